Source: an optimization exercise on an open RTL-to-GDS flow (aim: small area, a short achievable clock period and few clock cycles). Production flows keep margins and buffers that such runs may drop.
The RTL was checked by simulation tests, not by an equivalence proof against the original design.
The runs stand in the order in which they began. Some may have run side by side, so a run need not build on the results above it, and the first need not be the original design.
The series may have gaps, and a smaller design here may also do less where the tests do not look.

**design/flow/design.v**
```verilog
module Floating_Point_Adder(Sum, InA, InB);
	input [31:0] InA, InB;
	output [31:0] Sum;
	reg [7:0] Exponent, Exponent_A, Exponent_B, Exponent_A_Out, Exponent_B_Out;
	reg  Sign_A, Sign_B, Sign, S, Temp;
	reg [23:0] Fraction_A,  Fraction_B, Fraction, Fraction_A_Out, Fraction_B_Out;
	reg [24:0] Result_Fraction, Fraction_Temp;
	reg [7:0] Ex_Difference;
	always @ (InA or InB)
	begin
		Ex_Difference = 8'd0;
		Sign_A = InA[31];
		Sign_B = InB[31];
		Exponent_A = InA[30:23];
		Exponent_B = InB[30:23];
		Fraction_A = {1'b1,	InA[22:0]};
		Fraction_B = {1'b1, InB[22:0]};
		if (Exponent_A == Exponent_B)
		begin
			Exponent_A_Out = Exponent_A + 8'd1;
			Exponent_B_Out = Exponent_B + 8'd1;
			Fraction_A_Out = Fraction_A;
			Fraction_B_Out = Fraction_B;
			S = 1'b1;
		end
		else if (Exponent_A > Exponent_B)
		begin
			Ex_Difference = Exponent_A - Exponent_B; 
			Exponent_A_Out = Exponent_A + 8'd1;
			Exponent_B_Out = Exponent_A + 8'd1;
			Fraction_A_Out = Fraction_A;
			Fraction_B_Out = Fraction_B >> Ex_Difference;
			S = 1'b1;
		end
		else
		begin
			Ex_Difference = Exponent_B - Exponent_A;
			Exponent_A_Out = Exponent_B + 8'd1;
			Exponent_B_Out = Exponent_B + 8'd1;
			Fraction_A_Out = Fraction_B;
			Fraction_B_Out = Fraction_A >> Ex_Difference;
			S = 1'b0;
		end
		if (Sign_A ^ Sign_B)
			Result_Fraction = Fraction_A_Out - Fraction_B_Out;
		else
			Result_Fraction = Fraction_A_Out + Fraction_B_Out;
		Temp = Sign_A ^ Sign_B;
		Sign = S ? (Sign_A ^ (Result_Fraction[24] & Temp)) : (Sign_B ^ (Result_Fraction[24] & Temp));
		Fraction_Temp = (Result_Fraction[24] & Temp) ? (~Result_Fraction + 25'd1) : Result_Fraction;
		Fraction = Fraction_Temp[24:1];
		Exponent = Exponent_A_Out;
		repeat(24)
		begin
			if (Fraction[23] == 1'b0)
			begin
				Fraction = Fraction << 1'b1;
				Exponent = Exponent - 8'd1;
			end
		end
	end
	assign Sum = {Sign, Exponent, Fraction[22:0]};
endmodule
module Floating_Point_Sub(Sum, InA, InB);
	input [31:0] InA, InB;
	output [31:0] Sum;
	reg [7:0] Exponent, Exponent_A, Exponent_B, Exponent_A_Out, Exponent_B_Out;
	reg  Sign_A, Sign_B, Sign, S, Temp;
	reg [23:0] Fraction_A,  Fraction_B, Fraction, Fraction_A_Out, Fraction_B_Out;
	reg [24:0] Result_Fraction, Fraction_Temp;
	reg [7:0] Ex_Difference;
	always @ (InA or InB)
	begin
		Ex_Difference = 8'd0;
		Sign_A = InA[31];
		Sign_B = ~InB[31];
		Exponent_A = InA[30:23];
		Exponent_B = InB[30:23];
		Fraction_A = {1'b1,	InA[22:0]};
		Fraction_B = {1'b1, InB[22:0]};
		if (Exponent_A == Exponent_B)
		begin
			Exponent_A_Out = Exponent_A + 8'd1;
			Exponent_B_Out = Exponent_B + 8'd1;
			Fraction_A_Out = Fraction_A;
			Fraction_B_Out = Fraction_B;
			S = 1'b1;
		end
		else if (Exponent_A > Exponent_B)
		begin
			Ex_Difference = Exponent_A - Exponent_B; 
			Exponent_A_Out = Exponent_A + 8'd1;
			Exponent_B_Out = Exponent_A + 8'd1;
			Fraction_A_Out = Fraction_A;
			Fraction_B_Out = Fraction_B >> Ex_Difference;
			S = 1'b1;
		end
		else
		begin
			Ex_Difference = Exponent_B - Exponent_A;
			Exponent_A_Out = Exponent_B + 8'd1;
			Exponent_B_Out = Exponent_B + 8'd1;
			Fraction_A_Out = Fraction_B;
			Fraction_B_Out = Fraction_A >> Ex_Difference;
			S = 1'b0;
		end
		if (Sign_A ^ Sign_B)
			Result_Fraction = Fraction_A_Out - Fraction_B_Out;
		else
			Result_Fraction = Fraction_A_Out + Fraction_B_Out;
		Temp = Sign_A ^ Sign_B;
		Sign = S ? (Sign_A ^ (Result_Fraction[24] & Temp)) : (Sign_B ^ (Result_Fraction[24] & Temp));
		Fraction_Temp = (Result_Fraction[24] & Temp) ? (~Result_Fraction + 25'd1) : Result_Fraction;
		Fraction = Fraction_Temp[24:1];
		Exponent = Exponent_A_Out;
		repeat(24)
		begin
			if (Fraction[23] == 1'b0)
			begin
				Fraction = Fraction << 1'b1;
				Exponent = Exponent - 8'd1;
			end
		end
	end
	assign Sum = {Sign, Exponent, Fraction[22:0]};
endmodule
module compare_floating_point(out, InA, InB);
	input [31:0] InA, InB;
	output reg out;
	wire Sign_A, Sign_B;
	wire [7:0] Exponent_A, Exponent_B;
	wire [22:0] Fraction_A, Fraction_B;
	assign Sign_A = InA[31];
	assign Sign_B = InB[31];
	assign Exponent_A = InA[30:23];
	assign Exponent_B = InB[30:23];
	assign Fraction_A = InA[22:0];
	assign Fraction_B = InB[22:0];
	always @ (*)
	begin
		if(Sign_A > Sign_B )
			out <= 1'b0;
		else if(Sign_A < Sign_B)
			out <= 1'b1;
		else
		begin
			if (Exponent_A > Exponent_B)
				out <= 1'b1;
			else if (Exponent_A < Exponent_B)
				out <= 1'b0;
			else
			begin
				if(Fraction_A > Fraction_B)
					out <= 1'b1;
				else
					out <= 1'b0;
			end
		end
	end
endmodule
module ShiftRight(Out, In, i);
	input [4:0] i;
	input [31:0] In;
	output [31:0] Out;
	wire [7:0] Exponent, Exponent_new;
	assign Exponent = In[30:23];
	assign Exponent_new = Exponent - i;
	assign Out = {In[31], Exponent_new, In[22:0]};
endmodule
module tinhxyz(x1, y1, z1, x0, y0, z0, i, arctan);
	input [4:0] i;
	input [31:0] x0, y0, z0, arctan;
	output [31:0] x1, y1, z1;
	wire [31:0] x2, x3, x4, y2, y3, y4, z2, z3;
	ShiftRight SR1 (y2, y0, i);
	ShiftRight SR2 (x2, x0, i);
	Floating_Point_Adder FLA1 (x3, x0, y2);
	Floating_Point_Sub FLS1 (x4, x0, y2);
	Floating_Point_Adder FLA2 (y3, y0, x2);
	Floating_Point_Sub FLS2 (y4, y0, x2);
	Floating_Point_Adder FLA3 (z2, z0, arctan);
	Floating_Point_Sub FLS3 (z3, z0, arctan);
	assign x1 = (z0[31]) ? x3 : x4;
	assign y1 = (z0[31]) ? y4 : y3;
	assign z1 = (z0[31]) ? z2 : z3;
endmodule	
module Counter(Out, In, En, clr, clk, reset);
	input clk, reset, En, clr;
	input[7:0] In;
	output reg [7:0] Out;
	always @ (posedge clk, posedge reset)
	begin
		if(reset)
		begin
			Out <= 8'd1;
		end
		else
		begin
			if(clr)
				Out <= 8'd1;
			else if(En)
				Out <= In + 1'b1;
			else
				Out <= Out;
		end
	end
endmodule
module Register(Out, In, clk, reset);
	input clk, reset;
	input [31:0] In;
	output reg [31:0] Out;
	always @ (posedge clk, posedge reset)
	begin
		if(reset)
			Out <= 32'd0;
		else	
			Out <= In;
	end
endmodule
module SinX(Out, OE, In, start, clk, reset);
	input clk, reset, start;
	input[31:0] In;
	output [31:0] Out;
	output OE;
	reg [3:0] next_state, current_state;
	reg s;
	reg [31:0] I3;
	reg [31:0] xr, yr, zr;
	reg [31:0] arctan_i;
	wire [7:0] i;
	wire [31:0] t, t1, t2, I1, I4, I5, I6, I7, I8, z1, x0, y0, z0;
	wire k3, k4, k5, k6, En_C, rs;
	localparam [3:0]
		s0 = 4'b0000,
		s1 = 4'b0001,
		s2 = 4'b0010,
		s3 = 4'b0011,
		s4 = 4'b0100,
		s5 = 4'b0101,
		s6 = 4'b0110,
		s7 = 4'b0111;
	localparam [31:0] ARCTAN0 = 32'b01000010001101000000000000000000;
	localparam [31:0] KCORDIC = 32'b00111111000110110111010100000111;
	always @ (*)
	begin
		case (i[4:0])
			5'd0: arctan_i = 32'b01000010001101000000000000000000;
			5'd1: arctan_i = 32'b01000001110101001000010100111001;
			5'd2: arctan_i = 32'b01000001011000001001010001110100;
			5'd3: arctan_i = 32'b01000000111001000000000000100010;
			5'd4: arctan_i = 32'b01000000011001001110001010101001;
			5'd5: arctan_i = 32'b00111111111001010001101111001010;
			5'd6: arctan_i = 32'b00111111011001010010101000011010;
			5'd7: arctan_i = 32'b00111110111001010010110110101111;
			5'd8: arctan_i = 32'b00111110011001010010111010010100;
			5'd9: arctan_i = 32'b00111101111001010010111011001101;
			5'd10: arctan_i = 32'b00111101011001010010111011011100;
			5'd11: arctan_i = 32'b00111100111001010010111011011111;
			5'd12: arctan_i = 32'b00111100011001010010111011100000;
			5'd13: arctan_i = 32'b00111011111001010010111011100000;
			5'd14: arctan_i = 32'b00111011011001010010111011100000;
			5'd15: arctan_i = 32'b00111011111101010100011100011101;
			5'd16: arctan_i = 32'b00111010011001010010111011100000;
			5'd17: arctan_i = 32'b00111001111001010010111011100000;
			5'd18: arctan_i = 32'b00111001011001010010111011100000;
			5'd19: arctan_i = 32'b00111000111001010010111011100000;
			5'd20: arctan_i = 32'b00111000011001010010111011100000;
			default: arctan_i = 32'd0;
		endcase
	end
	always @ (posedge clk, posedge reset)
	begin
		if(reset)
			current_state <= s0;
		else
			current_state <= next_state;
	end
	always @ (*)
	begin
		case (current_state)
			s0: next_state = start ? s1 : s0;
			s1: next_state = s2;
			s2: next_state = k4 ? s2 : s3;
			s3: next_state = s4;
			s4: next_state = s5;
			s5: next_state = (i > 8'd20) ? s7 : s6;
			s6: next_state = s5;
			s7: next_state = s0;
			default: next_state = s0;
		endcase
	end
	always @ (posedge clk, posedge reset)
	begin
		if(reset)
		begin
			s <= 1'b0;
			I3 <= 32'd0;
			xr <= 32'd0;
			yr <= 32'd0;
			zr <= 32'd0;
		end
		else
		begin
			case (current_state)
				s3: I3 <= I4;
				s4:
				begin
					s <= k5 ? ~In[31] : In[31];
					xr <= KCORDIC;
					yr <= KCORDIC;
					zr <= z1;
				end
				s5:
				begin
					if (i <= 8'd20)
					begin
						xr <= x0;
						yr <= y0;
						zr <= z0;
					end
				end
				default: ;
			endcase
		end
	end
	assign t = (current_state == s1) ? {1'b0, In[30:0]} : I1;
	compare_floating_point c4(k4, t, 32'b01000011101101000000000000000000);
	assign t1 = (k4) ? t : t2;
	Register r1(t2, t1, clk, reset);
	Floating_Point_Sub sub1(I1, t2, 32'b01000011101101000000000000000000);
	compare_floating_point c3(k3, {1'b0, In[30:0]}, 32'b01000011101101000000000000000000);
	assign I4 = (k3) ? t : {1'b0, In[30:0]};
	compare_floating_point CLP1(k5, I3, 32'b01000011001101000000000000000000);
	Floating_Point_Sub FLS2(I5, 32'b01000011101101000000000000000000, I3);
	assign I6 = (k5) ? I5 : I3;
	compare_floating_point CLP2(k6, I6, 32'b01000010101101000000000000000000);
	Floating_Point_Sub FLS3 (I7, 32'b01000011001101000000000000000000, I6);
	assign I8 = (k6) ? I7 : I6;
	Floating_Point_Sub FLS1 (z1, I8, ARCTAN0);
	tinhxyz xyz (x0, y0, z0, xr, yr, zr, i[4:0], arctan_i);
	Counter co1(i, i, En_C, rs, clk, reset);
	assign En_C = (current_state == s6) ? 1'b1 : 1'b0;
	assign rs = (current_state == s0) ? 1'b1 : 1'b0;
	assign OE = (current_state == s7) ? 1'b1 : 1'b0;
	assign Out = (OE) ? {s, yr[30:0]} : 32'd0;
endmodule
```
**design/flow/run.sh**
```bash
#!/bin/bash
# synth_recipe.tcl (not shown) runs the flow's synth.tcl, then flattens the netlist and writes it again
# the make line also repeats each setting of config.mk as NAME=value (left out here)
make -C /OpenROAD-flow-scripts/flow DESIGN_CONFIG=/design/flow/config.mk WORK_HOME=/design/flow/orfs CLKGATE_MAP_FILE= SYNTH_SCRIPT=/design/flow/synth_recipe.tcl finish
```
**design/flow/config.mk**
```make
export PLATFORM = sky130hd
export DESIGN_NAME = SinX
export DESIGN_NICKNAME = SinX
export VERILOG_FILES = /design/flow/design.v
export SDC_FILE = /design/flow/constraint.sdc
export NUM_CORES = 4
export LEC_CHECK = 0
export ABC_CLOCK_PERIOD_IN_PS = 50000
export CAP_MARGIN = 20
export CORE_MARGIN = 2
export CORE_UTILIZATION = 40
export SLEW_MARGIN = 20
```
**design/flow/constraint.sdc**
```tcl
create_clock -name core_clock -period 80.0 [get_ports {clk}]
set_input_delay 16.0000 -clock core_clock [delete_from_list [all_inputs] [get_ports {clk}]]
set_output_delay 16.0000 -clock core_clock [all_outputs]
set_load 0.01 [all_outputs]
```
==> results of run 1 <==
[per-layer routing]
layer | up-vias | wire length [µm]
met2 | 4781 | 195500
met4 | 4 | 17150
li1 | 64444 | -
met3 | 772 | 29840
met5 | - | 23
met1 | 61295 | 199400
[registers in the layout, indices dropped and copies added, names as in the netlist]
| register | count |
|---|---|
| I3 | 32 |
| r1.Out | 32 |
| xr | 32 |
| yr | 32 |
| zr | 32 |
| co1.Out | 8 |
| current_state | 3 |
| s | 1 |
[through the flow]
step	util	std cells	hold slack (ns)	setup WS (ns)	area, µm²
global route	0.4161	21479	0.5248	14.46	122200
floorplan	-	18170	0.4527	27.45	118000
CTS	0.4160	21478	0.4965	19.81	122200
finish	0.4161	21479	0.4975	19.18	122200
detailed placement	0.4140	21446	0.4769	20.13	121600
global placement	0.4140	21446	0.4688	20.56	121600
[cell families (layout without fill, tap and decap cells)]
logic type | Yosys count | after routing | share of synthesized area
adder cells (fa/ha/maj) | 601 | 601 | 0.06444
multiplexers | 1256 | 1256 | 0.1163
AO/OA/AOI/OAI | 5276 | 5276 | 0.2834
flip-flops | 172 | 172 | 0.03648
AND/OR/NAND/NOR | 7282 | 7282 | 0.2886
XOR/XNOR | 1902 | 1902 | 0.1493
buffers and inverters | 1681 | 1071 | 0.06151
[layout make-up]
cell class / count / area, µm² / share of cell area
Clock inverter: 14 / 147.6 / 0.001208
Timing Repair Buffer: 403 / 3193 / 0.02612
Clock buffer: 18 / 439.2 / 0.003593
Multi-Input combinational cell: 16317 / 106800 / 0.8740
Tap cell: 3919 / 4903 / 0.04011
Sequential cell: 172 / 4312 / 0.03527
Inverter: 636 / 2414 / 0.01974
[critical path, delay by kind of cell, from the launching register on]
| kind | cells | cell delay, ns |
|---|---|---|
| adder cells (fa/ha/maj) | 54 | 15.60 |
| AND/OR/NAND/NOR | 91 | 15.39 |
| buffers and inverters | 10 | 1.43 |
| flip-flops | 1 | 0.96 |
| multiplexers | 20 | 5.72 |
| XOR/XNOR | 15 | 4.23 |
| AO/OA/AOI/OAI | 82 | 17.35 |
[cell usage in the layout, fill, tap and decap left out, types with 205 or more instances in the layout]
cell type / Yosys / layout
nand2_1: 2271 / 2269
nor2_1: 2266 / 2260
a21oi_1: 1604 / 1598
xnor2_1: 1241 / 1228
o21ai_0: 1227 / 1219
mux2i_1: 824 / 823
inv_1: 596 / 595
xor2_1: 575 / 572
ha_1: 563 / 560
nand3_1: 518 / 517
nor3_1: 452 / 447
mux2_2: 357 / 357
buf_4: 91 / 336
a211oi_1: 320 / 318
and2_1: 259 / 259
a31oi_1: 222 / 222
and3_1: 219 / 219
o211ai_1: 214 / 214
nand4_1: 205 / 205
[worst paths after layout]
check                                    from            endpoint  slack (ns)  depth (start not counted)
max reg2reg                I3[27]$_DFFE_PP0P_  zr[30]$_DFFE_PP0P_       19.18                        272
min                        I3[30]$_DFFE_PP0P_  I3[30]$_DFFE_PP0P_        0.50                          2
max                        I3[27]$_DFFE_PP0P_  zr[30]$_DFFE_PP0P_       19.18                        272
max in group asynchronous               reset  I3[23]$_DFFE_PP0P_       62.74                          3
min reg2reg                I3[30]$_DFFE_PP0P_  I3[30]$_DFFE_PP0P_        0.50                          2
min in group asynchronous               reset   xr[0]$_DFFE_PP0P_       15.91                          2
==> results_dict.tcl, run 1 <==
set metrics [dict create \
    endpoint_kind "register" \
    placementRows 199 \
    chipWidth_um 547.2 \
    setup_tns_ns 0 \
    finalSetupViolations 0 \
    synth_top_area_frac 0.09211 \
    dieArea_mm2 0.2994 \
    slew_headroom 0.2242 \
    start_util 0.4017 \
    maxSlewViolCount 0 \
    viasPerCell 6.113 \
    coreArea_mm2 0.2938 \
    cts_setup_buffers 0 \
    synth_commonest_cells "2271 x nand2_1, 2266 x nor2_1, 1604 x a21oi_1" \
    hold_buffers 0 \
    antenna_left 0 \
    drive_gt1_frac 0.06965 \
    max_freq_mhz 16.44 \
    antenna_found_initial 9 \
    min_path_type "register to register" \
    vias 131296 \
    synth_area_leaders "xnor2_1 9.2%, nand2_1 7.2%, nor2_1 7.2%, mux2i_1 7.0%, a21oi_1 6.8%" \
    min_period_over_period 0.7603 \
    cts.sinks 172 \
    slowest_delay_ns 0.96 \
    syn-cell-area_mm2 0.1180 \
    synth_fp_nets 18786 \
    numCtsBuffers 17 \
    ys_ff_latch 172 \
    path_max_fanout 23 \
    grt_use_total 0.2797 \
    antenna_cells 0 \
    fin_skew_ns 0.03852 \
    io_pins 68 \
    areaGrowthSynthToFinish_pct 3.588 \
    grt.overflow.total 0 \
    cts_resized 0 \
    busiest_layer "met2" \
    slowest_stage "dfrtp_1" \
    synth_edf_count 0 \
    grt_setup_unrepaired "false" \
    grt_pass1_vias 119395 \
    htree_levels 4 \
    chipHeight_um 547.2 \
    path_class "register to register" \
    cp.required_ns 80.47 \
    clock_latency_ns 0.59 \
    worstPathArrival_ns 61.29 \
    yosysMostFrequentCell "nand2_1" \
    period_minus_slack_ns 60.82 \
    wl_per_cell_um 20.57 \
    initialDrtViolationCount 13207 \
    drt-total-wl_um 441900 \
    grt_first_pass_wirelength_um 689100 \
    cts_max_path_buffers 2 \
    tightest_slew_ns 1.131 \
    syn_area_per_cell_um2 6.495 \
    use_met1 0.3835 \
    nFillCells 31745 \
    clock-root-buffer "clkbuf_16" \
    port_buffers 67 \
    grt_max_degree 87 \
    status "timing/DRC/antenna clean" \
    yosysSeqAreaShare 0.03648 \
    nets 18163 \
    cap_violations 0 \
    synthCells 18170 \
    cp-start-kind "register" \
    first_pass_iters 19 \
    grtUsageMet3 0.03032 \
    cp_common_cell "ha_1" \
    gp_congestion 1.005 \
    yosys.cell_types.count 171 \
    use_met2 0.4509 \
    dpl.hpwl_um 351500 \
    asyncSetResetFlopFracSynth 1.000 \
    drc_errors 0 \
    yosysWarningCount 6 \
    synth_top_cell_by_area "xnor2_1" \
    cts.clk_slew.worst_paths_ns 0.09 \
    cts_tree "built" \
    hold_violations 0 \
    synthFlopType "dfrtp_1" \
]
Testbench counts, summed over its fixed seeds: cycles 15,047.
Power of run 1 is left out: the tool's default activity adds up to more than one toggle a clock period on the data nets, which glitch-free logic cannot reach.
==> inputs of run 2 (changes only) <==
==> design/flow/design.v (replaced) <==
module fp_addsub(Sum, A, B, sub);
	input [31:0] A, B;
	input sub;
	output [31:0] Sum;
	wire sA = A[31];
	wire sB = B[31] ^ sub;
	wire [7:0] eA = A[30:23];
	wire [7:0] eB = B[30:23];
	wire [23:0] mA = {1'b1, A[22:0]};
	wire [23:0] mB = {1'b1, B[22:0]};
	wire swap = B[30:0] > A[30:0];
	wire [7:0] eBig = swap ? eB : eA;
	wire [7:0] d = swap ? (eB - eA) : (eA - eB);
	wire [23:0] mBig = swap ? mB : mA;
	wire [23:0] mSm = swap ? mA : mB;
	wire [23:0] mSh = (d[7:5] != 3'd0 || d[4:3] == 2'b11) ? 24'd0 : (mSm >> d[4:0]);
	wire eff_sub = sA ^ sB;
	wire [24:0] R = eff_sub ? ({1'b0, mBig} - {1'b0, mSh}) : ({1'b0, mBig} + {1'b0, mSh});
	wire [23:0] F = R[24:1];
	reg [4:0] lz;
	integer k;
	always @(*) begin
		lz = 5'd24;
		for (k = 0; k < 24; k = k + 1)
			if (F[k]) lz = 5'd23 - k[4:0];
	end
	wire [23:0] Fn = F << lz;
	wire [7:0] E = eBig + 8'd1 - {3'b000, lz};
	assign Sum = {swap ? sB : sA, E, Fn[22:0]};
endmodule
module SinX(Out, OE, In, start, clk, reset);
	input clk, reset, start;
	input [31:0] In;
	output [31:0] Out;
	output OE;
	localparam [31:0] C360 = 32'h43B40000;
	localparam [31:0] C180 = 32'h43340000;
	localparam [31:0] C90  = 32'h42B40000;
	localparam [31:0] C45  = 32'h42340000;
	localparam [31:0] KCORDIC = 32'h3F1B7507;
	reg st_idle, st_red, st_f2, st_f3, st_it, st_out;
	reg [4:0] i;
	reg s;
	reg [31:0] x, y, z;
	reg [31:0] arctan_i;
	always @(*) begin
		case (i)
			5'd1:  arctan_i = 32'h41D48539;
			5'd2:  arctan_i = 32'h41609474;
			5'd3:  arctan_i = 32'h40E40022;
			5'd4:  arctan_i = 32'h4064E2A9;
			5'd5:  arctan_i = 32'h3FE51BCA;
			5'd6:  arctan_i = 32'h3F652A1A;
			5'd7:  arctan_i = 32'h3EE52DAF;
			5'd8:  arctan_i = 32'h3E652E94;
			5'd9:  arctan_i = 32'h3DE52ECD;
			5'd10: arctan_i = 32'h3D652EDC;
			5'd11: arctan_i = 32'h3CE52EDF;
			5'd12: arctan_i = 32'h3C652EE0;
			5'd13: arctan_i = 32'h3BE52EE0;
			5'd14: arctan_i = 32'h3B652EE0;
			5'd15: arctan_i = 32'h3BF5471D;
			5'd16: arctan_i = 32'h3A652EE0;
			5'd17: arctan_i = 32'h39E52EE0;
			5'd18: arctan_i = 32'h39652EE0;
			5'd19: arctan_i = 32'h38E52EE0;
			5'd20: arctan_i = 32'h38652EE0;
			default: arctan_i = 32'h41D48539;
		endcase
	end
	wire d = z[31];
	wire kr = ~z[31] & (z[30:0] > C360[30:0]);
	wire kf1 = ~z[31] & (z[30:0] > C180[30:0]);
	wire kf2 = ~z[31] & (z[30:0] > C90[30:0]);
	wire [7:0] i8 = {3'b000, i};
	wire [31:0] ysh = {y[31], y[30:23] - i8, y[22:0]};
	wire [31:0] xsh = {x[31], x[30:23] - i8, x[22:0]};
	wire fold = st_red | st_f2;
	wire [31:0] xa = st_red ? C360 : (st_f2 ? C180 : x);
	wire [31:0] xb = fold ? z : ysh;
	wire [31:0] zb = st_red ? C360 : (st_f3 ? C45 : arctan_i);
	wire [31:0] xo, yo, zo;
	fp_addsub ax(xo, xa, xb, fold | ~d);
	fp_addsub ay(yo, y, xsh, d);
	fp_addsub az(zo, z, zb, st_red | st_f3 | ~d);
	always @(posedge clk, posedge reset) begin
		if (reset) begin
			st_idle <= 1'b1;
			st_red <= 1'b0;
			st_f2 <= 1'b0;
			st_f3 <= 1'b0;
			st_it <= 1'b0;
			st_out <= 1'b0;
		end else begin
			st_idle <= (st_idle & ~start) | st_out;
			st_red <= (st_idle & start) | (st_red & kr);
			st_f2 <= st_red & ~kr;
			st_f3 <= st_f2;
			st_it <= st_f3 | (st_it & (i != 5'd20));
			st_out <= st_it & (i == 5'd20);
		end
	end
	always @(posedge clk) begin
		if (st_idle) begin
			z <= {1'b0, In[30:0]};
			s <= In[31];
		end
		if (st_red) begin
			if (kr)
				z <= zo;
			else begin
				z <= kf1 ? xo : z;
				s <= s ^ kf1;
			end
		end
		if (st_f2) begin
			z <= kf2 ? xo : z;
			x <= KCORDIC;
			y <= KCORDIC;
			i <= 5'd1;
		end
		if (st_f3)
			z <= zo;
		if (st_it) begin
			x <= xo;
			y <= yo;
			z <= zo;
			i <= i + 5'd1;
		end
	end
	assign OE = st_out;
	assign Out = {s, y[30:0]};
endmodule
==> run 2 against run 1 <==
- still clean
- via count fell by 74%
- maximum frequency rose to 3.4 times the previous value
- worst hold slack got worse by 0.079 ns
- final area fell by 73%
- sequential cell count fell by 39
- sequential share of layout area rose by 7.8 points
- die area fell by 74%
- synthesized area fell by 74%
- cell count fell by 76%
- critical path type is now register to primary output
==> results_dict.tcl, run 2 <==
set metrics [dict create \
    status "timing/DRC/antenna clean" \
    critical-path-top-delay-family "buffers and inverters" \
    cp-start-kind "register" \
    first_pass_iters 8 \
    min_period_over_period 0.2224 \
    min_path_type "register to register" \
    nets 4404 \
    reg_top3 "x: 32 flops, y: 32 flops, z: 32 flops" \
    yosysSeqAreaShare 0.1215 \
    finalSetupViolations 0 \
    slew_headroom 0.2117 \
    synth_edf_count 101 \
    wl_per_cell_um 26.90 \
    grt_use_total 0.3411 \
    port_buffers 67 \
    drt-total-wl_um 137700 \
    period_minus_slack_ns 17.79 \
    syn_area_per_cell_um2 7.276 \
    asyncSetResetFlopFracSynth 0.04511 \
    max_freq_mhz 56.21 \
    synth_commonest_cells "505 x nand2_1, 344 x o21ai_0, 338 x nor2_1" \
    dieArea_mm2 0.07844 \
    cp.required_ns 64.00 \
    coreArea_mm2 0.07570 \
    cts_tree "built" \
    hold_buffers 0 \
    yosysMostFrequentCell "nand2_1" \
    placed_area_mm2 0.03197 \
    grt_pass1_vias 31028 \
    antenna_found_initial 10 \
    path_max_fanout 6 \
    grt_max_degree 74 \
    layout_common_cells "504 x nand2_1, 344 x o21ai_0, 336 x nor2_1" \
    placementRows 101 \
    initialDrtViolationCount 4734 \
    cts.clk_slew.worst_paths_ns 0.09 \
    final_common_cell "nand2_1" \
    slowest_delay_ns 0.80 \
    hold_violations 0 \
    synth_top_cell_by_area "edfxtp_1" \
    cts_max_path_buffers 2 \
    slowest_stage "clkdlybuf4s50_1" \
    maxSlewViolCount 0 \
    cp_cell_sequence "clkdlybuf4s50_1" \
    synth_area_leaders "edfxtp_1 9.9%, ha_1 9.6%, mux2i_1 8.4%, nand2_1 6.2%, o21ai_0 5.6%" \
    synth_top_area_frac 0.09948 \
    worstPathArrival_ns 1.79 \
    cp.buffers_inverters 1 \
    endpoint_kind "primary output" \
    start_util 0.4028 \
    synthCells 4190 \
    setup_tns_ns 0 \
    fin_skew_ns 0.02704 \
    areaGrowthSynthToFinish_pct 6.883 \
    synth_fp_nets 4472 \
    clock_latency_ns 0.52 \
    io_pins 68 \
    synthFlopType "edfxtp_1" \
    postLayoutCellArea_mm2 0.03259 \
    whs_ns 0.4181 \
    dpl.hpwl_um 109000 \
    yosysWarningCount 2 \
    yosys.cell_types.count 141 \
    tightest_slew_ns 1.182 \
    nFillCells 7903 \
    htree_levels 4 \
    syn-cell-area_mm2 0.03049 \
    viasPerCell 6.658 \
    cts.sinks 133 \
    cts_setup_buffers 0 \
    grt.overflow.total 0 \
    cap_violations 0 \
    grt_first_pass_wirelength_um 202400 \
    numCtsBuffers 17 \
    rrSetupSlack_ns 64.01 \
    ys_ff_latch 133 \
    post-route-util 0.4305 \
    clock-root-buffer "clkbuf_16" \
    grt_setup_unrepaired "false" \
    antenna_left 0 \
    vias 34084 \
    drive_gt1_frac 0.07715 \
    gp_congestion 1.103 \
    cts_resized 0 \
    chipWidth_um 280.1 \
    chipHeight_um 280.1 \
    path_class "register to primary output" \
    drc_errors 0 \
]
-- run 2: cell count changes after synthesis, moves of 394 or more --
| cell | before | now |
|---|---|---|
| nor2_1 | 2266 | 338 |
| nand2_1 | 2271 | 505 |
| a21oi_1 | 1604 | 286 |
| xnor2_1 | 1241 | 87 |
| o21ai_0 | 1227 | 344 |
| clkbuf_1 | 733 | 139 |
| mux2i_1 | 824 | 257 |
| xor2_1 | 575 | 63 |
| nand3_1 | 518 | 124 |
-- run 2: final timing paths --
| check | from | cells after the start | to |
|---|---|---|---|
| setup / recovery | y[29]$_SDFFCE_PN1N_ | 1 | Out[29] |
| hold / removal | st_f2$_DFF_PP0_ | 0 | st_f3$_DFF_PP0_ |
| setup reg to reg | x[23]$_SDFFCE_PN0N_ | 50 | y[30]$_SDFFCE_PN0N_ |
| hold reg to reg | st_f2$_DFF_PP0_ | 0 | st_f3$_DFF_PP0_ |
| max in group asynchronous | reset | 2 | st_idle$_DFF_PP1_ |
| min in group asynchronous | reset | 2 | st_out$_DFF_PP0_ |
-- run 2: layout make-up --
cell class	count	area [µm²]	area share
Multi-Input combinational cell	3601	24950	0.7656
Sequential cell	133	3706	0.1137
Timing Repair Buffer	143	1241	0.03809
Tap cell	978	1224	0.03755
Inverter	226	849.6	0.02607
Clock buffer	18	450.4	0.01382
Clock inverter	14	152.6	0.004685
Antenna cell	6	15.01	0.0004608
-- run 2: cells by family after synthesis --
kind of cell,after synthesis,share of synthesized area
AOI/OAI and AO/OA,1339,0.2955
buffers and inverters,456,0.06140
adders and majority gates,247,0.1048
DFF,133,0.1215
muxes,348,0.1320
and+or+nand+nor,1513,0.2389
xor gates and xnor gates,154,0.04584
-- run 2: stage by stage --
stage | cells | setup slack [ns]
after floorplan | 4190 | 63.20
final | 5119 | 62.21
after CTS | 5113 | 62.26
after global placement | 5081 | 62.75
after global routing | 5113 | 62.20
after detailed placement | 5081 | 62.70
-- run 2: per-layer routing --
metal | part of all wire | track usage | vias up
li1 | - | - | 15491
met1 | 0.40 | 0.4392 | 16137
met2 | 0.42 | 0.5152 | 2033
met3 | 0.12 | 0.09918 | 407
met4 | 0.057 | 0.1759 | 16
met5 | 0.00091 | 0 | -
Testbench counts for the RTL of run 2, summed over its fixed seeds: cycles 8,047.
Power of run 2 is left out for the same reason.
==> inputs of run 3 (changes only) <==
--- a/design/flow/design.v
+++ b/design/flow/design.v
@@ -15,18 +15,22 @@
 	wire [23:0] mSm = swap ? mA : mB;
 	wire [23:0] mSh = (d[7:5] != 3'd0 || d[4:3] == 2'b11) ? 24'd0 : (mSm >> d[4:0]);
 	wire eff_sub = sA ^ sB;
-	wire [24:0] R = eff_sub ? ({1'b0, mBig} - {1'b0, mSh}) : ({1'b0, mBig} + {1'b0, mSh});
-	wire [23:0] F = R[24:1];
-	reg [4:0] lz;
-	integer k;
-	always @(*) begin
-		lz = 5'd24;
-		for (k = 0; k < 24; k = k + 1)
-			if (F[k]) lz = 5'd23 - k[4:0];
-	end
-	wire [23:0] Fn = F << lz;
+	wire [24:0] R = {1'b0, mBig} + ({1'b0, mSh} ^ {25{eff_sub}}) + {24'd0, eff_sub};
+	wire [23:0] F0 = R[24:1];
+	wire z16 = F0[23:8] == 16'd0;
+	wire [23:0] F1 = z16 ? {F0[7:0], 16'd0} : F0;
+	wire z8 = F1[23:16] == 8'd0;
+	wire [23:0] F2 = z8 ? {F1[15:0], 8'd0} : F1;
+	wire z4 = F2[23:20] == 4'd0;
+	wire [23:0] F3 = z4 ? {F2[19:0], 4'd0} : F2;
+	wire z2 = F3[23:22] == 2'd0;
+	wire [23:0] F4 = z2 ? {F3[21:0], 2'd0} : F3;
+	wire z1 = ~F4[23];
+	wire [23:0] F5 = z1 ? {F4[22:0], 1'b0} : F4;
+	wire zero = z16 & (F0[7:0] == 8'd0);
+	wire [4:0] lz = zero ? 5'd24 : {z16, z8, z4, z2, z1};
 	wire [7:0] E = eBig + 8'd1 - {3'b000, lz};
-	assign Sum = {swap ? sB : sA, E, Fn[22:0]};
+	assign Sum = {swap ? sB : sA, E, F5[22:0]};
 endmodule
 module SinX(Out, OE, In, start, clk, reset);
 	input clk, reset, start;
@@ -69,20 +73,25 @@
 		endcase
 	end
 	wire d = z[31];
-	wire kr = ~z[31] & (z[30:0] > C360[30:0]);
-	wire kf1 = ~z[31] & (z[30:0] > C180[30:0]);
-	wire kf2 = ~z[31] & (z[30:0] > C90[30:0]);
+	wire k360 = ~z[31] & (z[30:0] > C360[30:0]);
+	wire k180 = ~z[31] & (z[30:0] > C180[30:0]);
+	wire k90 = ~z[31] & (z[30:0] > C90[30:0]);
 	wire [7:0] i8 = {3'b000, i};
 	wire [31:0] ysh = {y[31], y[30:23] - i8, y[22:0]};
 	wire [31:0] xsh = {x[31], x[30:23] - i8, x[22:0]};
-	wire fold = st_red | st_f2;
-	wire [31:0] xa = st_red ? C360 : (st_f2 ? C180 : x);
-	wire [31:0] xb = fold ? z : ysh;
-	wire [31:0] zb = st_red ? C360 : (st_f3 ? C45 : arctan_i);
+	wire [31:0] xa = st_it ? x : (st_red ? C360 : C180);
+	wire [31:0] xb = st_it ? ysh : z;
+	wire [31:0] ya = st_it ? y : C180;
+	wire [31:0] yb = st_it ? xsh : z;
+	wire [31:0] zb = st_it ? arctan_i : ((st_red & k360) ? C360 : C45);
 	wire [31:0] xo, yo, zo;
-	fp_addsub ax(xo, xa, xb, fold | ~d);
-	fp_addsub ay(yo, y, xsh, d);
-	fp_addsub az(zo, z, zb, st_red | st_f3 | ~d);
+	fp_addsub ax(xo, xa, xb, ~st_it | ~d);
+	fp_addsub ay(yo, ya, yb, ~st_it | d);
+	fp_addsub az(zo, z, zb, ~st_it | ~d);
+	wire red_it = st_red & ~k360 & ~k180 & ~k90;
+	wire f2_it = st_f2 & ~k90;
+	wire go_it = red_it | f2_it | st_f3;
+	wire last = st_it & (i == 5'd20);
 	always @(posedge clk, posedge reset) begin
 		if (reset) begin
 			st_idle <= 1'b1;
@@ -93,40 +102,29 @@
 			st_out <= 1'b0;
 		end else begin
 			st_idle <= (st_idle & ~start) | st_out;
-			st_red <= (st_idle & start) | (st_red & kr);
-			st_f2 <= st_red & ~kr;
-			st_f3 <= st_f2;
-			st_it <= st_f3 | (st_it & (i != 5'd20));
-			st_out <= st_it & (i == 5'd20);
+			st_red <= (st_idle & start) | (st_red & k360);
+			st_f2 <= st_red & ~k360 & k180;
+			st_f3 <= (st_red & ~k360 & ~k180 & k90) | (st_f2 & k90);
+			st_it <= go_it | (st_it & ~last);
+			st_out <= last;
 		end
 	end
 	always @(posedge clk) begin
-		if (st_idle) begin
+		if (st_idle | st_out)
 			z <= {1'b0, In[30:0]};
+		else if (st_red & ~k360 & k180)
+			z <= xo;
+		else if ((st_red & ~k360 & ~k180 & k90) | (st_f2 & k90))
+			z <= st_red ? yo : xo;
+		else
+			z <= zo;
+		if (st_idle)
 			s <= In[31];
-		end
-		if (st_red) begin
-			if (kr)
-				z <= zo;
-			else begin
-				z <= kf1 ? xo : z;
-				s <= s ^ kf1;
-			end
-		end
-		if (st_f2) begin
-			z <= kf2 ? xo : z;
-			x <= KCORDIC;
-			y <= KCORDIC;
-			i <= 5'd1;
-		end
-		if (st_f3)
-			z <= zo;
-		if (st_it) begin
-			x <= xo;
-			y <= yo;
-			z <= zo;
-			i <= i + 5'd1;
-		end
+		else if (st_red & ~k360 & k180)
+			s <= ~s;
+		x <= st_it ? xo : KCORDIC;
+		y <= st_it ? yo : KCORDIC;
+		i <= st_it ? i + 5'd1 : 5'd1;
 	end
 	assign OE = st_out;
 	assign Out = {s, y[30:0]};
--- a/design/flow/config.mk
+++ b/design/flow/config.mk
@@ -5,8 +5,9 @@
 export SDC_FILE = /design/flow/constraint.sdc
 export NUM_CORES = 4
 export LEC_CHECK = 0
+export ABC_AREA = 1
 export ABC_CLOCK_PERIOD_IN_PS = 50000
 export CAP_MARGIN = 20
 export CORE_MARGIN = 2
-export CORE_UTILIZATION = 40
+export CORE_UTILIZATION = 50
 export SLEW_MARGIN = 20
==> run 3 against run 2 <==
- still clean on timing, DRC and antenna
- register-to-register slack gained 0.31 ns
- non-clock buffer count shrank 60
- cell count shrank 1.5%
- first-iteration DRC count shrank 33%
- worst hold slack gained 0.052 ns
- clock skew shrank 0.011 ns
- largest cell class unchanged
==> results_dict.tcl, run 3 <==
set metrics [dict create \
    cts.clk_slew.worst_paths_ns 0.07 \
    tightest_slew_ns 1.087 \
    cts.sinks 133 \
    synth_fp_nets 4751 \
    antenna_left 0 \
    cts_tree "built" \
    grt_pass1_vias 26661 \
    dieArea_mm2 0.05203 \
    cp.buffers_inverters 1 \
    synth_edf_count 1 \
    gp_congestion 1.027 \
    grt_max_degree 83 \
    syn-cell-area_mm2 0.02511 \
    dp_slack_ns 63.02 \
    layout_common_cells "1288 x nand2_1, 508 x nand3_1, 491 x inv_1" \
    slew_headroom 0.2753 \
    chipHeight_um 228.1 \
    viasPerCell 5.823 \
    min_path_type "register to register" \
    drive_gt1_frac 0.03662 \
    reg_top3 "x: 32 flops, y: 32 flops, z: 32 flops" \
    path_max_fanout 4 \
    final_common_cell "nand2_1" \
    worstPathArrival_ns 1.48 \
    cts_max_path_buffers 2 \
    yosysWarningCount 1 \
    synth_commonest_cells "1288 x nand2_1, 508 x nand3_1, 491 x inv_1" \
    max_freq_mhz 57.22 \
    maxSlewViolCount 0 \
    initialDrtViolationCount 3149 \
    first_pass_iters 8 \
    areaGrowthSynthToFinish_pct 4.256 \
    synth_area_leaders "nand2_1 19%, ha_1 11%, nand3_1 10%, dfxtp_1 10%, inv_1 7.3%" \
    asyncSetResetFlopFracSynth 0.04511 \
    antenna_found_initial 2 \
    syn_area_per_cell_um2 5.606 \
    grt_first_pass_wirelength_um 154100 \
    antenna_cells 0 \
    cts_setup_buffers 0 \
    nFillCells 5626 \
    placementRows 82 \
    fin_skew_ns 0.01554 \
    finalSetupViolations 0 \
    numCtsBuffers 17 \
    cp.required_ns 64.00 \
    htree_levels 4 \
    endpoint_kind "primary output" \
    nets 4628 \
    critical-path-top-delay-family "buffers and inverters" \
    yosysSeqAreaShare 0.1077 \
    status "timing/DRC/antenna clean" \
    cp-start-kind "register" \
    coreArea_mm2 0.04986 \
    path_class "register to primary output" \
    wl_per_cell_um 20.13 \
    grt_setup_unrepaired "false" \
    start_util 0.5035 \
    cts_resized 0 \
    hold_buffers 0 \
    grt_use_total 0.3816 \
    synth_top_cell_by_area "nand2_1" \
    ys_ff_latch 133 \
    dpl.hpwl_um 83650 \
    chipWidth_um 228.1 \
    slowest_stage "clkdlybuf4s50_1" \
    io_pins 68 \
    cp_cell_sequence "clkdlybuf4s50_1" \
    yosys.cell_types.count 69 \
    grt.overflow.total 0 \
    slowest_delay_ns 0.58 \
    clock-root-buffer "clkbuf_16" \
    drc_errors 0 \
    min_period_over_period 0.2184 \
    setup_tns_ns 0 \
    period_minus_slack_ns 17.48 \
    synth_top_area_frac 0.1926 \
    yosysMostFrequentCell "nand2_1" \
    synthCells 4479 \
    clock_latency_ns 0.48 \
    synthFlopType "dfxtp_1" \
    finalWorstSetupSlack_ns 62.52 \
    drt-total-wl_um 101500 \
    hold_violations 0 \
    cap_violations 0 \
    port_buffers 67 \
    vias 29353 \
]
## run 3: cell types whose count changed in the layout (fill, tap and decap cells not counted), moves of 81 or more
cell / previous run / this run
mux2i_1: 257 / 1
dfxtp_1: 26 / 126
edfxtp_1: 101 / 1
nand2_1: 504 / 1288
nand3_1: 124 / 508
nor3_1: 118 / 37
inv_1: 219 / 491
## run 3: layer usage
layer  vias to the layer above  track usage  routed length (µm)
met5                         -            0                  30
met4                         4       0.1658                4632
met3                       216      0.08613                9782
met2                      1297       0.5978               44010
met1                     13360       0.5015               43030
li1                      14476            -                   -
## run 3: final cells by class
cell class	instances	area, µm²	area share
inverter	536	2014	0.07696
multi-input combinational	3585	19230	0.7348
clock buffer	18	439.2	0.01678
sequential	133	2708	0.1034
tap	672	840.8	0.03212
timing repair buffer	83	790.8	0.03021
clock inverter	14	148.9	0.005688
## run 3: through the flow
step | cells | hold WS, ns | area [µm²] | util
floorplan | 4479 | 0.4200 | 25110 | -
global placement | 5009 | 0.4549 | 25590 | 0.5131
detailed placement | 5009 | 0.4441 | 25590 | 0.5131
CTS | 5041 | 0.4688 | 26170 | 0.5249
global route | 5041 | 0.4880 | 26180 | 0.5250
finish | 5041 | 0.4699 | 26180 | 0.5250
## run 3: worst register-to-register path, delay by kind of cell, from the launching register on
kind            cells  cell delay [ns]
compound gates     20             3.88
simple gates       31             5.31
buf+inv            11             3.66
flops               1             0.72
fa+ha+maj           5             1.35
xor+xnor            3             0.70
## run 3: cells by family after synthesis
group / count (synthesis) / synth area share
AOI/OAI and AO/OA: 868 / 0.1906
xor gates and xnor gates: 167 / 0.05826
adders and majority gates: 237 / 0.1223
buffers and inverters: 761 / 0.1266
DFF: 133 / 0.1077
muxes: 1 / 0.0003987
and+or+nand+nor: 2312 / 0.3942
## run 3: path summary, 6_finish.rpt
| path | from | to | slack, ns | depth (start not counted) |
|---|---|---|---|---|
| min reg2reg | st_f3$_DFF_PP0_ | st_it$_DFF_PP0_ | 0.47 | 2 |
| max reg2reg | st_it$_DFF_PP0_ | z[30]$_DFF_P_ | 64.32 | 70 |
| max in group asynchronous | reset | st_idle$_DFF_PP1_ | 64.02 | 2 |
| max | y[24]$_SDFF_PN1_ | Out[24] | 62.52 | 1 |
| min | st_f3$_DFF_PP0_ | st_it$_DFF_PP0_ | 0.47 | 2 |
| min in group asynchronous | reset | st_out$_DFF_PP0_ | 15.72 | 2 |
Testbench counts for the RTL of run 3, summed over its fixed seeds: cycles 7,495.
Power of run 3 is left out for the same reason.
==> inputs of run 4 (changes only) <==
==> design/flow/config.mk (replaced) <==
export PLATFORM = sky130hd
export DESIGN_NAME = SinX
export DESIGN_NICKNAME = SinX
export VERILOG_FILES = /design/flow/design.v
export SDC_FILE = /design/flow/constraint.sdc
export NUM_CORES = 4
export LEC_CHECK = 0
export ABC_CLOCK_PERIOD_IN_PS = 50000
export CAP_MARGIN = 20
export CORE_MARGIN = 2
export CORE_UTILIZATION = 40
export SLEW_MARGIN = 20
==> run 4 against run 3 <==
- wire length rose by 10%
- count of clock-buffer cells in the layout fell by 1
- maximum frequency fell by 1.1%
- critical path depth did not move
- synthesized area rose by 5.8%
- worst hold slack got worse by 0.0095 ns
- setup slack got worse by 0.19 ns
- sequential share of layout area fell by 0.76 points
- final area rose by 7.9%
- critical path type unchanged
- critical endpoint is now Out[10]
==> results_dict.tcl, run 4 <==
set metrics [dict create \
    nets 4017 \
    ys_ff_latch 133 \
    grt.overflow.total 0 \
    synth_top_family_by_area "compound AO/OA/AOI/OAI gates" \
    grt_use_total 0.3173 \
    nFillCells 6899 \
    synth_area_leaders "ha_1 11%, dfxtp_1 9.5%, nand2_1 7.2%, mux2i_1 6.7%, a21oi_1 6.4%" \
    min_period_over_period 0.2208 \
    met1_length_um 48910 \
    max_freq_mhz 56.62 \
    path_class "register to primary output" \
    maxSlewViolCount 0 \
    port_buffers 67 \
    synth_top_area_frac 0.1050 \
    chipWidth_um 261.7 \
    reg_top3 "x: 32 flops, y: 32 flops, z: 32 flops" \
    drt-total-wl_um 112000 \
    dpl.cell_count 4588 \
    cts.clk_slew.worst_paths_ns 0.09 \
    clock_latency_ns 0.50 \
    slowest_delay_ns 0.69 \
    yosysSeqAreaShare 0.1018 \
    yosys.area_share.simple 0.2396 \
    top_layer "met5" \
    finalSetupViolations 0 \
    asyncSetResetFlopFracSynth 0.04511 \
    synth_xor_area_frac 0.05964 \
    cts_resized 0 \
    drive_gt1_frac 0.06067 \
    setup_tns_ns 0 \
    worstPathArrival_ns 1.66 \
    wl_met2_um 44680 \
    hold_buffers 0 \
    initialDrtViolationCount 3875 \
    synth_top_cell_by_area "ha_1" \
    synth_edf_count 1 \
    cp.required_ns 64.00 \
    min_path_type "register to register" \
    gp_congestion 1.035 \
    syn-cell-area_mm2 0.02656 \
    dr_wl_met3_um 14530 \
    wl_per_cell_um 24.19 \
    dieArea_mm2 0.06848 \
    tightest_slew_ns 1.299 \
    synthMuxAreaShare 0.1087 \
    yosys.cell_types.count 116 \
    drc_errors 0 \
    cp-start-kind "register" \
    cts_max_path_buffers 2 \
    cp.buffers_inverters 1 \
    multi_input_area_mm2 0.02192 \
    viasPerCell 6.413 \
    synth_fp_nets 4126 \
    grt_pass1_vias 26274 \
    yosysWarningCount 1 \
    cts_tree "built" \
    synth_compound_area_frac 0.2999 \
    chipHeight_um 261.7 \
    synthCells 3854 \
    hold_violations 0 \
    fin_skew_ns 0.02097 \
    syn_area_per_cell_um2 6.892 \
    cp.depth 1 \
    clock-root-buffer "clkbuf_16" \
    cts_setup_buffers 0 \
    start_util 0.4040 \
    coreArea_mm2 0.06575 \
    areaGrowthSynthToFinish_pct 6.317 \
    seq_area_mm2 0.002708 \
    grt_first_pass_wirelength_um 165100 \
    layout_common_cells "513 x nand2_1, 342 x a21oi_1, 311 x nor2_1" \
    antenna_left 0 \
    slowest_stage "clkdlybuf4s50_1" \
    cp_cell_sequence "clkdlybuf4s50_1" \
    first_pass_iters 10 \
    numCtsBuffers 17 \
    io_pins 68 \
    status "timing/DRC/antenna clean" \
    cap_violations 0 \
    whs_ns 0.4603 \
    path_max_fanout 5 \
    grt_setup_unrepaired "false" \
    synthAdderAreaFrac 0.1156 \
    endpoint_kind "primary output" \
    critical-path-top-delay-family "buffers and inverters" \
    yosysMostFrequentCell "nand2_1" \
    hold_depth 2 \
    slew_headroom 0.1095 \
    final_common_cell "nand2_1" \
    htree_levels 4 \
    antenna_found_initial 12 \
    grt_max_degree 75 \
    rr_worst_depth 50 \
    period_minus_slack_ns 17.66 \
    cts.sinks 133 \
    synth_commonest_cells "513 x nand2_1, 342 x a21oi_1, 311 x nor2_1" \
    vias 29693 \
    dpl.hpwl_um 89900 \
    synthFlopType "dfxtp_1" \
    placementRows 94 \
    stdcell_count 4630 \
]
run 4: logic make-up after synthesis:
logic type / count (synthesis)
buffers and inverters: 473
adder cells (fa/ha/maj): 237
AND/OR/NAND/NOR: 1358
multiplexers: 243
XOR/XNOR: 180
AO/OA/AOI/OAI: 1230
flip-flops: 133
run 4: layer usage:
layer	GRT usage	vias to the layer above
li1	-	13738
met1	0.4502	13951
met2	0.4479	1756
met3	0.1005	236
met4	0.1065	12
met5	0	-
run 4: final timing paths:
check / slack (ns) / start / end
min: 0.46 / st_f3$_DFF_PP0_ / st_it$_DFF_PP0_
min reg2reg: 0.46 / st_f3$_DFF_PP0_ / st_it$_DFF_PP0_
min in group asynchronous: 15.72 / reset / st_red$_DFF_PP0_
max: 62.34 / y[10]$_SDFF_PN1_ / Out[10]
max in group asynchronous: 64.03 / reset / st_idle$_DFF_PP1_
max reg2reg: 64.06 / st_it$_DFF_PP0_ / z[30]$_DFF_P_
run 4: cell type report:
type | count | share of cell area
clock inverters | 15 | 0.005583
multi-input cells | 3248 | 0.7762
flip-flops and latches | 133 | 0.09588
well taps | 864 | 0.03828
diodes | 8 | 0.0007089
inverters | 226 | 0.03004
repair buffers | 119 | 0.03828
clock buffers | 17 | 0.01506
run 4: stage by stage:
| step | area (µm²) | setup slack, ns | utilization |
|---|---|---|---|
| after floorplan | 26560 | 63.39 | - |
| final | 28240 | 62.34 | 0.4295 |
| after global placement | 27600 | 62.90 | 0.4198 |
| after CTS | 28180 | 62.34 | 0.4287 |
| after global routing | 28220 | 62.33 | 0.4292 |
| after detailed placement | 27600 | 62.89 | 0.4198 |
Power of run 4 is left out for the same reason.
==> inputs of run 5 (changes only) <==
==> design/flow/design.v (replaced) <==
module fp_addsub(Sum, A, B, sub);
	input [31:0] A, B;
	input sub;
	output [31:0] Sum;
	wire sA = A[31];
	wire sB = B[31] ^ sub;
	wire [7:0] eA = A[30:23];
	wire [7:0] eB = B[30:23];
	wire [23:0] mA = {1'b1, A[22:0]};
	wire [23:0] mB = {1'b1, B[22:0]};
	wire [8:0] dd = {1'b0,eA} - {1'b0,eB};
	wire swap = dd[8] | ((dd[7:0] == 8'd0) & (B[22:0] > A[22:0]));
	wire [7:0] eBig = swap ? eB : eA;
	 wire [7:0] d = dd[8] ? -dd[7:0] : dd[7:0];
	wire [23:0] mBig = swap ? mB : mA;
	wire [23:0] mSm = swap ? mA : mB;
	wire [23:0] mSh = (d[7:5] != 3'd0 || d[4:3] == 2'b11) ? 24'd0 : (mSm >> d[4:0]);
	wire eff_sub = sA ^ sB;
	wire [24:0] R = {1'b0, mBig} + ({1'b0, mSh} ^ {25{eff_sub}}) + {24'd0, eff_sub};
	wire [23:0] F0 = R[24:1];
	reg [4:0] lz;
	integer k;
	always @(*) begin
		lz = 5'd24;
		for (k = 0; k < 24; k = k + 1)
			if (F0[k]) lz = 5'd23 - k[4:0];
	end
	wire [23:0] F5 = F0 << lz;
	wire [7:0] E = eBig + 8'd1 - {3'b000, lz};
	assign Sum = {swap ? sB : sA, E, F5[22:0]};
endmodule
module SinX(Out, OE, In, start, clk, reset);
	input clk, reset, start;
	input [31:0] In;
	output [31:0] Out;
	output OE;
	localparam [31:0] C360 = 32'h43B40000;
	localparam [31:0] C180 = 32'h43340000;
	localparam [31:0] C90  = 32'h42B40000;
	localparam [31:0] C45  = 32'h42340000;
	localparam [31:0] KCORDIC = 32'h3F1B7507;
	reg st_idle, st_red, st_f2, st_f3, st_it, st_out;
	reg [4:0] i;
	reg s;
	reg [31:0] x, y, z;
	wire [31:0] arctan_i =
		(i == 5'd2) ? 32'h41D48539 :
		(i == 5'd3) ? 32'h41609474 :
		(i == 5'd4) ? 32'h40E40022 :
		(i == 5'd5) ? 32'h4064E2A9 :
		(i == 5'd6) ? 32'h3FE51BCA :
		(i == 5'd7) ? 32'h3F652A1A :
		(i == 5'd8) ? 32'h3EE52DAF :
		(i == 5'd9) ? 32'h3E652E94 :
		(i == 5'd10) ? 32'h3DE52ECD :
		(i == 5'd11) ? 32'h3D652EDC :
		(i == 5'd12) ? 32'h3CE52EDF :
		(i == 5'd13) ? 32'h3C652EE0 :
		(i == 5'd14) ? 32'h3BE52EE0 :
		(i == 5'd15) ? 32'h3B652EE0 :
		(i == 5'd16) ? 32'h3BF5471D :
		(i == 5'd17) ? 32'h3A652EE0 :
		(i == 5'd18) ? 32'h39E52EE0 :
		(i == 5'd19) ? 32'h39652EE0 :
		32'h38E52EE0;
	wire k360 = ~z[31] & (z[30:0] > C360[30:0]);
	wire k180 = ~z[31] & (z[30:0] > C180[30:0]);
	wire k90 = ~z[31] & (z[30:0] > C90[30:0]);
	wire [7:0] i8 = {3'b000, i};
	wire [31:0] ysh = {y[31], y[30:23] - i8, y[22:0]};
	wire [31:0] xsh = {x[31], x[30:23] - i8, x[22:0]};
	wire [31:0] zb = st_it ? arctan_i : (k180 ? C360 : (k90 ? C180 : C45));
	wire [31:0] xo, yo, zo;
	fp_addsub az(zo, z, zb, ~st_it | ~z[31]);
	wire d = zo[31];
	fp_addsub ax(xo, x, ysh, ~d);
	fp_addsub ay(yo, y, xsh, d);
	wire fold = (st_red & ~k360 & k180) | ((st_red | st_f2) & ~k180 & k90);
	wire go_it = ((st_red | st_f2) & ~k90) | st_f3;
	wire last = st_it & (i == 5'd20);
	always @(posedge clk, posedge reset) begin
		if (reset) begin
			st_idle <= 1'b1;
			st_red <= 1'b0;
			st_f2 <= 1'b0;
			st_f3 <= 1'b0;
			st_it <= 1'b0;
			st_out <= 1'b0;
		end else begin
			st_idle <= (st_idle & ~start) | st_out;
			st_red <= (st_idle & start) | (st_red & k360);
			st_f2 <= st_red & ~k360 & k180;
			st_f3 <= (st_red | st_f2) & ~k180 & k90;
			st_it <= go_it | (st_it & ~last);
			st_out <= last;
		end
	end
	always @(posedge clk) begin
		if (st_idle | st_out)
			z <= {1'b0, In[30:0]};
		else
			z <= {zo[31] & ~fold, zo[30:0]};
		if (st_idle)
			s <= In[31];
		else if (st_red & ~k360 & k180)
			s <= ~s;
		x <= (st_it | go_it) ? xo : KCORDIC;
		y <= (st_it | go_it) ? yo : KCORDIC;
		i <= (st_it | go_it) ? i + 5'd1 : 5'd1;
	end
	assign OE = st_out;
	assign Out = {s, y[30:0]};
endmodule
--- a/design/flow/config.mk
+++ b/design/flow/config.mk
@@ -5,8 +5,9 @@
 export SDC_FILE = /design/flow/constraint.sdc
 export NUM_CORES = 4
 export LEC_CHECK = 0
+export ABC_AREA = 1
 export ABC_CLOCK_PERIOD_IN_PS = 50000
 export CAP_MARGIN = 20
 export CORE_MARGIN = 2
-export CORE_UTILIZATION = 40
+export CORE_UTILIZATION = 50
 export SLEW_MARGIN = 20
==> run 5 against run 4 <==
- synthesized area is 21% lower
- cell count is 9.8% lower
- via count is 15% lower
- maximum frequency is 0.53% higher
- largest cell class unchanged
- die area is 36% lower
==> results_dict.tcl, run 5 <==
set metrics [dict create \
    io_pins 68 \
    first_pass_iters 6 \
    min_path_type "register to register" \
    yosysSeqAreaShare 0.1047 \
    cts.sinks 108 \
    seq_area_mm2 0.002203 \
    dpl.hpwl_um 69580 \
    maxSlewViolCount 0 \
    cp.buffers_inverters 1 \
    grt_first_pass_wirelength_um 129000 \
    synth_fp_nets 3907 \
    antenna_left 0 \
    chipWidth_um 209.2 \
    max_freq_mhz 56.92 \
    worstPathArrival_ns 1.57 \
    min_period_over_period 0.2196 \
    synth_area_leaders "nand2_1 18%, nand3_1 14%, ha_1 11%, dfxtp_1 9.6%, inv_1 7.0%" \
    yosysMostFrequentCell "nand2_1" \
    synth_commonest_cells "998 x nand2_1, 592 x nand3_1, 393 x inv_1" \
    holdPathEnd "i[0]$_SDFF_PP1_" \
    setup_tns_ns 0 \
    slew_headroom 0.2726 \
    cts.clk_slew.worst_paths_ns 0.10 \
    slowest_stage "clkdlybuf4s50_1" \
    slowest_delay_ns 0.69 \
    gp_congestion 1.035 \
    hold_depth 1 \
    hold_violations 0 \
    drc_errors 0 \
    met1_length_um 38870 \
    clock-root-buffer "clkbuf_16" \
    cp-start-kind "register" \
    ys_ff_latch 108 \
    drive_gt1_frac 0.04565 \
    wl_met2_um 33250 \
    multi_input_area_mm2 0.01659 \
    nFillCells 4523 \
    dp_slack_ns 62.87 \
    finalSetupViolations 0 \
    grt_pass1_vias 22484 \
    critical-path-top-delay-family "buffers and inverters" \
    rr_worst_depth 63 \
    cap_violations 0 \
    coreArea_mm2 0.04176 \
    grt_use_total 0.3776 \
    viasPerCell 6.051 \
    synthFlopType "dfxtp_1" \
    dpl.cell_count 4159 \
    period_minus_slack_ns 17.57 \
    cts_tree "built" \
    grt.overflow.total 0 \
    r2r-start "z[30]$_DFF_P_" \
    reg_top3 "x: 32 flops, y: 32 flops, z: 32 flops" \
    areaGrowthSynthToFinish_pct 5.129 \
    grt_max_degree 73 \
    chipHeight_um 209.2 \
    cp.required_ns 64.00 \
    start_util 0.5041 \
    cts_setup_buffers 0 \
    status "timing/DRC/antenna clean" \
    worstReg2RegEnd "z[30]$_DFF_P_" \
    path_max_fanout 6 \
    cp_cell_sequence "clkdlybuf4s50_1" \
    synth_top_area_frac 0.1779 \
    hold_buffers 0 \
    antenna_cells 0 \
    vias 25263 \
    tightest_slew_ns 1.080 \
    path_class "register to primary output" \
    initialDrtViolationCount 3231 \
    syn_area_per_cell_um2 5.729 \
    numCtsBuffers 9 \
    dieArea_mm2 0.04376 \
    htree_levels 3 \
    drt-total-wl_um 84620 \
    syn-cell-area_mm2 0.02105 \
    nets 3863 \
    synthCells 3675 \
    finalWorstSetupSlack_ns 62.43 \
    cts_resized 0 \
    min_from "i[0]$_SDFF_PP1_" \
    synth_edf_count 1 \
    cts_max_path_buffers 2 \
    port_buffers 67 \
    placementRows 75 \
    asyncSetResetFlopFracSynth 0.05556 \
    wl_per_cell_um 20.27 \
    rrSetupSlack_ns 66.30 \
    yosysWarningCount 2 \
    grt_setup_unrepaired "false" \
    fin_skew_ns 0.02531 \
    antenna_found_initial 2 \
    layout_common_cells "998 x nand2_1, 592 x nand3_1, 393 x inv_1" \
    final_common_cell "nand2_1" \
    clock_latency_ns 0.39 \
    top_layer "met5" \
    yosys.cell_types.count 70 \
    synth_top_cell_by_area "nand2_1" \
    stdcell_count 4175 \
    dr_wl_met3_um 10080 \
    endpoint_kind "primary output" \
]
==> run 5: cell count changes after synthesis, moves of 71 or more <==
cell and delta:
a21o_1 -95, nor2_1 -71, nand2_1 +485, xnor2_1 -127, xor2_1 +103, a21oi_1 -173, inv_1 +172, nand3_1 +489
mux2i_1 -170
==> run 5: worst register-to-register path, delay by kind of cell (launching register included) <==
| kind | cells | cell delay [ns] |
|---|---|---|
| buffers and inverters | 11 | 2.25 |
| AND/OR/NAND/NOR | 20 | 2.86 |
| XOR/XNOR | 2 | 0.38 |
| AO/OA/AOI/OAI | 24 | 5.58 |
| flip-flops | 1 | 0.41 |
| adder cells (fa/ha/maj) | 6 | 2.10 |
==> run 5: area by class of cell <==
class / count / area share
multi-input combinational: 3008 / 0.7497
sequential: 108 / 0.09955
inverter: 417 / 0.07072
timing repair buffer: 87 / 0.03709
tap: 539 / 0.03047
clock buffer: 10 / 0.01035
clock inverter: 6 / 0.002148
==> run 5: stage by stage <==
| stage | instance area, µm² | util | hold WS [ns] |
|---|---|---|---|
| after floorplan | 21050 | - | 0.4447 |
| after global placement | 21860 | 0.5234 | 0.4754 |
| after detailed placement | 21860 | 0.5234 | 0.4775 |
| after CTS | 22130 | 0.5300 | 0.4957 |
| after global routing | 22130 | 0.5300 | 0.5180 |
| final | 22130 | 0.5300 | 0.4948 |
==> run 5: logic make-up (layout without fill, tap and decap cells) <==
group / after synthesis / in the layout / share of synthesized area
multiplexers: 7 / 7 / 0.003328
AND/OR/NAND/NOR: 2010 / 2010 / 0.4182
buffers and inverters: 559 / 520 / 0.1083
adder cells (fa/ha/maj): 197 / 197 / 0.1210
flip-flops: 108 / 108 / 0.1047
XOR/XNOR: 166 / 166 / 0.07298
AO/OA/AOI/OAI: 628 / 628 / 0.1716
==> run 5: worst max-delay path by stage <==
| stage | slack (ns) | end | startpoint | cells after the start |
|---|---|---|---|---|
| final | 62.43 | Out[24] | y[24]$_SDFF_PP1_ | 1 |
| after global routing | 62.37 | Out[24] | y[24]$_SDFF_PP1_ | 1 |
| after CTS | 62.44 | Out[24] | y[24]$_SDFF_PP1_ | 1 |
| after detailed placement | 62.87 | Out[24] | y[24]$_SDFF_PP1_ | 1 |
| after global placement | 62.88 | Out[24] | y[24]$_SDFF_PP1_ | 1 |
| after floorplan | 63.50 | Out[31] | s$_DFFE_PP_ | 1 |
==> run 5: layer usage <==
metal / vias to the layer above / GRT usage
met5: - / 0
li1: 12184 / -
met3: 132 / 0.09348
met4: 2 / 0.1084
met1: 11657 / 0.5609
met2: 1288 / 0.5317
Testbench counts for the RTL of run 5, summed over its fixed seeds: cycles 7,175.
Power of run 5 is left out for the same reason.
==> inputs of run 6 (changes only) <==
==> design/flow/flow/run.sh (new file) <==
#!/bin/bash
# The standard layout (standard.sh: the standard synthesis, then ORFS to
# finish), except that the input and output ports are buffered with
# sky130_fd_sc_hd__buf_2 cells instead of the buffer ORFS picks by default
# (a clkdlybuf4s50_1 delay cell). Each make run's full output goes to a log
# file of its own in this folder; ORFS's per-step logs are under orfs/logs.
set -euo pipefail
bash standard.sh synth > make_synth.log 2>&1
bash standard.sh "BUFFER_PORTS_ARGS=-buffer_cell sky130_fd_sc_hd__buf_2" finish > make_finish.log 2>&1
==> design/flow/standard.sh (new file) <==
#!/bin/bash
# synth_recipe.tcl (not shown) runs the flow's synth.tcl, then flattens the netlist and writes it again
# the make line also repeats each setting of config.mk as NAME=value (left out here)
make -C /OpenROAD-flow-scripts/flow DESIGN_CONFIG=/design/flow/config.mk WORK_HOME=/design/flow/orfs CLKGATE_MAP_FILE= SYNTH_SCRIPT=/design/flow/synth_recipe.tcl "${@:-finish}"
removed: design/flow/run.sh
==> run 6 against run 5 <==
- largest cell class unchanged
- count of clock-buffer cells in the layout unchanged
- first-iteration DRC count up 7.5%
- clock skew barely moved
- non-clock buffer count is the same
==> results_dict.tcl, run 6 <==
set metrics [dict create \
    setup_tns_ns 0 \
    rrSetupSlack_ns 66.28 \
    synthCells 3675 \
    tightest_slew_ns 1.056 \
    fin_skew_ns 0.02568 \
    cts.sinks 108 \
    synth_area_leaders "nand2_1 18%, nand3_1 14%, ha_1 11%, dfxtp_1 9.6%, inv_1 7.0%" \
    max_freq_mhz 58.36 \
    areaGrowthSynthToFinish_pct 3.572 \
    grt_first_pass_wirelength_um 127600 \
    synthFlopType "dfxtp_1" \
    start_util 0.5041 \
    cts_setup_buffers 0 \
    io_pins 68 \
    holdPathEnd "i[0]$_SDFF_PP1_" \
    synth_edf_count 1 \
    htree_levels 3 \
    yosysSeqAreaShare 0.1047 \
    clock_latency_ns 0.39 \
    stdcell_count 4175 \
    whs_ns 0.5147 \
    cp-start-kind "register" \
    grt_max_degree 84 \
    drc_errors 0 \
    synth_top_area_frac 0.1779 \
    cts_resized 0 \
    cp.required_ns 64.00 \
    cp_cell_sequence "buf_2" \
    syn_area_per_cell_um2 5.729 \
    asyncSetResetFlopFracSynth 0.05556 \
    worstPathArrival_ns 1.14 \
    min_period_over_period 0.2142 \
    cp.buffers_inverters 1 \
    cts_tree "built" \
    path_max_fanout 6 \
    port_buffers 67 \
    nFillCells 4491 \
    slowest_stage "dfxtp_1" \
    antenna_found_initial 4 \
    grt_setup_unrepaired "false" \
    grt.overflow.total 0 \
    yosysMostFrequentCell "nand2_1" \
    initialDrtViolationCount 3472 \
    antenna_cells 0 \
    slowest_delay_ns 0.50 \
    numCtsBuffers 9 \
    rr_worst_depth 66 \
    synth_fp_nets 3907 \
    critical-path-top-delay-family "flip-flops" \
    grt_pass1_vias 22075 \
    drive_gt1_frac 0.06436 \
    placementRows 75 \
    r2r-start "i[1]$_SDFF_PP0_" \
    antenna_left 0 \
    viasPerCell 6.043 \
    status "timing/DRC/antenna clean" \
    reg_top3 "x: 32 flops, y: 32 flops, z: 32 flops" \
    layout_common_cells "998 x nand2_1, 592 x nand3_1, 393 x inv_1" \
    worstReg2RegEnd "z[30]$_DFF_P_" \
    path_class "register to primary output" \
    chipHeight_um 209.2 \
    min_from "i[0]$_SDFF_PP1_" \
    gp_congestion 1.013 \
    wl_per_cell_um 20.29 \
    final_common_cell "nand2_1" \
    slew_headroom 0.2906 \
    clock-root-buffer "clkbuf_16" \
    min_path_type "register to register" \
    cap_violations 0 \
    hold_depth 1 \
    synth_top_cell_by_area "nand2_1" \
    synth_commonest_cells "998 x nand2_1, 592 x nand3_1, 393 x inv_1" \
    hold_violations 0 \
    grt_use_total 0.3744 \
    cts.clk_slew.worst_paths_ns 0.10 \
    hold_buffers 0 \
    cts_max_path_buffers 2 \
    coreArea_mm2 0.04176 \
    dpl.cell_count 4159 \
    finalSetupViolations 0 \
    yosysWarningCount 2 \
    ys_ff_latch 108 \
    syn-cell-area_mm2 0.02105 \
    endpoint_kind "primary output" \
    first_pass_iters 6 \
    vias 25229 \
    chipWidth_um 209.2 \
    yosys.cell_types.count 70 \
    dieArea_mm2 0.04376 \
    drt-total-wl_um 84700 \
    dpl.hpwl_um 69620 \
    nets 3863 \
    period_minus_slack_ns 17.14 \
    maxSlewViolCount 0 \
]
[run 6: metal layers]
metal | global-route usage | share of wire | wire (µm)
met1 | 0.5629 | 0.46 | 39370
met2 | 0.5306 | 0.39 | 33270
met3 | 0.08431 | 0.12 | 9886
met4 | 0.09581 | 0.025 | 2148
met5 | 0 | 0.00022 | 19
[run 6: area by class of cell]
class | count | area [µm²] | area share
multi-input combinational | 3008 | 16590 | 0.7609
sequential | 108 | 2203 | 0.1010
inverter | 417 | 1565 | 0.07178
tap | 539 | 674.4 | 0.03093
timing repair buffer | 87 | 485.5 | 0.02226
clock buffer | 10 | 239.0 | 0.01096
clock inverter | 6 | 45.04 | 0.002066
[run 6: stage by stage]
| step | cell area, µm² | utilization | worst slack (ns) |
|---|---|---|---|
| global route | 21800 | 0.5222 | 62.82 |
| CTS | 21800 | 0.5222 | 62.86 |
| detailed placement | 21520 | 0.5154 | 63.28 |
| finish | 21800 | 0.5222 | 62.86 |
| global placement | 21520 | 0.5154 | 63.32 |
| floorplan | 21050 | - | 63.50 |
[run 6: cells by family after synthesis]
kind of cell / after synthesis / synth area share
multiplexers: 7 / 0.003328
buffers and inverters: 559 / 0.1083
AND/OR/NAND/NOR: 2010 / 0.4182
flip-flops: 108 / 0.1047
XOR/XNOR: 166 / 0.07298
adder cells (fa/ha/maj): 197 / 0.1210
AO/OA/AOI/OAI: 628 / 0.1716
[run 6: worst max-delay path by stage]
stage	startpoint	endpoint	slack, ns	cells past startpoint
4_1_cts	y[24]$_SDFF_PP1_	Out[24]	62.86	1
3_5_place_dp	y[24]$_SDFF_PP1_	Out[24]	63.28	1
6_report	y[24]$_SDFF_PP1_	Out[24]	62.86	1
3_3_place_gp	y[24]$_SDFF_PP1_	Out[24]	63.32	1
2_1_floorplan	s$_DFFE_PP_	Out[31]	63.50	1
5_1_grt	y[24]$_SDFF_PP1_	Out[24]	62.82	1
Power of run 6 is left out for the same reason.
==> inputs of run 7 (changes only) <==
==> design/flow/flow/run.sh (replaced) <==
#!/bin/bash
# The standard layout (standard.sh: the standard synthesis, then ORFS to
# finish), except that the input and output ports are buffered with
# sky130_fd_sc_hd__buf_1 cells instead of the buffer ORFS picks by default
# (a clkdlybuf4s50_1 delay cell). Each make run's full output goes to a log
# file of its own in this folder; ORFS's per-step logs are under orfs/logs.
set -euo pipefail
bash standard.sh synth > make_synth.log 2>&1
bash standard.sh "BUFFER_PORTS_ARGS=-buffer_cell sky130_fd_sc_hd__buf_1" finish > make_finish.log 2>&1
==> run 7 against run 6 <==
- worst hold slack better by 0.00098 ns
- synthesized area stayed put
- setup slack worse by 0.032 ns
- utilization is 0.20 points lower
- first-iteration DRC count is 1.5% lower
- count of clock-buffer cells in the layout stayed put
- final area is 0.38% lower
- highest routed layer is now met4
- still clean
- die area stayed put
- critical endpoint unchanged
- critical path type unchanged
- wire length is 1.1% lower
==> results_dict.tcl, run 7 <==
set metrics [dict create \
    status "timing/DRC/antenna clean" \
    cts.clk_slew.worst_paths_ns 0.09 \
    cp-start-kind "register" \
    htree_levels 3 \
    synth_fp_nets 3907 \
    grt_use_total 0.3706 \
    clock-root-buffer "clkbuf_16" \
    numCtsBuffers 9 \
    cts_resized 0 \
    wl_per_cell_um 20.07 \
    yosysSeqAreaShare 0.1047 \
    period_minus_slack_ns 17.17 \
    drive_gt1_frac 0.04565 \
    synthFlopType "dfxtp_1" \
    worstReg2RegEnd "z[30]$_DFF_P_" \
    dp_slack_ns 63.26 \
    grt_first_pass_wirelength_um 126500 \
    grt_setup_unrepaired "false" \
    final_common_cell "nand2_1" \
    viasPerCell 6.040 \
    synth_commonest_cells "998 x nand2_1, 592 x nand3_1, 393 x inv_1" \
    critical-path-top-delay-family "flip-flops" \
    cts.sinks 108 \
    nets 3863 \
    yosys.cell_types.count 70 \
    asyncSetResetFlopFracSynth 0.05556 \
    cts_max_path_buffers 2 \
    chipHeight_um 209.2 \
    synth_top_area_frac 0.1779 \
    grt_max_degree 84 \
    dr_wl_met3_um 9404 \
    dieArea_mm2 0.04376 \
    cts_tree "built" \
    synth_area_leaders "nand2_1 18%, nand3_1 14%, ha_1 11%, dfxtp_1 9.6%, inv_1 7.0%" \
    path_class "register to primary output" \
    fin_skew_ns 0.03552 \
    slowest_stage "dfxtp_1" \
    hold_buffers 0 \
    min_path_type "register to register" \
    finalWorstSetupSlack_ns 62.83 \
    timing.critical_path.to "Out[24]" \
    yosysWarningCount 2 \
    vias 25217 \
    endpoint_kind "primary output" \
    layout_common_cells "998 x nand2_1, 592 x nand3_1, 393 x inv_1" \
    yosysMostFrequentCell "nand2_1" \
    start_util 0.5041 \
    rr_worst_depth 67 \
    clock_latency_ns 0.39 \
    min_period_over_period 0.2146 \
    io_pins 68 \
    slew_headroom 0.2522 \
    path_max_fanout 6 \
    port_buffers 67 \
    top_layer "met4" \
    cts_setup_buffers 0 \
    antenna_left 0 \
    maxSlewViolCount 0 \
    drt-total-wl_um 83800 \
    grt_pass1_vias 21833 \
    nFillCells 4464 \
    crit_start "y[24]$_SDFF_PP1_" \
    hold_violations 0 \
    slowest_delay_ns 0.52 \
    drc_errors 0 \
    syn_area_per_cell_um2 5.729 \
    rrSetupSlack_ns 66.15 \
    wl_met2_um 32920 \
    chipWidth_um 209.2 \
    synth_top_cell_by_area "nand2_1" \
    dpl.hpwl_um 69170 \
    initialDrtViolationCount 3421 \
    cp.required_ns 64.00 \
    max_freq_mhz 58.25 \
    grt.overflow.total 0 \
    gp_congestion 1.031 \
    ys_ff_latch 108 \
    coreArea_mm2 0.04176 \
    first_pass_iters 8 \
    cp.depth 1 \
    r2r-start "z[30]$_DFF_P_" \
    placementRows 75 \
    syn-cell-area_mm2 0.02105 \
    synth_edf_count 1 \
    hold_depth 2 \
    synthCells 3675 \
    met1_length_um 38810 \
    worstPathArrival_ns 1.17 \
    cp.buffers_inverters 1 \
    antenna_found_initial 0 \
    tightest_slew_ns 1.112 \
    antenna_cells 0 \
    setup_tns_ns 0 \
    areaGrowthSynthToFinish_pct 3.174 \
    reg_top3 "x: 32 flops, y: 32 flops, z: 32 flops" \
    cp_cell_sequence "buf_1" \
    finalSetupViolations 0 \
    cap_violations 0 \
]
[run 7: worst reg2reg max path: cells and delay by family (launching register included)]
kind                       cells  cell delay (ns)
AOI/OAI and AO/OA             25             5.21
xor gates and xnor gates       2             0.39
adders and majority gates      6             2.08
buffers and inverters         11             2.15
DFF                            1             0.41
and+or+nand+nor               23             3.50
[run 7: worst min-delay path by stage]
stage / from / end / slack (ns)
floorplan: i[0]$_SDFF_PP1_ / i[0]$_SDFF_PP1_ / 0.44
global placement: st_out$_DFF_PP0_ / st_idle$_DFF_PP1_ / 0.49
detailed placement: i[0]$_SDFF_PP1_ / i[0]$_SDFF_PP1_ / 0.50
CTS: i[0]$_SDFF_PP1_ / i[0]$_SDFF_PP1_ / 0.52
global route: i[0]$_SDFF_PP1_ / i[0]$_SDFF_PP1_ / 0.54
finish: st_out$_DFF_PP0_ / st_idle$_DFF_PP1_ / 0.52
[run 7: through the flow]
step / instances / util / hold WS (ns) / area, µm²
2_1_floorplan: 3675 / - / 0.4447 / 21050
3_3_place_gp: 4159 / 0.5133 / 0.4866 / 21440
3_5_place_dp: 4159 / 0.5133 / 0.5006 / 21440
4_1_cts: 4175 / 0.5202 / 0.5183 / 21720
5_1_grt: 4175 / 0.5202 / 0.5384 / 21720
6_report: 4175 / 0.5202 / 0.5157 / 21720
[run 7: layout make-up]
cell class / instances / area, µm² / area share
inverter: 417 / 1565 / 0.07206
tap: 539 / 674.4 / 0.03105
timing repair buffer: 87 / 401.6 / 0.01849
multi-input combinational: 3008 / 16590 / 0.7639
sequential: 108 / 2203 / 0.1014
clock inverter: 6 / 55.05 / 0.002535
clock buffer: 10 / 229.0 / 0.01054
[run 7: per-layer routing]
metal,vias to the layer above,GRT usage
met5,-,0
met4,0,0.1069
met3,133,0.06402
met2,1304,0.5230
met1,11565,0.5663
li1,12215,-
[run 7: kinds of logic (layout without fill, tap and decap cells)]
group / after synthesis / after routing / synth area share
xor+xnor: 166 / 166 / 0.07298
simple gates: 2010 / 2010 / 0.4182
buf+inv: 559 / 520 / 0.1083
fa+ha+maj: 197 / 197 / 0.1210
mux: 7 / 7 / 0.003328
flops: 108 / 108 / 0.1047
compound gates: 628 / 628 / 0.1716
Power of run 7 is left out for the same reason.
==> inputs of run 8 (changes only) <==
--- a/design/flow/design.v
+++ b/design/flow/design.v
@@ -9,14 +9,59 @@
 	wire [23:0] mA = {1'b1, A[22:0]};
 	wire [23:0] mB = {1'b1, B[22:0]};
 	wire [8:0] dd = {1'b0,eA} - {1'b0,eB};
-	wire swap = dd[8] | ((dd[7:0] == 8'd0) & (B[22:0] > A[22:0]));
+	function automatic gt23;
+		input [22:0] a, b;
+		reg [31:0] g, e;
+		integer l, k;
+		begin
+			g = {9'd0, b & ~a};
+			e = {9'h1FF, ~(a ^ b)};
+			for (l = 1; l < 32; l = l * 2)
+				for (k = 0; k < 32; k = k + 2 * l) begin
+					g[k] = g[k + l] | (e[k + l] & g[k]);
+					e[k] = e[k + l] & e[k];
+				end
+			gt23 = g[0];
+		end
+	endfunction
+	wire swap = dd[8] | ((dd[7:0] == 8'd0) & gt23(A[22:0], B[22:0]));
 	wire [7:0] eBig = swap ? eB : eA;
-	 wire [7:0] d = dd[8] ? -dd[7:0] : dd[7:0];
+	wire [7:0] d = dd[8] ? -dd[7:0] : dd[7:0];
 	wire [23:0] mBig = swap ? mB : mA;
 	wire [23:0] mSm = swap ? mA : mB;
 	wire [23:0] mSh = (d[7:5] != 3'd0 || d[4:3] == 2'b11) ? 24'd0 : (mSm >> d[4:0]);
 	wire eff_sub = sA ^ sB;
-	wire [24:0] R = {1'b0, mBig} + ({1'b0, mSh} ^ {25{eff_sub}}) + {24'd0, eff_sub};
+	wire [23:0] bx = mSh ^ {24{eff_sub}};
+	function automatic [24:0] bk_add;
+		input [23:0] a, b;
+		input ci;
+		reg [31:0] g, p, G, P;
+		integer l, k;
+		begin
+			g = {8'd0, a & b};
+			p = {8'd0, a ^ b};
+			g[0] = g[0] | (p[0] & ci);
+			G = g; P = p;
+			for (l = 1; l < 32; l = l * 2)
+				for (k = 2 * l - 1; k < 32; k = k + 2 * l) begin
+					G[k] = G[k] | (P[k] & G[k - l]);
+					P[k] = P[k] & P[k - l];
+				end
+			for (l = 8; l >= 1; l = l / 2)
+				for (k = 3 * l - 1; k < 32; k = k + 2 * l) begin
+					G[k] = G[k] | (P[k] & G[k - l]);
+					P[k] = P[k] & P[k - l];
+				end
+			bk_add[0] = p[0] ^ ci;
+			for (k = 1; k < 24; k = k + 1)
+				bk_add[k] = p[k] ^ G[k - 1];
+			bk_add[24] = G[23];
+		end
+	endfunction
+	wire [24:0] R0 = bk_add(mBig, bx, eff_sub);
+	wire [23:0] Rl = R0[23:0];
+	wire rc = R0[24];
+	wire [24:0] R = {rc ^ eff_sub, Rl};
 	wire [23:0] F0 = R[24:1];
 	reg [4:0] lz;
 	integer k;
==> design/flow/flow/run.sh (replaced) <==
#!/bin/bash
# The standard layout (standard.sh: the standard synthesis, then ORFS to
# finish), except that the input and output ports are buffered with
# sky130_fd_sc_hd__buf_2 cells instead of the buffer ORFS picks by default
# (a clkdlybuf4s50_1 delay cell). Each make run's full output goes to a log
# file of its own in this folder; ORFS's per-step logs are under orfs/logs.
set -euo pipefail
bash standard.sh synth > make_synth.log 2>&1
bash standard.sh "BUFFER_PORTS_ARGS=-buffer_cell sky130_fd_sc_hd__buf_2" finish > make_finish.log 2>&1
==> run 8 against run 7 <==
- still clean
- clock skew is 0.019 ns lower
- cell count is 3.7% lower
- via count is 7.7% lower
- first-iteration DRC count is 34% lower
- worst hold slack worse by 0.0045 ns
- largest cell class unchanged
==> results_dict.tcl, run 8 <==
set metrics [dict create \
    cp.buffers_inverters 1 \
    tightest_slew_ns 1.056 \
    grt_pass1_vias 21473 \
    io_pins 68 \
    dp_slack_ns 63.37 \
    maxSlewViolCount 0 \
    cts_resized 0 \
    cts_max_path_buffers 2 \
    grt_max_degree 95 \
    period_minus_slack_ns 17.04 \
    setup_tns_ns 0 \
    finalSetupViolations 0 \
    yosysMostFrequentCell "nand2_1" \
    cts.sinks 108 \
    syn-cell-area_mm2 0.02060 \
    path_max_fanout 6 \
    first_pass_iters 6 \
    min_period_over_period 0.2130 \
    yosysSeqAreaShare 0.1069 \
    asyncSetResetFlopFracSynth 0.05556 \
    nFillCells 4317 \
    layout_common_cells "930 x nand2_1, 477 x nand3_1, 441 x inv_1" \
    cp.required_ns 64.00 \
    synthCells 3521 \
    numCtsBuffers 9 \
    synth_top_area_frac 0.1698 \
    drc_errors 0 \
    path_class "register to primary output" \
    cap_violations 0 \
    slowest_delay_ns 0.46 \
    synth_area_leaders "nand2_1 17%, ha_1 12%, nand3_1 12%, dfxtp_1 9.8%, inv_1 8.0%" \
    drt-total-wl_um 76410 \
    multi_input_area_mm2 0.01606 \
    synth_xor_area_frac 0.06443 \
    clock-root-buffer "clkbuf_16" \
    grt.overflow.total 0 \
    grt_use_total 0.3432 \
    cts.clk_slew.worst_paths_ns 0.08 \
    antenna_cells 0 \
    worstPathArrival_ns 1.04 \
    synth_compound_area_frac 0.1785 \
    grt_setup_unrepaired "false" \
    synth_commonest_cells "932 x nand2_1, 477 x nand3_1, 441 x inv_1" \
    viasPerCell 5.792 \
    min_path_type "register to register" \
    synthMuxAreaShare 0.004372 \
    htree_levels 3 \
    chipWidth_um 207 \
    ys_ff_latch 108 \
    reg_top3 "x: 32 flops, y: 32 flops, z: 32 flops" \
    hold_buffers 0 \
    antenna_left 0 \
    yosysWarningCount 2 \
    slowest_stage "dfxtp_1" \
    synth_edf_count 1 \
    cp_cell_sequence "buf_2" \
    fin_skew_ns 0.01675 \
    seq_area_mm2 0.002203 \
    dpl.hpwl_um 62330 \
    antenna_found_initial 1 \
    synth_top_family_by_area "simple AND/OR/NAND/NOR gates" \
    gp_congestion 1.013 \
    synth_fp_nets 3803 \
    start_util 0.5058 \
    finalWorstSetupSlack_ns 62.96 \
    cts_setup_buffers 0 \
    placementRows 74 \
    max_freq_mhz 58.68 \
    yosys.cell_types.count 60 \
    grt_first_pass_wirelength_um 117700 \
    slew_headroom 0.2936 \
    initialDrtViolationCount 2274 \
    yosys.area_share.simple 0.3642 \
    port_buffers 67 \
    coreArea_mm2 0.04074 \
    syn_area_per_cell_um2 5.852 \
    final_common_cell "nand2_1" \
    chipHeight_um 207 \
    synth_top_cell_by_area "nand2_1" \
    vias 23280 \
    status "timing/DRC/antenna clean" \
    cp-start-kind "register" \
    wl_per_cell_um 19.01 \
    synthAdderAreaFrac 0.1660 \
    drive_gt1_frac 0.05736 \
    synthFlopType "dfxtp_1" \
    hold_violations 0 \
    rrSetupSlack_ns 67.08 \
    critical-path-top-delay-family "flip-flops" \
    areaGrowthSynthToFinish_pct 4.439 \
    dieArea_mm2 0.04285 \
    clock_latency_ns 0.40 \
    cts_tree "built" \
    endpoint_kind "primary output" \
    nets 3764 \
]
run 8: worst paths after layout:
path / start / end / cells past startpoint
setup / recovery: y[24]$_SDFF_PP1_ / Out[24] / 1
hold / removal: st_out$_DFF_PP0_ / z[31]$_SDFF_PP0_ / 1
setup reg to reg: i[0]$_SDFF_PP1_ / y[30]$_SDFF_PP0_ / 63
hold reg to reg: st_out$_DFF_PP0_ / z[31]$_SDFF_PP0_ / 1
max in group asynchronous: reset / st_idle$_DFF_PP1_ / 2
min in group asynchronous: reset / st_it$_DFF_PP0_ / 2
run 8: layout make-up:
| type | instances | share of cell area |
|---|---|---|
| Tap cell | 532 | 0.03093 |
| Sequential cell | 108 | 0.1024 |
| Clock inverter | 6 | 0.002326 |
| Clock buffer | 10 | 0.01163 |
| Inverter | 475 | 0.08285 |
| Multi-Input combinational cell | 2798 | 0.7463 |
| Timing Repair Buffer | 90 | 0.02361 |
run 8: cells by family (layout without fill, tap and decap cells):
group           after synthesis  after routing
xor+xnor                    149            149
compound gates              658            658
flops                       108            108
fa+ha+maj                   247            247
buf+inv                     615            581
mux                           9              9
simple gates               1735           1735
run 8: stage by stage:
stage	instance area, µm²	utilization	hold slack, ns	cells
after floorplan	20600	-	0.4443	3521
after global placement	21210	0.5207	0.4840	4003
after detailed placement	21210	0.5207	0.4978	4003
after CTS	21510	0.5280	0.5105	4019
after global routing	21520	0.5282	0.5316	4019
final	21520	0.5282	0.5112	4019
run 8: per-layer routing:
layer,vias to the layer above,track usage,wire length [µm]
met1,10663,0.4226,31480
met3,163,0.03881,4475
li1,11567,-,-
met4,0,0.1571,3705
met2,887,0.5989,36750
met5,-,0,0
Testbench counts for the RTL of run 8, summed over its fixed seeds: cycles 7,175.
Power of run 8 is left out for the same reason.
==> inputs of run 9 (changes only) <==
--- a/design/flow/design.v
+++ b/design/flow/design.v
@@ -1,3 +1,18 @@
+module rca(s, co, a, b, ci);
+	parameter W = 8;
+	input [W-1:0] a, b;
+	input ci;
+	output [W-1:0] s;
+	output co;
+	wire [W:0] c;
+	assign c[0] = ci;
+	genvar g;
+	generate for (g = 0; g < W; g = g + 1) begin : bit_
+		assign s[g] = a[g] ^ b[g] ^ c[g];
+		assign c[g+1] = (a[g] & b[g]) | (c[g] & (a[g] ^ b[g]));
+	end endgenerate
+	assign co = c[W];
+endmodule
 module fp_addsub(Sum, A, B, sub);
 	input [31:0] A, B;
 	input sub;
@@ -8,7 +23,10 @@
 	wire [7:0] eB = B[30:23];
 	wire [23:0] mA = {1'b1, A[22:0]};
 	wire [23:0] mB = {1'b1, B[22:0]};
-	wire [8:0] dd = {1'b0,eA} - {1'b0,eB};
+	wire [7:0] ddl;
+	wire ddc;
+	rca #(8) u_dd(ddl, ddc, eA, ~eB, 1'b1);
+	wire [8:0] dd = {~ddc, ddl};
 	function automatic gt23;
 		input [22:0] a, b;
 		reg [31:0] g, e;
==> design/flow/flow/run.sh (replaced) <==
#!/bin/bash
# The standard layout (standard.sh: the standard synthesis, then ORFS to
# finish), except that the input and output ports are buffered with
# sky130_fd_sc_hd__buf_1 cells instead of the buffer ORFS picks by default
# (a clkdlybuf4s50_1 delay cell). Each make run's full output goes to a log
# file of its own in this folder; ORFS's per-step logs are under orfs/logs.
set -euo pipefail
bash standard.sh synth > make_synth.log 2>&1
bash standard.sh "BUFFER_PORTS_ARGS=-buffer_cell sky130_fd_sc_hd__buf_1" finish > make_finish.log 2>&1
==> run 9 against run 8 <==
- still clean
- utilization about the same
- worst hold slack got worse by 0.024 ns
- clock skew increased by 0.010 ns
- sequential share of layout area increased by 0.26 points
- via count decreased by 2.2%
- wire length increased by 1.7%
- final area decreased by 2.5%
- synthesized area decreased by 2.1%
- register-to-register slack got worse by 1.3 ns
- setup slack got worse by 0.025 ns
- largest cell class unchanged
==> results_dict.tcl, run 9 <==
set metrics [dict create \
    status "timing/DRC/antenna clean" \
    synth_edf_count 1 \
    min_period_over_period 0.2133 \
    gp_congestion 1.023 \
    min_path_type "register to register" \
    cap_violations 0 \
    grt.overflow.total 0 \
    placementRows 73 \
    setup_tns_ns 0 \
    cp_cell_sequence "buf_1" \
    grt_use_total 0.3662 \
    synth_top_area_frac 0.1655 \
    chipWidth_um 204.8 \
    syn_area_per_cell_um2 5.937 \
    cts_max_path_buffers 2 \
    cts_tree "built" \
    synthFlopType "dfxtp_1" \
    antenna_left 0 \
    ys_ff_latch 108 \
    endpoint_kind "primary output" \
    maxSlewViolCount 0 \
    synth_commonest_cells "889 x nand2_1, 508 x nand3_1, 415 x inv_1" \
    max_freq_mhz 58.59 \
    cts.clk_slew.worst_paths_ns 0.08 \
    first_pass_iters 6 \
    yosysMostFrequentCell "nand2_1" \
    hold_violations 0 \
    yosysWarningCount 2 \
    dpl.hpwl_um 63840 \
    drive_gt1_frac 0.03804 \
    drt-total-wl_um 77730 \
    rrSetupSlack_ns 65.81 \
    rr_worst_depth 56 \
    worstReg2RegEnd "y[30]$_SDFF_PP0_" \
    clock_latency_ns 0.40 \
    cp-start-kind "register" \
    cts_setup_buffers 0 \
    chipHeight_um 204.8 \
    multi_input_area_mm2 0.01570 \
    slowest_stage "dfxtp_1" \
    cp.buffers_inverters 1 \
    synth_top_cell_by_area "nand2_1" \
    min_from "st_f3$_DFF_PP0_" \
    vias 22764 \
    areaGrowthSynthToFinish_pct 4.052 \
    finalSetupViolations 0 \
    antenna_cells 0 \
    drc_errors 0 \
    r2r-start "i[0]$_SDFF_PP1_" \
    start_util 0.5075 \
    yosysSeqAreaShare 0.1093 \
    reg_top3 "x: 32 flops, y: 32 flops, z: 32 flops" \
    cp.required_ns 64.00 \
    yosys.cell_types.count 67 \
    seq_area_mm2 0.002203 \
    io_pins 68 \
    viasPerCell 5.852 \
    slowest_delay_ns 0.40 \
    initialDrtViolationCount 2249 \
    synth_area_leaders "nand2_1 17%, nand3_1 13%, ha_1 11%, dfxtp_1 10%, o21ai_0 7.8%" \
    critical-path-top-delay-family "flip-flops" \
    asyncSetResetFlopFracSynth 0.05556 \
    numCtsBuffers 9 \
    dieArea_mm2 0.04195 \
    hold_depth 2 \
    path_class "register to primary output" \
    fin_skew_ns 0.02682 \
    grt_max_degree 84 \
    syn-cell-area_mm2 0.02016 \
    path_max_fanout 5 \
    port_buffers 67 \
    cts.sinks 108 \
    nFillCells 4279 \
    htree_levels 3 \
    synthCells 3396 \
    grt_first_pass_wirelength_um 118400 \
    coreArea_mm2 0.03973 \
    wl_per_cell_um 19.98 \
    grt_pass1_vias 21435 \
    holdPathEnd "st_it$_DFF_PP0_" \
    grt_setup_unrepaired "false" \
    nets 3638 \
    final_common_cell "nand2_1" \
    worstPathArrival_ns 1.07 \
    tightest_slew_ns 0.9709 \
    hold_buffers 0 \
    period_minus_slack_ns 17.07 \
    slew_headroom 0.3527 \
    antenna_found_initial 2 \
    clock-root-buffer "clkbuf_16" \
    synth_fp_nets 3674 \
    layout_common_cells "887 x nand2_1, 508 x nand3_1, 415 x inv_1" \
    cts_resized 0 \
]
-- run 9: changes by cell type in the layout (fill, tap and decap cells not counted), moves of 8 or more --
cell,previous run,this run
or2_2,24,12
xor2_1,124,116
a21oi_1,152,129
fa_1,44,62
o21ai_0,328,310
inv_1,441,415
nand2_1,930,887
inv_2,27,19
nand3_1,477,508
nor3_1,37,23
buf_2,67,0
buf_1,0,67
ha_1,203,181
-- run 9: routing by layer --
layer	vias to the layer above	wire length (µm)	GRT usage
li1	11134	-	-
met3	191	4725	0.04391
met5	-	0	0
met1	10493	30770	0.4343
met2	946	37600	0.6427
met4	0	4634	0.1969
-- run 9: how the worst max path moves through the flow --
stage | startpoint | to | slack, ns | cells past startpoint
6_report | y[22]$_SDFF_PP0_ | Out[22] | 62.93 | 1
5_1_grt | y[18]$_SDFF_PP0_ | Out[18] | 62.88 | 1
4_1_cts | y[18]$_SDFF_PP0_ | Out[18] | 62.95 | 1
3_5_place_dp | y[22]$_SDFF_PP0_ | Out[22] | 63.36 | 1
3_3_place_gp | y[22]$_SDFF_PP0_ | Out[22] | 63.37 | 1
2_1_floorplan | s$_DFFE_PP_ | Out[31] | 63.50 | 1
-- run 9: per-stage QoR --
step	util	cells	hold slack [ns]	instance area [µm²]	setup slack, ns
after CTS	0.5274	3889	0.4915	20950	62.95
after floorplan	-	3396	0.4191	20160	63.50
after global routing	0.5280	3890	0.5169	20980	62.88
after global placement	0.5197	3873	0.4457	20650	63.37
after detailed placement	0.5197	3873	0.4667	20650	63.36
final	0.5280	3890	0.4873	20980	62.93
-- run 9: logic make-up after synthesis --
logic type,count (synthesis),synth area share
AO/OA/AOI/OAI,593,0.1638
multiplexers,7,0.003475
XOR/XNOR,141,0.06236
buffers and inverters,583,0.1127
AND/OR/NAND/NOR,1721,0.3746
flip-flops,108,0.1093
adder cells (fa/ha/maj),243,0.1739
-- run 9: area by class of cell --
| type | instances | share of cell area |
|---|---|---|
| multi-input cells | 2705 | 0.7483 |
| inverters | 446 | 0.07980 |
| well taps | 525 | 0.03131 |
| repair buffers | 90 | 0.02117 |
| clock inverters | 5 | 0.002863 |
| clock buffers | 11 | 0.01157 |
| flip-flops and latches | 108 | 0.1050 |
Testbench counts for the RTL of run 9, summed over its fixed seeds: cycles 7,175.
Power of run 9 is left out for the same reason.
==> inputs of run 10 (changes only) <==
--- a/design/flow/design.v
+++ b/design/flow/design.v
@@ -81,14 +81,17 @@
 	wire rc = R0[24];
 	wire [24:0] R = {rc ^ eff_sub, Rl};
 	wire [23:0] F0 = R[24:1];
-	reg [4:0] lz;
-	integer k;
-	always @(*) begin
-		lz = 5'd24;
-		for (k = 0; k < 24; k = k + 1)
-			if (F0[k]) lz = 5'd23 - k[4:0];
-	end
-	wire [23:0] F5 = F0 << lz;
+	wire z16 = F0[23:8] == 16'd0;
+	wire [23:0] F1 = z16 ? {F0[7:0], 16'd0} : F0;
+	wire z8 = F1[23:16] == 8'd0;
+	wire [23:0] F2 = z8 ? {F1[15:0], 8'd0} : F1;
+	wire z4 = F2[23:20] == 4'd0;
+	wire [23:0] F3 = z4 ? {F2[19:0], 4'd0} : F2;
+	wire z2 = F3[23:22] == 2'd0;
+	wire [23:0] F4 = z2 ? {F3[21:0], 2'd0} : F3;
+	wire z1 = ~F4[23];
+	wire [23:0] F5 = z1 ? {F4[22:0], 1'b0} : F4;
+	wire [4:0] lz = (z16 & F0[7:0] == 8'd0) ? 5'd24 : {z16, z8, z4, z2, z1};
 	wire [7:0] E = eBig + 8'd1 - {3'b000, lz};
 	assign Sum = {swap ? sB : sA, E, F5[22:0]};
 endmodule
==> run 10 against run 9 <==
- still clean
- global-route usage decreased by 0.94 points
- synthesized area is 1.3% lower
- count of clock-buffer cells in the layout is 1 lower
- setup slack improved by 0.022 ns
- sequential cell count unchanged
- final area is 1.6% lower
- wire length shrank 4.2%
- clock skew down 0.0077 ns
- die area fell by 1.3%
- non-clock buffer count decreased by 5
- worst hold slack improved by 0.024 ns
- critical path type unchanged
==> results_dict.tcl, run 10 <==
set metrics [dict create \
    port_buffers 67 \
    initialDrtViolationCount 2661 \
    worstPathArrival_ns 1.05 \
    start_util 0.5032 \
    drt-total-wl_um 74460 \
    drive_gt1_frac 0.04401 \
    worstReg2RegEnd "z[30]$_DFF_P_" \
    finalSetupViolations 0 \
    cap_violations 0 \
    synth_top_area_frac 0.1984 \
    first_pass_iters 6 \
    fin_skew_ns 0.01915 \
    min_period_over_period 0.2131 \
    htree_levels 3 \
    grt.overflow.total 0 \
    yosys.cell_types.count 62 \
    vias 22247 \
    synthFlopType "dfxtp_1" \
    syn_area_per_cell_um2 5.848 \
    synthCells 3403 \
    rr_worst_depth 82 \
    r2r-start "z[29]$_DFF_P_" \
    asyncSetResetFlopFracSynth 0.05556 \
    antenna_found_initial 1 \
    setup_tns_ns 0 \
    synth_area_leaders "nand2_1 20%, ha_1 11%, dfxtp_1 10%, o21ai_0 9.2%, inv_1 8.1%" \
    reg_top3 "x: 32 flops, y: 32 flops, z: 32 flops" \
    gp_congestion 1.049 \
    cp.required_ns 64.00 \
    io_pins 68 \
    endpoint_kind "primary output" \
    cts.sinks 108 \
    cp.buffers_inverters 1 \
    cts_max_path_buffers 2 \
    nFillCells 4294 \
    chipWidth_um 203.5 \
    dieArea_mm2 0.04141 \
    maxSlewViolCount 0 \
    holdPathEnd "i[0]$_SDFF_PN1_" \
    cts_setup_buffers 0 \
    max_freq_mhz 58.67 \
    slowest_delay_ns 0.41 \
    min_path_type "register to register" \
    syn-cell-area_mm2 0.01990 \
    viasPerCell 5.722 \
    min_from "i[0]$_SDFF_PN1_" \
    layout_common_cells "1049 x nand2_1, 429 x inv_1, 365 x o21ai_0" \
    final_common_cell "nand2_1" \
    cp-start-kind "register" \
    clock_latency_ns 0.41 \
    rrSetupSlack_ns 63.16 \
    grt_max_degree 92 \
    placementRows 73 \
    path_class "register to primary output" \
    grt_setup_unrepaired "false" \
    hold_buffers 0 \
    slew_headroom 0.1682 \
    nets 3636 \
    dpl.hpwl_um 61930 \
    drc_errors 0 \
    slowest_stage "dfxtp_1" \
    synth_fp_nets 3681 \
    cts_tree "built" \
    yosysWarningCount 2 \
    path_max_fanout 5 \
    period_minus_slack_ns 17.05 \
    synth_commonest_cells "1052 x nand2_1, 429 x inv_1, 366 x o21ai_0" \
    numCtsBuffers 9 \
    grt_use_total 0.3568 \
    hold_violations 0 \
    chipHeight_um 203.5 \
    critical-path-top-delay-family "flip-flops" \
    cp_cell_sequence "buf_1" \
    status "timing/DRC/antenna clean" \
    hold_depth 1 \
    coreArea_mm2 0.03955 \
    ys_ff_latch 108 \
    synth_edf_count 1 \
    grt_first_pass_wirelength_um 113400 \
    areaGrowthSynthToFinish_pct 3.715 \
    grt_pass1_vias 19783 \
    clock-root-buffer "clkbuf_16" \
    yosysSeqAreaShare 0.1107 \
    cts.clk_slew.worst_paths_ns 0.10 \
    yosysMostFrequentCell "nand2_1" \
    cts_resized 0 \
    antenna_cells 0 \
    antenna_left 0 \
    tightest_slew_ns 1.235 \
    synth_top_cell_by_area "nand2_1" \
    wl_per_cell_um 19.15 \
]
run 10: cell count changes after synthesis, moves of 10 or more:
cell / change
nor3_1: +10
o21ai_1: +28
inv_1: +14
a31oi_1: -13
nand3_1: -307
nor2_1: +51
o21ai_0: +53
nand2_1: +163
run 10: routing by layer:
layer  global-route usage  routed length, µm  vias up
met5                    0                  9        -
met4              0.08160               1506        2
met3               0.1181               9656       79
met2               0.4876              28830     1004
met1               0.5321              34460    10275
li1                     -                  -    10887
run 10: cell families (layout without fill, tap and decap cells):
kind of cell,count (synthesis),in the layout,share of synthesized area
AOI/OAI and AO/OA,665,665,0.1834
xor gates and xnor gates,141,141,0.06318
adders and majority gates,243,243,0.1762
buffers and inverters,602,562,0.1194
DFF,108,108,0.1107
muxes,11,11,0.005533
and+or+nand+nor,1633,1633,0.3416
run 10: stage by stage:
stage	std cells	setup WS [ns]	hold slack [ns]	utilization	cell area (µm²)
after floorplan	3403	63.50	0.4447	-	19900
after global placement	3872	63.42	0.4905	0.5143	20340
after detailed placement	3872	63.40	0.4905	0.5145	20350
after CTS	3888	62.94	0.5082	0.5218	20640
after global routing	3888	61.66	0.5292	0.5219	20640
final	3888	62.95	0.5118	0.5219	20640
run 10: how the worst max path moves through the flow:
stage	from	end	slack, ns	depth (start not counted)
after global placement	y[0]$_SDFF_PN1_	Out[0]	63.42	1
after global routing	z[29]$_DFF_P_	z[30]$_DFF_P_	61.66	82
after floorplan	s$_DFFE_PP_	Out[31]	63.50	1
after CTS	y[0]$_SDFF_PN1_	Out[0]	62.94	1
final	y[0]$_SDFF_PN1_	Out[0]	62.95	1
after detailed placement	y[0]$_SDFF_PN1_	Out[0]	63.40	1
run 10: area by class of cell:
class	instances	area [µm²]	share of cell area
multi-input cells	2693	15370	0.7446
flip-flops and latches	108	2203	0.1067
inverters	461	1733	0.08395
well taps	525	656.9	0.03182
repair buffers	85	386.6	0.01873
clock buffers	10	229.0	0.01109
clock inverters	6	62.56	0.003031
Testbench counts for the RTL of run 10, summed over its fixed seeds: cycles 7,175.
Power of run 10 is left out for the same reason.
==> inputs of run 11 (changes only) <==
--- a/design/flow/design.v
+++ b/design/flow/design.v
@@ -14,6 +14,7 @@
 	assign co = c[W];
 endmodule
 module fp_addsub(Sum, A, B, sub);
+	parameter NORM_CASCADE = 0;
 	input [31:0] A, B;
 	input sub;
 	output [31:0] Sum;
@@ -81,17 +82,31 @@
 	wire rc = R0[24];
 	wire [24:0] R = {rc ^ eff_sub, Rl};
 	wire [23:0] F0 = R[24:1];
-	wire z16 = F0[23:8] == 16'd0;
-	wire [23:0] F1 = z16 ? {F0[7:0], 16'd0} : F0;
-	wire z8 = F1[23:16] == 8'd0;
-	wire [23:0] F2 = z8 ? {F1[15:0], 8'd0} : F1;
-	wire z4 = F2[23:20] == 4'd0;
-	wire [23:0] F3 = z4 ? {F2[19:0], 4'd0} : F2;
-	wire z2 = F3[23:22] == 2'd0;
-	wire [23:0] F4 = z2 ? {F3[21:0], 2'd0} : F3;
-	wire z1 = ~F4[23];
-	wire [23:0] F5 = z1 ? {F4[22:0], 1'b0} : F4;
-	wire [4:0] lz = (z16 & F0[7:0] == 8'd0) ? 5'd24 : {z16, z8, z4, z2, z1};
+	wire [4:0] lz;
+	wire [23:0] F5;
+	generate if (NORM_CASCADE) begin : norm_c
+		wire z16 = F0[23:8] == 16'd0;
+		wire [23:0] F1 = z16 ? {F0[7:0], 16'd0} : F0;
+		wire z8 = F1[23:16] == 8'd0;
+		wire [23:0] F2 = z8 ? {F1[15:0], 8'd0} : F1;
+		wire z4 = F2[23:20] == 4'd0;
+		wire [23:0] F3 = z4 ? {F2[19:0], 4'd0} : F2;
+		wire z2 = F3[23:22] == 2'd0;
+		wire [23:0] F4 = z2 ? {F3[21:0], 2'd0} : F3;
+		wire z1 = ~F4[23];
+		assign F5 = z1 ? {F4[22:0], 1'b0} : F4;
+		assign lz = (z16 & F0[7:0] == 8'd0) ? 5'd24 : {z16, z8, z4, z2, z1};
+	end else begin : norm_p
+		reg [4:0] lzp;
+		integer k;
+		always @(*) begin
+			lzp = 5'd24;
+			for (k = 0; k < 24; k = k + 1)
+				if (F0[k]) lzp = 5'd23 - k[4:0];
+		end
+		assign lz = lzp;
+		assign F5 = F0 << lzp;
+	end endgenerate
 	wire [7:0] E = eBig + 8'd1 - {3'b000, lz};
 	assign Sum = {swap ? sB : sA, E, F5[22:0]};
 endmodule
@@ -139,8 +154,8 @@
 	wire [31:0] xo, yo, zo;
 	fp_addsub az(zo, z, zb, ~st_it | ~z[31]);
 	wire d = zo[31];
-	fp_addsub ax(xo, x, ysh, ~d);
-	fp_addsub ay(yo, y, xsh, d);
+	fp_addsub #(1) ax(xo, x, ysh, ~d);
+	fp_addsub #(1) ay(yo, y, xsh, d);
 	wire fold = (st_red & ~k360 & k180) | ((st_red | st_f2) & ~k180 & k90);
 	wire go_it = ((st_red | st_f2) & ~k90) | st_f3;
 	wire last = st_it & (i == 5'd20);
==> run 11 against run 10 <==
- sequential cell count unchanged
- synthesized cell count is 1.7% lower
- utilization increased by 0.77 points
- setup slack lost 0.041 ns
- sequential share of layout area is essentially flat
- worst hold slack worse by 0.034 ns
- non-clock buffer count grew 3
- synthesized area fell by 0.36%
- first-iteration DRC count down 8.7%
- final area shrank 0.15%
- still clean on timing, DRC and antenna
- critical endpoint is now Out[1]
- count of clock-buffer cells in the layout stayed put
- cell count is 1.6% lower
==> results_dict.tcl, run 11 <==
set metrics [dict create \
    setup_tns_ns 0 \
    synth_area_leaders "nand2_1 18%, ha_1 11%, o21ai_0 11%, dfxtp_1 10%, inv_1 8.4%" \
    wl_per_cell_um 19.30 \
    syn-cell-area_mm2 0.01983 \
    grt_first_pass_wirelength_um 112700 \
    min_period_over_period 0.2136 \
    yosysMostFrequentCell "nand2_1" \
    synthCells 3346 \
    endpoint_kind "primary output" \
    initialDrtViolationCount 2430 \
    drc_errors 0 \
    chipWidth_um 203.2 \
    htree_levels 3 \
    grt_max_degree 69 \
    min_from "st_f3$_DFF_PP0_" \
    synth_compound_area_frac 0.2046 \
    period_minus_slack_ns 17.09 \
    drt-total-wl_um 73850 \
    synth_top_area_frac 0.1753 \
    chipHeight_um 203.2 \
    cp.required_ns 64.00 \
    cts_setup_buffers 0 \
    yosysWarningCount 3 \
    first_pass_iters 7 \
    cts_tree "built" \
    dieArea_mm2 0.04127 \
    tightest_slew_ns 1.089 \
    antenna_cells 0 \
    path_class "register to primary output" \
    gp_congestion 1.027 \
    synth_commonest_cells "926 x nand2_1, 444 x inv_1, 420 x o21ai_0" \
    clock-root-buffer "clkbuf_16" \
    asyncSetResetFlopFracSynth 0.05556 \
    path_max_fanout 6 \
    max_freq_mhz 58.53 \
    vias 22154 \
    cp-start-kind "register" \
    cts_resized 0 \
    grt.overflow.total 0 \
    yosysSeqAreaShare 0.1111 \
    r2r-start "i[0]$_SDFF_PN1_" \
    cts.clk_slew.worst_paths_ns 0.10 \
    antenna_left 0 \
    synthMuxAreaShare 0.008076 \
    cap_violations 0 \
    synth_fp_nets 3624 \
    synthFlopType "dfxtp_1" \
    min_path_type "register to register" \
    synth_edf_count 1 \
    synth_xor_area_frac 0.06221 \
    slowest_stage "dfxtp_1" \
    grt_use_total 0.3534 \
    status "timing/DRC/antenna clean" \
    start_util 0.5095 \
    syn_area_per_cell_um2 5.927 \
    cp.buffers_inverters 1 \
    areaGrowthSynthToFinish_pct 3.937 \
    antenna_found_initial 1 \
    cp_cell_sequence "buf_1" \
    coreArea_mm2 0.03892 \
    slew_headroom 0.2666 \
    yosys.area_share.simple 0.3171 \
    drive_gt1_frac 0.04383 \
    grt_setup_unrepaired "false" \
    hold_buffers 0 \
    synth_top_family_by_area "simple AND/OR/NAND/NOR gates" \
    final_common_cell "nand2_1" \
    hold_violations 0 \
    nets 3582 \
    synthAdderAreaFrac 0.1768 \
    finalSetupViolations 0 \
    grt_pass1_vias 19779 \
    viasPerCell 5.790 \
    layout_common_cells "923 x nand2_1, 444 x inv_1, 418 x o21ai_0" \
    cts_max_path_buffers 2 \
    placementRows 72 \
    port_buffers 67 \
    fin_skew_ns 0.02707 \
    yosys.cell_types.count 64 \
    maxSlewViolCount 0 \
    dpl.hpwl_um 61190 \
    io_pins 68 \
    numCtsBuffers 9 \
    reg_top3 "x: 32 flops, y: 32 flops, z: 32 flops" \
    critical-path-top-delay-family "flip-flops" \
    synth_top_cell_by_area "nand2_1" \
    cts.sinks 108 \
    ys_ff_latch 108 \
    slowest_delay_ns 0.46 \
    clock_latency_ns 0.41 \
    rrSetupSlack_ns 63.72 \
    worstPathArrival_ns 1.09 \
    crit_start "y[1]$_SDFF_PN1_" \
]
-- run 11: cell count changes after synthesis, sizes merged, moves of 5 or more --
cell,change
nand2,-124
o21ai,+35
a21oi,-13
or2,+10
nand3,-9
inv,+8
xor2,-7
a31oi,+6
xnor2,+6
buf,-5
clkbuf,+5
mux2i,+5
o22ai,+5
-- run 11: cells by family (layout without fill, tap and decap cells) --
logic type / Yosys count / after routing
muxes: 16 / 16
xor gates and xnor gates: 140 / 140
adders and majority gates: 243 / 243
AOI/OAI and AO/OA: 724 / 724
buffers and inverters: 611 / 573
DFF: 108 / 108
and+or+nand+nor: 1504 / 1504
-- run 11: path summary, 6_finish.rpt --
kind,to,cells past startpoint
min in group asynchronous,st_red$_DFF_PP0_,2
setup / recovery,Out[1],1
setup reg to reg,y[30]$_SDFF_PN0_,66
hold / removal,st_it$_DFF_PP0_,2
hold reg to reg,st_it$_DFF_PP0_,2
max in group asynchronous,st_idle$_DFF_PP1_,2
-- run 11: worst reg2reg max path: cells and delay by family, from the launching register on --
family                   cells  cell delay [ns]
buffers and inverters        6             1.24
multiplexers                 2             0.50
XOR/XNOR                     2             0.39
flip-flops                   1             0.49
AO/OA/AOI/OAI               11             3.03
adder cells (fa/ha/maj)     14             5.56
AND/OR/NAND/NOR             31             4.97
-- run 11: area by class of cell --
type                            count  area [µm²]
Clock buffer                       10       250.2
Clock inverter                      5       53.80
Fill cell                        4204       18310
Inverter                          470        1767
Multi-Input combinational cell   2627       15280
Sequential cell                   108        2203
Tap cell                          518       648.1
Timing Repair Buffer               88       409.1
-- run 11: metal layers --
metal | GRT usage | up-vias | part of all wire
met1 | 0.5360 | 10288 | 0.48
met2 | 0.4889 | 985 | 0.39
li1 | - | 10797 | -
met3 | 0.09316 | 84 | 0.11
met4 | 0.08551 | 0 | 0.024
met5 | 0 | - | 0
-- run 11: metrics by stage --
| step | instance area (µm²) | worst slack [ns] | hold WS (ns) | instances | utilization |
|---|---|---|---|---|---|
| after floorplan | 19830 | 63.50 | 0.4218 | 3346 | - |
| after global placement | 20300 | 63.40 | 0.4501 | 3811 | 0.5215 |
| after detailed placement | 20300 | 63.36 | 0.4628 | 3811 | 0.5216 |
| after CTS | 20600 | 62.90 | 0.4786 | 3826 | 0.5294 |
| after global routing | 20610 | 62.29 | 0.5083 | 3826 | 0.5296 |
| final | 20610 | 62.91 | 0.4780 | 3826 | 0.5296 |
Testbench counts for the RTL of run 11, summed over its fixed seeds: cycles 7,175.
Power of run 11 is left out for the same reason.
==> inputs of run 12 (changes only) <==
--- a/design/flow/config.mk
+++ b/design/flow/config.mk
@@ -9,5 +9,5 @@
 export ABC_CLOCK_PERIOD_IN_PS = 50000
 export CAP_MARGIN = 20
 export CORE_MARGIN = 2
-export CORE_UTILIZATION = 50
+export CORE_UTILIZATION = 65
 export SLEW_MARGIN = 20
==> run 12 against run 11 <==
- maximum frequency increased by 0.46%
- utilization grew 15 points
- global-route usage up 8.0 points
==> results_dict.tcl, run 12 <==
set metrics [dict create \
    asyncSetResetFlopFracSynth 0.05556 \
    cts_resized 0 \
    wl_per_cell_um 18.98 \
    final_common_cell "nand2_1" \
    antenna_found_initial 2 \
    yosysWarningCount 3 \
    grt_pass1_vias 19645 \
    finalWorstSetupSlack_ns 62.99 \
    synth_edf_count 1 \
    grtUsageMet3 0.1745 \
    cts.clk_slew.worst_paths_ns 0.08 \
    cp.buffers_inverters 1 \
    hold_violations 0 \
    whs_ns 0.5155 \
    multi_input_area_mm2 0.01527 \
    period_minus_slack_ns 17.01 \
    use_met1 0.6271 \
    cp-start-kind "register" \
    port_buffers 67 \
    min_period_over_period 0.2126 \
    tightest_slew_ns 1.165 \
    placementRows 63 \
    synth_area_leaders "nand2_1 18%, ha_1 11%, o21ai_0 11%, dfxtp_1 10%, inv_1 8.4%" \
    max_freq_mhz 58.79 \
    grt_first_pass_wirelength_um 106800 \
    clock_latency_ns 0.40 \
    yosysSeqAreaShare 0.1111 \
    use_met2 0.5833 \
    maxSlewViolCount 0 \
    drt-total-wl_um 70200 \
    synth_top_area_frac 0.1753 \
    first_pass_iters 8 \
    seq_area_mm2 0.002203 \
    endpoint_kind "primary output" \
    reg_top3 "x: 32 flops, y: 32 flops, z: 32 flops" \
    grt_setup_unrepaired "false" \
    status "timing/DRC/antenna clean" \
    numCtsBuffers 9 \
    synthFlopType "dfxtp_1" \
    synth_fp_nets 3624 \
    clock-root-buffer "clkbuf_16" \
    synthCells 3346 \
    syn_area_per_cell_um2 5.927 \
    viasPerCell 6.157 \
    fin_skew_ns 0.01231 \
    nFillCells 2762 \
    cts.sinks 108 \
    antenna_left 0 \
    cts_setup_buffers 0 \
    initialDrtViolationCount 3176 \
    yosysMostFrequentCell "nand2_1" \
    drc_errors 0 \
    dieArea_mm2 0.03192 \
    chipWidth_um 178.7 \
    cp_cell_sequence "buf_1" \
    yosys.cell_types.count 64 \
    cts_max_path_buffers 2 \
    nets 3579 \
    areaGrowthSynthToFinish_pct 2.940 \
    hold_buffers 0 \
    min_path_type "register to register" \
    ys_ff_latch 108 \
    dp_slack_ns 63.41 \
    layout_common_cells "923 x nand2_1, 444 x inv_1, 418 x o21ai_0" \
    dpl.hpwl_um 57340 \
    setup_tns_ns 0 \
    io_pins 68 \
    slew_headroom 0.2150 \
    path_class "register to primary output" \
    gp_congestion 1.130 \
    cap_violations 0 \
    grt.overflow.total 0 \
    post-route-util 0.6833 \
    path_max_fanout 6 \
    busiest_layer "met1" \
    syn-cell-area_mm2 0.01983 \
    chipHeight_um 178.7 \
    coreArea_mm2 0.02987 \
    worstPathArrival_ns 1.01 \
    synth_top_cell_by_area "nand2_1" \
    finalSetupViolations 0 \
    slowest_delay_ns 0.41 \
    slowest_stage "dfxtp_1" \
    grt_max_degree 92 \
    drive_gt1_frac 0.04295 \
    cp.required_ns 64.00 \
    synth_commonest_cells "926 x nand2_1, 444 x inv_1, 420 x o21ai_0" \
    vias 22769 \
    htree_levels 3 \
    critical-path-top-delay-family "flip-flops" \
    grt_use_total 0.4337 \
    start_util 0.6638 \
    cts_tree "built" \
]
==> run 12: cell types whose count changed in the layout (fill, tap and decap cells not counted), sizes merged <==
| cell | change |
|---|---|
| diode | +2 |
| inv | +3 |
| clkinv | -2 |
| buf | -3 |
==> run 12: kinds of logic (layout without fill, tap and decap cells) <==
logic type / count (synthesis) / count (layout) / synth area share
adders and majority gates: 243 / 243 / 0.1768
and+or+nand+nor: 1504 / 1504 / 0.3171
DFF: 108 / 108 / 0.1111
other: 0 / 2 / 0
AOI/OAI and AO/OA: 724 / 724 / 0.2046
buffers and inverters: 611 / 571 / 0.1201
muxes: 16 / 16 / 0.008076
xor gates and xnor gates: 140 / 140 / 0.06221
==> run 12: per-stage QoR <==
stage	std cells	cell area, µm²
2_1_floorplan	3346	19830
3_3_place_gp	3680	20110
3_5_place_dp	3680	20110
4_1_cts	3696	20410
5_1_grt	3696	20410
6_report	3698	20410
==> run 12: final cells by class <==
cell class,instances,share of cell area
antenna,2,0.0002452
clock inverter,6,0.003065
clock buffer,10,0.01122
inverter,470,0.08655
tap,390,0.02390
timing repair buffer,85,0.01894
sequential,108,0.1079
multi-input combinational,2627,0.7481
==> run 12: per-layer routing <==
metal	share of wire	vias to the layer above
li1	-	10790
met1	0.43	10377
met2	0.38	1443
met3	0.16	157
met4	0.030	2
met5	0.00011	-
==> run 12: final timing paths <==
kind	startpoint	end	slack (ns)	cells past startpoint
min	st_f3$_DFF_PP0_	st_it$_DFF_PP0_	0.52	2
min reg2reg	st_f3$_DFF_PP0_	st_it$_DFF_PP0_	0.52	2
min in group asynchronous	reset	st_red$_DFF_PP0_	15.48	2
max	y[1]$_SDFF_PN1_	Out[1]	62.99	1
max reg2reg	i[0]$_SDFF_PN1_	y[30]$_SDFF_PN0_	63.70	66
max in group asynchronous	reset	st_idle$_DFF_PP1_	64.26	2
Power of run 12 is left out for the same reason.
==> inputs of run 13 (changes only) <==
--- a/design/flow/config.mk
+++ b/design/flow/config.mk
@@ -9,5 +9,5 @@
 export ABC_CLOCK_PERIOD_IN_PS = 50000
 export CAP_MARGIN = 20
 export CORE_MARGIN = 2
-export CORE_UTILIZATION = 65
+export CORE_UTILIZATION = 75
 export SLEW_MARGIN = 20
==> run 13 against run 12 <==
- still clean on timing, DRC and antenna
- utilization rose by 9.9 points
- final area is 0.44% lower
- sequential cell count unchanged
- synthesized area unchanged
- first-iteration DRC count rose by 23%
- wire length down 3.8%
- die area shrank 13%
- critical path depth is the same
- critical endpoint unchanged
- largest cell class unchanged
==> results_dict.tcl, run 13 <==
set metrics [dict create \
    status "timing/DRC/antenna clean" \
    placementRows 59 \
    antenna_left 0 \
    io_pins 68 \
    synthFlopType "dfxtp_1" \
    slew_headroom 0.3004 \
    chipHeight_um 166.6 \
    max_freq_mhz 58.76 \
    synthCells 3346 \
    nets 3575 \
    cts_setup_buffers 0 \
    worstPathArrival_ns 1.02 \
    grt_first_pass_wirelength_um 105900 \
    synth_fp_nets 3624 \
    hold_violations 0 \
    reg_top3 "x: 32 flops, y: 32 flops, z: 32 flops" \
    min_period_over_period 0.2127 \
    gp_congestion 1.201 \
    chipWidth_um 166.6 \
    drive_gt1_frac 0.04179 \
    cts_max_path_buffers 2 \
    clock_latency_ns 0.39 \
    setup_tns_ns 0 \
    port_buffers 67 \
    min_path_type "register to register" \
    coreArea_mm2 0.02598 \
    ys_ff_latch 108 \
    vias 22996 \
    fin_skew_ns 0.02178 \
    grt_use_total 0.4728 \
    period_minus_slack_ns 17.02 \
    synth_top_cell_by_area "nand2_1" \
    wl_per_cell_um 18.57 \
    synth_top_area_frac 0.1753 \
    path_class "register to primary output" \
    yosysSeqAreaShare 0.1111 \
    cts_resized 0 \
    cap_violations 0 \
    grt_max_degree 91 \
    viasPerCell 6.323 \
    cts.sinks 108 \
    first_pass_iters 10 \
    cp.buffers_inverters 1 \
    drt-total-wl_um 67530 \
    yosys.cell_types.count 64 \
    use_met2 0.6852 \
    grt.overflow.total 0 \
    grtUsageMet3 0.1647 \
    finalWorstSetupSlack_ns 62.98 \
    cp-start-kind "register" \
    drc_errors 0 \
    slowest_delay_ns 0.43 \
    use_met1 0.6508 \
    dp_slack_ns 63.40 \
    syn_area_per_cell_um2 5.927 \
    synth_edf_count 1 \
    layout_common_cells "923 x nand2_1, 444 x inv_1, 418 x o21ai_0" \
    slowest_stage "dfxtp_1" \
    tightest_slew_ns 1.038 \
    areaGrowthSynthToFinish_pct 2.492 \
    synth_area_leaders "nand2_1 18%, ha_1 11%, o21ai_0 11%, dfxtp_1 10%, inv_1 8.4%" \
    path_max_fanout 6 \
    start_util 0.7631 \
    endpoint_kind "primary output" \
    yosysWarningCount 3 \
    antenna_found_initial 2 \
    grt_setup_unrepaired "false" \
    htree_levels 3 \
    grt_pass1_vias 20679 \
    cp.required_ns 64.00 \
    maxSlewViolCount 0 \
    syn-cell-area_mm2 0.01983 \
    cp_cell_sequence "buf_1" \
    dpl.hpwl_um 54750 \
    asyncSetResetFlopFracSynth 0.05556 \
    final_common_cell "nand2_1" \
    initialDrtViolationCount 3919 \
    antenna_cells 0 \
    critical-path-top-delay-family "flip-flops" \
    yosysMostFrequentCell "nand2_1" \
    dieArea_mm2 0.02776 \
    clock-root-buffer "clkbuf_16" \
    finalSetupViolations 0 \
    numCtsBuffers 9 \
    hold_buffers 0 \
    synth_commonest_cells "926 x nand2_1, 444 x inv_1, 420 x o21ai_0" \
    cts.clk_slew.worst_paths_ns 0.09 \
    cts_tree "built" \
    busiest_layer "met2" \
]
-- run 13: changes by cell type in the layout (fill, tap and decap cells not counted), sizes merged --
cell,delta
inv,-3
clkinv,+1
buf,-4
clkinvlp,+1
diode,-2
clkbuf,+1
-- run 13: final cells by class --
cell class	instances	area, µm²
Sequential cell	108	2203
Multi-Input combinational cell	2627	15270
Clock buffer	11	254.0
Tap cell	335	419.2
Fill cell	2116	5660
Clock inverter	5	52.55
Inverter	470	1767
Timing Repair Buffer	81	356.6
-- run 13: worst paths after layout --
check                                 from           endpoint  slack [ns]  cells past startpoint
setup / recovery           y[1]$_SDFF_PN1_             Out[1]       62.98                      1
hold / removal             st_f3$_DFF_PP0_    st_it$_DFF_PP0_        0.48                      2
setup reg to reg             z[30]$_DFF_P_   x[30]$_SDFF_PN0_       63.36                     82
hold reg to reg            st_f3$_DFF_PP0_    st_it$_DFF_PP0_        0.48                      2
max in group asynchronous            reset  st_idle$_DFF_PP1_       64.25                      2
min in group asynchronous            reset   st_out$_DFF_PP0_       15.49                      2
-- run 13: cells by family after synthesis --
family,count (synthesis),share of synthesized area
mux,16,0.008076
xor+xnor,140,0.06221
compound gates,724,0.2046
flops,108,0.1111
simple gates,1504,0.3171
fa+ha+maj,243,0.1768
buf+inv,611,0.1201
-- run 13: metal layers --
layer / vias up / share of wire
li1: 10788 / -
met1: 10321 / 0.39
met2: 1642 / 0.40
met3: 245 / 0.17
met4: 0 / 0.042
met5: - / 0
-- run 13: worst min-delay path, stage by stage (launching register included) --
cell and delay [ns]:
dfrtp_1 0.34, nor2_1 0.06, nand2_1 0.05
-- run 13: per-stage QoR --
stage / area, µm² / std cells / hold WS, ns / utilization
final: 20320 / 3637 / 0.4799 / 0.7822
after floorplan: 19830 / 3346 / 0.4218 / -
after detailed placement: 20020 / 3621 / 0.4673 / 0.7703
after global routing: 20320 / 3637 / 0.4981 / 0.7822
after CTS: 20320 / 3637 / 0.4770 / 0.7821
after global placement: 20020 / 3621 / 0.4576 / 0.7703
Power of run 13 is left out for the same reason.
==> inputs of run 14 (changes only) <==
==> design/flow/run.sh (new file) <==
#!/bin/bash
# synth_recipe.tcl (not shown) runs the flow's synth.tcl, then flattens the netlist and writes it again
# the make line also repeats each setting of config.mk as NAME=value (left out here)
make -C /OpenROAD-flow-scripts/flow DESIGN_CONFIG=/design/flow/config.mk WORK_HOME=/design/flow/orfs CLKGATE_MAP_FILE= SYNTH_SCRIPT=/design/flow/synth_recipe.tcl finish
--- a/design/flow/config.mk
+++ b/design/flow/config.mk
@@ -9,5 +9,5 @@
 export ABC_CLOCK_PERIOD_IN_PS = 50000
 export CAP_MARGIN = 20
 export CORE_MARGIN = 2
-export CORE_UTILIZATION = 75
+export CORE_UTILIZATION = 65
 export SLEW_MARGIN = 20
removed: design/flow/flow/run.sh
removed: design/flow/standard.sh
==> run 14 against run 13 <==
- still clean on timing, DRC and antenna
- final area rose by 2.5%
- highest routed layer is now met5
- count of clock-buffer cells in the layout decreased by 1
- clock skew decreased by 0.0031 ns
- cell count increased by 1.6%
==> results_dict.tcl, run 14 <==
set metrics [dict create \
    port_buffers 67 \
    setup_tns_ns 0 \
    coreArea_mm2 0.02987 \
    grt_max_degree 71 \
    cp_cell_sequence "clkdlybuf4s50_1" \
    placementRows 63 \
    min_from "st_f3$_DFF_PP0_" \
    grt.overflow.total 0 \
    syn_area_per_cell_um2 5.927 \
    yosysSeqAreaShare 0.1111 \
    yosysWarningCount 3 \
    clock_latency_ns 0.41 \
    initialDrtViolationCount 3472 \
    nets 3578 \
    max_freq_mhz 57.31 \
    finalWorstSetupSlack_ns 62.55 \
    slew_headroom 0.1939 \
    yosys.cell_types.count 64 \
    grt_first_pass_wirelength_um 108700 \
    dp_slack_ns 63.02 \
    synth_edf_count 1 \
    first_pass_iters 7 \
    worstPathArrival_ns 1.45 \
    areaGrowthSynthToFinish_pct 5.004 \
    dieArea_mm2 0.03192 \
    cts.sinks 108 \
    viasPerCell 6.182 \
    drt-total-wl_um 71270 \
    synth_top_area_frac 0.1753 \
    cts_tree "built" \
    slowest_delay_ns 0.61 \
    wl_per_cell_um 19.28 \
    cts_resized 0 \
    status "timing/DRC/antenna clean" \
    cp.required_ns 64.00 \
    drive_gt1_frac 0.04266 \
    min_path_type "register to register" \
    synthFlopType "dfxtp_1" \
    hold_violations 0 \
    endpoint_kind "primary output" \
    drc_errors 0 \
    synth_area_leaders "nand2_1 18%, ha_1 11%, o21ai_0 11%, dfxtp_1 10%, inv_1 8.4%" \
    r2r-start "i[0]$_SDFF_PN1_" \
    synth_commonest_cells "926 x nand2_1, 444 x inv_1, 420 x o21ai_0" \
    synthCells 3346 \
    layout_common_cells "923 x nand2_1, 444 x inv_1, 418 x o21ai_0" \
    cts.clk_slew.worst_paths_ns 0.08 \
    cts_max_path_buffers 2 \
    final_common_cell "nand2_1" \
    dpl.hpwl_um 57730 \
    synth_fp_nets 3624 \
    critical-path-top-delay-family "buffers and inverters" \
    cts_setup_buffers 0 \
    io_pins 68 \
    slowest_stage "clkdlybuf4s50_1" \
    syn-cell-area_mm2 0.01983 \
    path_max_fanout 5 \
    chipHeight_um 178.7 \
    grt_use_total 0.4415 \
    antenna_left 0 \
    start_util 0.6638 \
    crit_start "y[22]$_SDFF_PN0_" \
    cp-start-kind "register" \
    asyncSetResetFlopFracSynth 0.05556 \
    htree_levels 3 \
    vias 22849 \
    fin_skew_ns 0.01870 \
    cp.buffers_inverters 1 \
    period_minus_slack_ns 17.45 \
    finalSetupViolations 0 \
    grt_setup_unrepaired "false" \
    antenna_found_initial 5 \
    gp_congestion 1.147 \
    reg_top3 "x: 32 flops, y: 32 flops, z: 32 flops" \
    yosysMostFrequentCell "nand2_1" \
    clock-root-buffer "clkbuf_16" \
    numCtsBuffers 9 \
    chipWidth_um 178.7 \
    tightest_slew_ns 1.194 \
    min_period_over_period 0.2181 \
    maxSlewViolCount 0 \
    hold_buffers 0 \
    grt_pass1_vias 20331 \
    path_class "register to primary output" \
    ys_ff_latch 108 \
    cap_violations 0 \
    synth_top_cell_by_area "nand2_1" \
]
[run 14: kinds of logic (layout without fill, tap and decap cells)]
family | count (synthesis) | count (layout) | share of synthesized area
xor gates and xnor gates | 140 | 140 | 0.06221
and+or+nand+nor | 1504 | 1504 | 0.3171
muxes | 16 | 16 | 0.008076
buffers and inverters | 611 | 570 | 0.1201
adders and majority gates | 243 | 243 | 0.1768
DFF | 108 | 108 | 0.1111
AOI/OAI and AO/OA | 724 | 724 | 0.2046
other | 0 | 1 | 0
[run 14: path summary, 6_finish.rpt]
check                           slack [ns]                end  cells after the start
worst max-delay path                 62.55            Out[22]                      1
worst min-delay path                  0.50    st_it$_DFF_PP0_                      2
worst max register to register       62.99   y[30]$_SDFF_PN0_                     66
worst min register to register        0.50    st_it$_DFF_PP0_                      2
max in group asynchronous            63.92  st_idle$_DFF_PP1_                      2
min in group asynchronous            15.82    st_it$_DFF_PP0_                      2
[run 14: area by class of cell]
class / instances / area [µm²]
multi-input cells: 2627 / 15270
fillers: 2738 / 9052
flip-flops and latches: 108 / 2203
inverters: 470 / 1767
repair buffers: 84 / 798.3
well taps: 390 / 488.0
clock buffers: 10 / 229.0
clock inverters: 6 / 62.56
diodes: 1 / 2.502
[run 14: metal layers]
metal  part of all wire  vias up  global-route usage  wire length [µm]
met3               0.16      178              0.1804             11450
li1                   -    10800                   -                 -
met5            0.00086        -                   0                61
met2               0.40     1433              0.6158             28160
met1               0.41    10428              0.6125             29480
met4              0.030       10              0.1433              2128
[run 14: per-stage QoR]
stage	area, µm²	hold WS, ns	utilization	cells
detailed placement	20520	0.4598	0.6868	3678
floorplan	19830	0.4218	-	3346
CTS	20810	0.4981	0.6966	3694
finish	20820	0.4988	0.6970	3696
global placement	20520	0.4441	0.6868	3678
global route	20820	0.5366	0.6969	3695
Power of run 14 is left out for the same reason.

[static timing again, ports no longer ideal]
Ports are ideal in the flow. The routed layouts listed here were re-timed in OpenROAD.
Step 1 assumes that a clkbuf_16 drives the clock port and a buf_2 every other input.
Step 2, shift: input delay + t, output delay - t, t = (earliest + latest rising clock arrival at the registers) / 2. This alone moves slack from input paths to output paths.
Slacks: ideal ports / drivers / drivers and shift; pairs: ideal ports / drivers.
run	t, ns	setup slack, ns	worst data-port slew with drivers (ns)
run 1	0.664	19.180 / 19.180 / 19.180	0.06
run 2	0.566	62.211 / 62.151 / 62.661	0.05
run 3	0.532	62.525 / 62.466 / 62.998	0.04
run 4	0.544	62.338 / 62.286 / 62.820	0.05
run 5	0.430	62.431 / 62.377 / 62.808	0.03
run 6	0.434	62.864 / 62.808 / 63.242	0.03
run 7	0.427	62.832 / 62.775 / 63.202	0.03
run 8	0.446	62.958 / 62.901 / 63.347	0.04
run 9	0.439	62.932 / 62.877 / 63.316	0.04
run 10	0.454	62.954 / 62.897 / 63.159	0.04
run 11	0.453	62.913 / 62.858 / 63.310	0.04
run 12	0.442	62.992 / 62.939 / 63.381	0.04
run 13	0.428	62.981 / 62.929 / 63.356	0.04
run 14	0.450	62.552 / 62.499 / 62.948	0.04
After both steps setup and hold are still met in every run listed.
